Source: an optimization exercise on an open RTL-to-GDS flow (aim: small area). Production flows keep margins and buffers that such runs may drop.
RTL that was checked went through simulation tests only; none was proved equivalent to the original.
Order is by start time. A run may have started before the one above it ended, and the first run may already hold edits.
Not every run is shown, and edits may drop behaviour that the tests do not exercise.
No functional check of the RTL was part of run 3.
Power figures rest on the tool's default switching activity, not on a simulated workload.

==> design/flow/design.v <==
module hvsync_generator(clk, rst, vga_h_sync, vga_v_sync, inDisplayArea, CounterX, CounterY);
input clk;
input rst;
output vga_h_sync, vga_v_sync;
output inDisplayArea;
output [9:0] CounterX;
output [8:0] CounterY;
reg [9:0] CounterX;
reg [8:0] CounterY;
wire CounterXmaxed = (CounterX==10'h2FF);
always @(posedge clk, posedge rst)
if(rst)
	CounterX <= 0;
else if(CounterXmaxed)
	CounterX <= 0;
else
	CounterX <= CounterX + 1;
always @(posedge clk, posedge rst)
if(rst)
	CounterY <= 0;
else if(CounterXmaxed) CounterY <= CounterY + 1;
reg	vga_HS, vga_VS;
always @(posedge clk, posedge rst)
if(rst) begin
	vga_HS <= 0;
	vga_VS <= 0;
end
else begin
	vga_HS <= (CounterX[9:4]==6'h29);  
	vga_VS <= (CounterY==500);  
end
reg inDisplayArea;
always @(posedge clk, posedge rst)
if(rst)
	inDisplayArea <= 0;
else if(inDisplayArea==0)
	inDisplayArea <= (CounterXmaxed) && (CounterY<478);
else
	inDisplayArea <= !(CounterX==629);
assign vga_h_sync = ~vga_HS;
assign vga_v_sync = ~vga_VS;
endmodule
module pong(clk, rst, Movleft, Movright, vga_h_sync, vga_v_sync, vga_R, vga_G, vga_B, Shoot);
input clk, rst, Movleft, Movright, Shoot;
output vga_h_sync, vga_v_sync, vga_R, vga_G, vga_B;
wire inDisplayArea;
wire [9:0] CounterX;
wire [8:0] CounterY;
integer start;
integer GameO;
hvsync_generator syncgen(.clk(clk), .rst(rst), .vga_h_sync(vga_h_sync), .vga_v_sync(vga_v_sync), 
  .inDisplayArea(inDisplayArea), .CounterX(CounterX), .CounterY(CounterY));
reg [8:0] PaddlePosition;  
reg [19:0] accum;
wire pps = (accum == 0);
always @(posedge clk, posedge rst) begin
    if(rst) begin
        PaddlePosition <= 249;
        accum <= 0;
    end
    else begin
        accum <= (pps ? 5_000 : accum) - 1;  
        if (pps && (start == 0) && (GameO==0)) begin
                if(Movright)
                   begin
                   	   if(~&PaddlePosition)begin         
                   		  PaddlePosition <= PaddlePosition + 1;
                   	   end
                   end
                else if (Movleft)
                   begin
                   	   if(|PaddlePosition)begin         
                   		   PaddlePosition <= PaddlePosition - 1;
                   	   end
                   end
        end
        if(start == 1) begin
            PaddlePosition <= 249;
        end
    end
end
reg ball_inX, ball_inY;
reg [9:0] ballX;  
reg [8:0] ballY;  
always @(posedge clk, posedge rst)
        if(rst) ball_inX <= 0;
        else if(ball_inX==0) ball_inX <= (CounterX==ballX) & ball_inY; 
        else ball_inX <= !(CounterX==ballX+16);  
always @(posedge clk, posedge rst)
        if(rst) ball_inY <= 0;
        else if(ball_inY==0) ball_inY <= (CounterY==ballY); 
        else ball_inY <= !(CounterY==ballY+16);  
wire ball = ball_inX & ball_inY;
wire border = (CounterX[9:3]==0) || (CounterX[9:3]==78) || (CounterY[8:3]==0) || (CounterY[8:3]==59);  
wire paddle = (CounterX>=PaddlePosition+8) && (CounterX<=PaddlePosition+120) && (CounterY[8:4]==27);  
wire BouncingObject = border | paddle;  
wire deatharea = (CounterX>=0) && (CounterX<=640) && (CounterY[8:4]==28);  
reg [8:4] y0; 
reg [8:4] y1;
reg [8:4] y2;
reg [8:4] y3;
reg [8:4] y4;
reg [8:4] y5;
reg [8:4] y6;
reg [8:4] y7;
reg [8:4] y8;
wire block0 =  (CounterX>=40) && (CounterX<= 100) && (CounterY[8:4] == y0);
wire block1 = (CounterX>=102) && (CounterX<= 162) && (CounterY[8:4] == y1);
wire block2 = (CounterX>=164) && (CounterX<= 224) && (CounterY[8:4] == y2);
wire block3 = (CounterX>=226) && (CounterX<= 286) && (CounterY[8:4] == y3);
wire block4 = (CounterX>=288) && (CounterX<= 348) && (CounterY[8:4] == y4);
wire block5 = (CounterX>=350) && (CounterX<= 410) && (CounterY[8:4] == y5);
wire block6 = (CounterX>=412) && (CounterX<= 472) && (CounterY[8:4] == y6);
wire block7 = (CounterX>=474) && (CounterX<= 534) && (CounterY[8:4] == y7);
wire block8 = (CounterX>=536) && (CounterX<= 596) && (CounterY[8:4] == y8);
wire blocks = block0 | block1 | block2 | block3 | block4 | block5 | block6 | block7 | block8;
reg ResetCollision;
always @(posedge clk, posedge rst) if(rst) ResetCollision <= 0; else ResetCollision <= (CounterY==500) & (CounterX==0);   
reg CollisionX1, CollisionX2, CollisionY1, CollisionY2;
always @(posedge clk, posedge rst) if(rst) CollisionX1<=0; else if(ResetCollision) CollisionX1<=0; else if(BouncingObject & (CounterX==ballX   ) & (CounterY==ballY+ 8)) CollisionX1<=1;
always @(posedge clk, posedge rst) if(rst) CollisionX2<=0; else if(ResetCollision) CollisionX2<=0; else if(BouncingObject & (CounterX==ballX+16) & (CounterY==ballY+ 8)) CollisionX2<=1;
always @(posedge clk, posedge rst) if(rst) CollisionY1<=0; else if(ResetCollision) CollisionY1<=0; else if(BouncingObject & (CounterX==ballX+ 8) & (CounterY==ballY   )) CollisionY1<=1;
always @(posedge clk, posedge rst) if(rst) CollisionY2<=0; else if(ResetCollision) CollisionY2<=0; else if(BouncingObject & (CounterX==ballX+ 8) & (CounterY==ballY+16)) CollisionY2<=1;
reg Block00Collision, Block01Collision, Block10Collision, Block11Collision, Block20Collision, Block21Collision, Block30Collision, Block31Collision, Block40Collision, Block41Collision, Blcok50Collision, Blcok51Collision, Block60Collision, Block61Collision, Block70Collision, Block71Collision, Block80Collision, Block81Collision;
always @(posedge clk, posedge rst) if(rst) Block00Collision<=0; else if(ResetCollision) Block00Collision<=0; else if(block0 & (CounterX==ballX) & (CounterY==ballY+8)) Block00Collision<=1;  
always @(posedge clk, posedge rst) if(rst) Block01Collision<=0; else if(ResetCollision) Block01Collision<=0; else if(block0 & (CounterX==ballX+8) & (CounterY==ballY)) Block01Collision<=1;
always @(posedge clk, posedge rst) if(rst) Block10Collision<=0; else if(ResetCollision) Block10Collision<=0; else if(block1 & (CounterX==ballX) & (CounterY==ballY+8)) Block10Collision<=1;  
always @(posedge clk, posedge rst) if(rst) Block11Collision<=0; else if(ResetCollision) Block11Collision<=0; else if(block1 & (CounterX==ballX+8) & (CounterY==ballY)) Block11Collision<=1;
always @(posedge clk, posedge rst) if(rst) Block20Collision<=0; else if(ResetCollision) Block20Collision<=0; else if(block2 & (CounterX==ballX) & (CounterY==ballY+8)) Block20Collision<=1;  
always @(posedge clk, posedge rst) if(rst) Block21Collision<=0; else if(ResetCollision) Block21Collision<=0; else if(block2 & (CounterX==ballX+8) & (CounterY==ballY)) Block21Collision<=1;
always @(posedge clk, posedge rst) if(rst) Block30Collision<=0; else if(ResetCollision) Block30Collision<=0; else if(block3 & (CounterX==ballX) & (CounterY==ballY+8)) Block30Collision<=1;  
always @(posedge clk, posedge rst) if(rst) Block31Collision<=0; else if(ResetCollision) Block31Collision<=0; else if(block3 & (CounterX==ballX+8) & (CounterY==ballY)) Block31Collision<=1;
always @(posedge clk, posedge rst) if(rst) Block40Collision<=0; else if(ResetCollision) Block40Collision<=0; else if(block4 & (CounterX==ballX) & (CounterY==ballY+8)) Block40Collision<=1;  
always @(posedge clk, posedge rst) if(rst) Block41Collision<=0; else if(ResetCollision) Block41Collision<=0; else if(block4 & (CounterX==ballX+8) & (CounterY==ballY)) Block41Collision<=1;
always @(posedge clk, posedge rst) if(rst) Blcok50Collision<=0; else if(ResetCollision) Blcok50Collision<=0; else if(block5 & (CounterX==ballX) & (CounterY==ballY+8)) Blcok50Collision<=1;  
always @(posedge clk, posedge rst) if(rst) Blcok51Collision<=0; else if(ResetCollision) Blcok51Collision<=0; else if(block5 & (CounterX==ballX+8) & (CounterY==ballY)) Blcok51Collision<=1;
always @(posedge clk, posedge rst) if(rst) Block60Collision<=0; else if(ResetCollision) Block60Collision<=0; else if(block6 & (CounterX==ballX) & (CounterY==ballY+8)) Block60Collision<=1;  
always @(posedge clk, posedge rst) if(rst) Block61Collision<=0; else if(ResetCollision) Block61Collision<=0; else if(block6 & (CounterX==ballX+8) & (CounterY==ballY)) Block61Collision<=1;
always @(posedge clk, posedge rst) if(rst) Block70Collision<=0; else if(ResetCollision) Block70Collision<=0; else if(block7 & (CounterX==ballX) & (CounterY==ballY+8)) Block70Collision<=1;  
always @(posedge clk, posedge rst) if(rst) Block71Collision<=0; else if(ResetCollision) Block71Collision<=0; else if(block7 & (CounterX==ballX+8) & (CounterY==ballY)) Block71Collision<=1;
always @(posedge clk, posedge rst) if(rst) Block80Collision<=0; else if(ResetCollision) Block80Collision<=0; else if(block8 & (CounterX==ballX) & (CounterY==ballY+8)) Block80Collision<=1;  
always @(posedge clk, posedge rst) if(rst) Block81Collision<=0; else if(ResetCollision) Block81Collision<=0; else if(block8 & (CounterX==ballX+8) & (CounterY==ballY)) Block81Collision<=1;
wire BlockCollision = Block00Collision | Block01Collision | Block10Collision | Block11Collision | Block20Collision | Block21Collision | Block30Collision | Block31Collision | Block40Collision | Block41Collision | Blcok50Collision | Blcok51Collision | Block60Collision | Block61Collision | Block70Collision | Block71Collision | Block80Collision | Block81Collision;
reg CollisionDeath;
always @(posedge clk, posedge rst) if(rst) CollisionDeath<=0; else if(ResetCollision) CollisionDeath<=0; else if(deatharea & (CounterX==ballX   ) & (CounterY==ballY+ 8)) CollisionDeath<=1;  
wire BCollision = ResetCollision;
reg [2:0] lives;
integer livereset;
integer exitstart;
integer respawn;
integer death;
reg [2:0] lives_n;
reg lives_dec;
integer GameO_n, livereset_n, respawn_n, start_n;
reg [8:4] y0_n, y1_n, y2_n, y3_n, y4_n, y5_n, y6_n, y7_n, y8_n;
always @* begin
    lives_n = lives; lives_dec = 0;
    GameO_n = GameO; livereset_n = livereset; respawn_n = respawn; start_n = start;
    y0_n = y0; y1_n = y1; y2_n = y2; y3_n = y3; y4_n = y4; y5_n = y5; y6_n = y6; y7_n = y7; y8_n = y8;
        if(BCollision | CollisionDeath | (lives_n==0) | Shoot)
        begin 
            if((Block00Collision | Block01Collision) & (respawn_n==0))
                y0_n = 30;
            else if((Block10Collision | Block11Collision) & (respawn_n==0))
                y1_n = 30;
            else if((Block20Collision | Block21Collision) & (respawn_n==0))
                y2_n = 30;
            else if((Block30Collision | Block31Collision) & (respawn_n==0))
                y3_n = 30;
            else if((Block40Collision | Block41Collision) & (respawn_n==0))
                y4_n = 30;
            else if((Blcok50Collision | Blcok51Collision) & (respawn_n==0))
                y5_n = 30;
            else if((Block60Collision | Block61Collision) & (respawn_n==0))
                y6_n = 30;
            else if((Block70Collision | Block71Collision) & (respawn_n==0))
                y7_n = 30;
            else if((Block80Collision | Block81Collision) & (respawn_n==0))
                y8_n = 30;
            else if(CollisionDeath && (livereset_n <= 0) && (GameO_n==0) && (start_n==0)) begin        
                lives_dec = 1;
                livereset_n = 1;
                end
            else if (Shoot && (GameO_n==0)) livereset_n = 0;
             if(Shoot && (GameO_n==1)) begin
                y0_n = 7; y1_n = 7; y2_n = 7; y3_n = 7; y4_n = 7; y5_n = 7; y6_n = 7; y7_n = 7; y8_n = 7;
                lives_n = 3;
                livereset_n = 1;
                start_n = 1;
                GameO_n = 0;
            end
            if(lives_n == 0) begin
                 GameO_n = 1;
            end
            if((exitstart == 1) && (start_n == 1)) begin
                start_n = 0;
            end
        end
        else if(y0_n==30 & y1_n==30 & y2_n==30 & y3_n==30 & y4_n==30 & y5_n==30 & y6_n==30 & y7_n==30 & y8_n==30)
        begin
            respawn_n = 1;
            lives_n = lives_n+1;
            y0_n = 7; y1_n = 7; y2_n = 7; y3_n = 7; y4_n = 7; y5_n = 7; y6_n = 7; y7_n = 7; y8_n = 7;
        end
        if(death==1 & respawn_n==1) begin
            respawn_n = 0;
        end
end
always @(posedge clk, posedge rst) begin
    if(rst) begin
        lives <= 3;
        GameO <= 0;
        y0 <= 7; y1 <= 7; y2 <= 7; y3 <= 7; y4 <= 7; y5 <= 7; y6 <= 7; y7 <= 7; y8 <= 7;
        livereset <= 0;
        respawn <= 0;
        start <= 1;
    end
    else begin
        lives <= lives_dec ? lives-1 : lives_n;
        GameO <= GameO_n;
        y0 <= y0_n; y1 <= y1_n; y2 <= y2_n; y3 <= y3_n; y4 <= y4_n; y5 <= y5_n; y6 <= y6_n; y7 <= y7_n; y8 <= y8_n;
        livereset <= livereset_n;
        respawn <= respawn_n;
        start <= start_n;
    end
end
reg [8:4] a0, a1, a2, a3, a4, a5;
reg [9:0] b0, b1, b2, b3, b4, b5, b6, b7, b8, b9, b10;
wire Gtop = (CounterX>=125) && (CounterX<=190) && (CounterY[8:4]==a0);       
wire Gbottom = (CounterX>=125) && (CounterX<=190) && (CounterY[8:4]==a1);    
wire Gmiddle = (CounterX>=165) && (CounterX<=190) && (CounterY[8:4]==a2);    
wire Gleft = (CounterX>=b0) && (CounterX<=135) && (CounterY[8:6]==3);       
wire Gright = (CounterX>=b1) && (CounterX<=190) && (CounterY[8:5]==7);      
wire Aleft = (CounterX>=b2) && (CounterX<=220) && (CounterY[8:6]==3);       
wire Aright = (CounterX>=b3) && (CounterX<=275) && (CounterY[8:6]==3);      
wire Atop = (CounterX>=210) && (CounterX<=275) && (CounterY[8:4]==a0);       
wire Amid = (CounterX>=210) && (CounterX<=275) && (CounterY[8:4]==a2);       
wire Mleft = (CounterX>=b4) && (CounterX<=305) && (CounterY[8:6]==3);       
wire Mright = (CounterX>=b5) && (CounterX<=360) && (CounterY[8:6]==3);      
wire Mtop1 = (CounterX>=295) && (CounterX<=322) && (CounterY[8:4]==a0);      
wire Mtop2 = (CounterX>=333) && (CounterX<=360) && (CounterY[8:4]==a0);      
wire Mmid = (CounterX>=b6) && (CounterX<=333) && (CounterY[8:6]==3);        
wire Eleft = (CounterX>=b7) && (CounterX<=390) && (CounterY[8:6]==3);       
wire Etop = (CounterX>=380) && (CounterX<=445) && (CounterY[8:4]==a0);       
wire Emid = (CounterX>=380) && (CounterX<=445) && (CounterY[8:4]==a2);       
wire Ebottom = (CounterX>=380) && (CounterX<=445) && (CounterY[8:4]==a1);    
wire Oleft = (CounterX>=b0) && (CounterX<=135) && (CounterY[8:6]==5);       
wire Oright = (CounterX>=b1) && (CounterX<=190) && (CounterY[8:6]==5);      
wire Otop = (CounterX>=125) && (CounterX<=190) && (CounterY[8:4]==a3);       
wire Obottom = (CounterX>=125) && (CounterX<=190) && (CounterY[8:4]==a5);    
wire Vleft = (CounterX>=b2) && (CounterX<=220) && (CounterY[8:5]==10);       
wire Vleft1 = (CounterX>=b2) && (CounterX<=220) && (CounterY[8:4]==19);      
wire Vleft2 = (CounterX>=b8) && (CounterX<=230) && (CounterY[8:4]==22);      
wire Vright = (CounterX>=b3) && (CounterX<=275) && (CounterY[8:5]==10);      
wire Vright1 = (CounterX>=b3) && (CounterX<=275) && (CounterY[8:4]==19);     
wire Vright2 = (CounterX>=b9) && (CounterX<=265) && (CounterY[8:4]==22);     
wire Vbottom = (CounterX>=230) && (CounterX<=255) && (CounterY[8:4]==a5);     
wire E2left = (CounterX>=b4) && (CounterX<=305) && (CounterY[8:6]==5);      
wire E2top = (CounterX>=295) && (CounterX<=360) && (CounterY[8:4]==a3);      
wire E2mid = (CounterX>=295) && (CounterX<=360) && (CounterY[8:4]==a4);      
wire E2bottom = (CounterX>=295) && (CounterX<=360) && (CounterY[8:4]==a5);   
wire Rleft = (CounterX>=b7) && (CounterX<=390) && (CounterY[8:6]==5);       
wire Rtop = (CounterX>=380) && (CounterX<=445) && (CounterY[8:4]==a3);       
wire Rmid = (CounterX>=380) && (CounterX<=435) && (CounterY[8:4]==a4);       
wire Rright = (CounterX>=b7) && (CounterX<=390) && (CounterY[8:5]==11);     
wire Rright2 = (CounterX>=b10) && (CounterX<=445) && (CounterY[8:4]==20);    
wire Rright3 = (CounterX>=b10) && (CounterX<=445) && (CounterY[8:5]==11);    
wire GameOver = Rright2 | Rright3 | Rleft | Rtop | Rmid | Rright | Gtop | Gbottom |Gmiddle | Gleft | Gright | Aleft | Aright | Atop | Amid | Mleft | Mright | Mtop1 | Mtop2 | Mmid | Eleft | Etop | Emid | Ebottom | Oleft | Oright | Otop | Obottom | Vleft | Vright | Vbottom | E2left | E2top | E2mid | E2bottom | Vleft2 | Vright2 | Vright1 | Vleft1;
always @(posedge clk, posedge rst)begin
    if(rst) begin
        a0 <= 30; a1 <= 30; a2 <= 30; a3 <= 30; a4 <= 30; a5 <= 30; b0 <= 136; b1 <= 191; b2 <= 221; b3 <= 276; b4 <= 306; b5 <= 361; b6 <= 334; b7 <= 391; b8 <= 231; b9 <= 266; b10 <= 446;
    end
    else begin
        if(GameO == 1)begin
            a0 <= 11; a1 <= 15; a2 <= 13; a3 <= 19; a4 <= 21; a5 <= 23; b0 <= 125; b1 <= 180; b2 <= 210; b3 <= 265; b4 <= 295; b5 <= 350; b6 <= 322; b7 <= 380; b8 <= 220; b9 <= 255; b10 <= 435;
        end
        else if(GameO == 0)begin
            a0 <= 30; a1 <= 30; a2 <= 30; a3 <= 30; a4 <= 30; a5 <= 30; b0 <= 136; b1 <= 191; b2 <= 221; b3 <= 276; b4 <= 306; b5 <= 361; b6 <= 334; b7 <= 391; b8 <= 231; b9 <= 266; b10 <= 446;
        end
    end
end
reg [8:4] c, c0, c1, c2;
reg [9:0] d1, d2, d3, d4;
wire threetop = (CounterX>=257) && (CounterX<=322) && (CounterY[8:4]==c0);  
wire threemid = (CounterX>=257) && (CounterX<=322) && (CounterY[8:4]==c1);  
wire threebottom = (CounterX>=257) && (CounterX<=322) && (CounterY[8:4]==c2);  
wire threeleft = (CounterX>=d4) && (CounterX<=322) && (CounterY[8:6]==3);  
wire twoleft = (CounterX>=d1) && (CounterX<= 267) && (CounterY[8:5]==7);  
wire tworight = (CounterX>=d3) && (CounterX<=322) && (CounterY[8:5]==6);  
wire onemid = (CounterX>=d2) && (CounterX<=295) && (CounterY[8:6]==3);  
wire onetop = (CounterX>=257) && (CounterX<=295) && (CounterY[8:4]==c); 
wire countdown = onemid | onetop | threebottom | threetop | threemid | threeleft | twoleft | tworight;
reg [27:0] accum1;
wire pps1 = (accum1 == 0);
reg [3:0] i;
reg s;
reg [3:0] i_n;
reg s_n;
reg [8:4] c_n, c0_n, c1_n, c2_n;
reg [9:0] d1_n, d2_n, d3_n, d4_n;
always @* begin
        i_n = i; s_n = s; c_n = c; c0_n = c0; c1_n = c1; c2_n = c2; d1_n = d1; d2_n = d2; d3_n = d3; d4_n = d4;
        if(pps1 && (start==1))begin
            i_n = i_n+1;
        end
        else if(start == 0) begin
            s_n = 0;
        end
        if(i_n==1)begin
            c0_n = 11; c1_n = 13; c2_n = 15; d4_n = 312;
        end
        if(i_n==2)begin
            d1_n = 257; d3_n = 312; d4_n = 323;
        end
        if(i_n==3)begin
            d1_n = 268; d2_n = 285; d3_n = 323; c0_n = 30; c1_n = 30; c_n = 11;
        end
        if(i_n==4)begin
            s_n = 1;
            c2_n = 30; d2_n = 296; c_n = 30;
            i_n = 0;
        end
end
always @(posedge clk, posedge rst) begin
    if(rst) begin
        accum1 <= 0;
        i <= 0;
        s <= 0;
        c <= 30; c0 <= 30; c1 <= 30; c2 <= 30; d1 <= 268; d2 <= 296; d3 <= 323; d4 <= 323;
    end
    else begin
        accum1 <= (pps1 ? 500_000 : accum1) - 1;
        i <= i_n; s <= s_n;
        c <= c_n; c0 <= c0_n; c1 <= c1_n; c2 <= c2_n; d1 <= d1_n; d2 <= d2_n; d3 <= d3_n; d4 <= d4_n;
    end
end
integer exitstart_n;
always @* begin
       exitstart_n = exitstart;
       if(s==1) begin
           exitstart_n = 1;
       end
       if((start==0) && (exitstart_n==1))begin
           exitstart_n = 0;
       end
end
always @(posedge clk, posedge rst)begin
    if(rst) begin
        exitstart <= 0;
    end
    else begin
        exitstart <= exitstart_n;
    end
end
wire UpdateBallPosition = ResetCollision;   
reg ball_dirX, ball_dirY;
integer negX;
integer negY;
integer posX;
integer posY;
reg [9:0] ballX_n;
reg [8:0] ballY_n;
reg ball_dirX_n, ball_dirY_n;
integer negX_n, negY_n, posX_n, posY_n, death_n;
always @* begin
    ballX_n = ballX; ballY_n = ballY; ball_dirX_n = ball_dirX; ball_dirY_n = ball_dirY;
    negX_n = negX; negY_n = negY; posX_n = posX; posY_n = posY; death_n = death;
        if(UpdateBallPosition && (GameO==0))
        begin
        	if(~(CollisionX1 & CollisionX2) & !death_n & (respawn==0) | BlockCollision)         
        	begin
        		ballX_n = ballX + (ball_dirX ? negX_n : posX_n);  
        		if(CollisionX2) ball_dirX_n = 1; 
        		else if(CollisionX1) ball_dirX_n = 0;
        		else if(BlockCollision & (posX_n == 0) & (negX_n == 0)) begin
        		      posX_n = 2;
        		      negX_n = -2;
        		      ball_dirY_n = 0;
        		      if(PaddlePosition > 249)
        		          ball_dirX_n = 0;
        		      else if(PaddlePosition < 249)
        		          ball_dirX_n = 1;
        		end
        		else if(BlockCollision & (ball_dirX==1) & (ball_dirY==0)) ball_dirY_n = 1;
        		else if(BlockCollision & (ball_dirX==0) & (ball_dirY==0)) ball_dirY_n = 1;
        		else if(BlockCollision & (ball_dirX==1) & (ball_dirY==1)) ball_dirY_n = 0;
        		else if(BlockCollision & (ball_dirX==0) & (ball_dirY==1)) ball_dirY_n = 0;
        	end
        	if(~(CollisionY1 & CollisionY2 & (respawn==0)) & !death_n | BlockCollision)         
        	begin
        		ballY_n = ballY + (ball_dirY ? negY_n : posY_n);  
        		if(CollisionY2) ball_dirY_n = 1; 
        		else if(CollisionY1) begin
        		  ball_dirY_n = 0;
        		  negX_n = -2;
        		  posX_n = 2;
        		end
        	end
        	if(CollisionDeath | (respawn==1))  
        	begin
        	   ballX_n = PaddlePosition+50;
               ballY_n = 420;
               negX_n = 0;  
               posX_n = 0;  
               negY_n = 0;
               posY_n = 0;
               death_n = 1;  
        	end
        	else if(death_n==1) begin
        	   ballX_n = PaddlePosition+55;
        	   if(Shoot && (start==0))begin  
        	       negY_n = -16;
        	       posY_n = 16;
        	       death_n = 0;
        	    end
        	end
        end
end
always @(posedge clk, posedge rst) begin
if(rst)begin
    negX <= 0; negY <= 0; posX <= 0; posY <= 0;
    death <= 1;
    ballX <= 180;
    ballY <= 420;
    ball_dirX <= 0;
    ball_dirY <= 0;
end
else begin
    negX <= negX_n; negY <= negY_n; posX <= posX_n; posY <= posY_n;
    death <= death_n;
    ballX <= ballX_n;
    ballY <= ballY_n;
    ball_dirX <= ball_dirX_n;
    ball_dirY <= ball_dirY_n;
end
end
wire R = BouncingObject | ball | GameOver;  
wire G = BouncingObject | ball | blocks | GameOver;
wire B = BouncingObject | ball | blocks | GameOver | countdown;
reg vga_R, vga_G, vga_B;
always @(posedge clk, posedge rst)
if(rst) begin
	vga_R <= 0;
	vga_G <= 0;
	vga_B <= 0;
end
else begin
	vga_R <= R & inDisplayArea;
	vga_G <= G & inDisplayArea;
	vga_B <= B & inDisplayArea;
end
endmodule
==> design/flow/run.sh <==
#!/bin/bash
# synth_recipe.tcl (not shown) runs the flow's synth.tcl, then flattens the netlist and writes it again
# the make line also repeats each setting of config.mk as NAME=value (left out here)
make -C /OpenROAD-flow-scripts/flow DESIGN_CONFIG=/design/flow/config.mk WORK_HOME=/design/flow/orfs CLKGATE_MAP_FILE= SYNTH_SCRIPT=/design/flow/synth_recipe.tcl finish
==> design/flow/config.mk <==
export PLATFORM = sky130hd
export DESIGN_NAME = pong
export DESIGN_NICKNAME = pong
export VERILOG_FILES = /design/flow/design.v
export SDC_FILE = /design/flow/constraint.sdc
export NUM_CORES = 4
export LEC_CHECK = 0
export CAP_MARGIN = 20
export CORE_MARGIN = 2
export CORE_UTILIZATION = 40
export SLEW_MARGIN = 20
==> design/flow/constraint.sdc <==
create_clock -name core_clock -period 20.0 [get_ports {clk}]
set_input_delay 4.0000 -clock core_clock [delete_from_list [all_inputs] [get_ports {clk}]]
set_output_delay 4.0000 -clock core_clock [all_outputs]
set_load 0.01 [all_outputs]
==> results of run 1 <==
sequential cells by signal, summed over array words and instances (netlist names), 3 cells and up:
register          cells
PaddlePosition        9
accum                20
accum1               28
ballX                10
ballY                 6
exitstart            32
i                     4
lives                 3
negX                 32
posX                 32
respawn              32
start                32
syncgen.CounterX     10
syncgen.CounterY      9
cells by family (layout without fill, tap and decap cells):
logic type                 count (synthesis)  after routing  synth area share (%)
AOI/OAI and AO/OA                        350            350                  12.4
xor gates and xnor gates                 125            125                  6.05
adders and majority gates                 99             99                  6.97
buffers and inverters                    154            167                  3.32
DFF                                      328            328                  45.6
muxes                                     24             24                  1.43
and+or+nand+nor                          823            823                  24.2
placed cells by master (no fill, tap or decap), types with 31 or more instances in the layout:
cell type  count
nand4_1       31
a21oi_1       93
nor4_1        76
ha_1          96
dfstp_2       33
nor2_1       198
nor2b_1      109
o21ai_0       91
xnor2_1       66
xor2_1        59
and2_1        38
dfrtp_1      295
nand2_1      133
nand3_1       51
clkbuf_16     38
inv_1         68
nor3_1        54
layer usage:
metal / share of wire, % / wire (um) / up-vias
met5: 0 / 0 / -
met4: 2.8 / 1220 / 0
met3: 4.8 / 2100 / 80
met2: 45 / 19700 / 341
met1: 47 / 20800 / 6845
li1: - / - / 6735
final timing paths:
kind / start / to / slack [ps] / cells after the start
max in group asynchronous: rst / respawn[16] / 14480 / 4
setup / recovery: Movright / PaddlePosition[8] / 13940 / 11
hold reg to reg: accum[0] / accum[0] / 460 / 1
setup reg to reg: syncgen.CounterX[0] / vga_B / 15580 / 10
min in group asynchronous: rst / negX[17] / 4030 / 2
hold / removal: accum[0] / accum[0] / 460 / 1
through the flow:
stage                     std cells  power (mW)
after floorplan                1903       0.706
after global placement         2438       0.715
after detailed placement       2438       0.716
after CTS                      2507        1.42
after global routing           2508        1.45
final                          2508        1.40
layout make-up:
class                           instances  share of cell area [%]
Multi-Input combinational cell       1421                    46.2
Sequential cell                       328                    41.2
Clock buffer                           56                    5.18
Tap cell                              592                    3.70
Timing Repair Buffer                   29                    1.36
Inverter                               69                    1.33
Clock inverter                         13                    1.07
where the power goes:
part / internal, mW / switching, mW / total, mW
clock: 0.417 / 0.279 / 0.696
sequential: 0.666 / 0.00256 / 0.669
combinational: 0.0100 / 0.0254 / 0.0354
total: 1.09 / 0.307 / 1.40
critical path: stages:
cell             delay, ps
clkdlybuf4s50_1        510
inv_1                  190
fa_1                   500
a21o_1                 190
a21oi_1                160
nor2b_1                 80
o21ai_0                210
a21oi_1                110
xnor2_1                140
or3_1                  310
a21oi_1                140
==> metrics.log, run 1 <==
INFO  metric run_status = complete, no violations
INFO  metric clk_path_buf_depth = 3
INFO  metric globalRoute.totalOverflow = 0
INFO  metric floorplan.initialDensity = 40.7%
INFO  metric final_antenna_net_count = 0
INFO  metric power_per_cell_area = 69.8 nW/um^2
INFO  metric dieArea = 47000 sq um
INFO  metric max_slew.worst_pin.slew = 1100 ps
INFO  metric ys_seq_elements = 328
INFO  metric aggregate_global_route_resource_usage = 19.2%
INFO  metric synthFlopType = dfrtp_1
INFO  metric final_cell_area = 20000 sq um
INFO  metric report.final.slew_viol_count = 0
INFO  metric path_clk_slew = 50 ps
INFO  metric slew_headroom = 26.2%
INFO  metric yosys_top_cell_by_area = dfrtp_1
INFO  metric gr-usage-met3 = 3.03%
INFO  metric area.sequential = 8250 sq um
INFO  metric final_util = 45.1%
INFO  metric netlist_top_cells_count = 295 x dfrtp_1, 200 x nor2_1, 133 x nand2_1
INFO  metric post-dp-hpwl = 30200 um
INFO  metric finalHoldViolCount = 0
INFO  metric num_rows = 77
INFO  metric cts_resized = 0
INFO  metric synth_area = 18100 sq um
INFO  metric clock_sink_count = 328
INFO  metric cp_data_required_time = 20480 ps
INFO  metric htree_levels = 2
INFO  metric clk_root_buffer_cell = clkbuf_16
INFO  metric port-buffer-count = 9
INFO  metric synth_area_leaders = dfrtp_1 41%, ha_1 6.6%, dfstp_2 4.8%, nor2_1 4.1%, nor2b_1 3.8%
INFO  metric setup_ws = 13940 ps
INFO  metric dpl_worst_slack = 13400 ps
INFO  metric crit_path_end_kind = register
INFO  metric worstPathMaxFanout = 9
INFO  metric synth-seq-area-share = 45.6%
INFO  metric hold_buffers_post_cts = 0
INFO  metric rsz_0062_raised_after_global_routing = false
INFO  metric die_w = 217 um
INFO  metric synth.yosys.warnings = 2
INFO  metric fin_crit_sh = 30.3%
INFO  metric p_leak = 9.48 nW
INFO  metric grt_antenna_before_repair = 0
INFO  metric synth_top_cell_area_share = 40.8%
INFO  metric grt.met2_usage = 29.9%
INFO  metric totalNegativeSetupSlack = 0 ps
INFO  metric finalHoldWorstSlack = 463 ps
INFO  metric finClkSkew = 19.5 ps
INFO  metric worst_hold_path_type = register to register
INFO  metric async_reset_ff_share = 100%
INFO  metric synthesis.instances = 1903
INFO  metric ir_worst_vdd = 0.0643 mV
INFO  metric initialDrtViolationCount = 981
INFO  metric grt_use_met1 = 27.1%
INFO  metric first_global_vias = 13777
INFO  metric number_of_enable_flip_flop_cells_after_synthesis = 0
INFO  metric boundaryPins = 10
INFO  metric synthDistinctLibCells = 92
INFO  metric fp.coreArea = 44400 sq um
INFO  metric max_cap_violations = 0
INFO  metric layout.filler_cells = 4161
INFO  metric drive_gt1_share = 8.46%
INFO  metric synth_nets = 2007
INFO  metric synth.avg_cell_area = 9.51 sq um
INFO  metric postCtsSetupBuffers = 0
INFO  metric placedInstanceArea = 18800 sq um
INFO  metric die-height = 217 um
INFO  metric final_nets = 1991
INFO  metric total_drc_errors_in_the_routed_layout = 0
INFO  metric finalSetupViolCount = 0
INFO  metric totalWireLength = 43800 um
INFO  metric crit_type = input port to register
INFO  metric multi_input_area = 9260 sq um
INFO  metric cts-buffers-inserted = 38
INFO  metric yosys.cell_count.top_type = dfrtp_1
INFO  metric area_growth_syn_to_layout = 10.8%
INFO  metric finalWorstPathRequiredPeriod = 6060 ps
INFO  metric routed_via_density = 5.58
INFO  metric antenna_diode_count = 0
INFO  metric route.vias.total = 14001
INFO  metric worst_ep_arrival_time = 6540 ps
INFO  metric grt_pass1_wl = 73100 um
INFO  metric gp_congestion = 0.973
INFO  metric post_drt_wl_per_cell = 17.5 um
INFO  metric achievable-frequency = 165 MHz
INFO  metric setup.worst_path.start_class = input port
INFO  metric busiest_layer = met2
INFO  metric drt_pass1_iterations = 6
INFO  metric cts_tree = done
INFO  metric grt_start_max_net_pins = 197
INFO  metric insertion_delay = 560 ps
==> inputs of run 2 (changes only) <==
==> design/flow/design.v (replaced) <==
module hvsync_generator(clk, rst, vga_h_sync, vga_v_sync, inDisplayArea, CounterX, CounterY, frame_tick);
input clk;
input rst;
output vga_h_sync, vga_v_sync;
output inDisplayArea;
output [9:0] CounterX;
output [8:0] CounterY;
output frame_tick;
reg [9:0] CounterX;
reg [8:0] CounterY;
wire CounterXmaxed = CounterX[9] & (&CounterX[7:0]);
always @(posedge clk, posedge rst)
if(rst)
	CounterX <= 0;
else if(CounterXmaxed)
	CounterX <= 0;
else
	CounterX <= CounterX + 1;
always @(posedge clk, posedge rst)
if(rst)
	CounterY <= 0;
else if(CounterXmaxed) CounterY <= CounterY + 1;
reg vga_HS, vga_VS;
always @(posedge clk, posedge rst)
if(rst) begin
	vga_HS <= 0;
	vga_VS <= 0;
end
else begin
	vga_HS <= CounterX[9] & CounterX[7] & ~CounterX[6] & ~CounterX[5] & CounterX[4];
	vga_VS <= (CounterY==500);
end
reg inDisplayArea;
always @(posedge clk, posedge rst)
if(rst)
	inDisplayArea <= 0;
else if(inDisplayArea==0)
	inDisplayArea <= (CounterXmaxed) && (CounterY<478);
else
	inDisplayArea <= !(CounterX==629);
assign frame_tick = vga_VS & (CounterX==1);
assign vga_h_sync = ~vga_HS;
assign vga_v_sync = ~vga_VS;
endmodule
module pong(clk, rst, Movleft, Movright, vga_h_sync, vga_v_sync, vga_R, vga_G, vga_B, Shoot);
input clk, rst, Movleft, Movright, Shoot;
output vga_h_sync, vga_v_sync, vga_R, vga_G, vga_B;
wire inDisplayArea;
wire [9:0] X;
wire [8:0] Y;
wire ResetCollision;
hvsync_generator syncgen(.clk(clk), .rst(rst), .vga_h_sync(vga_h_sync), .vga_v_sync(vga_v_sync),
  .inDisplayArea(inDisplayArea), .CounterX(X), .CounterY(Y), .frame_tick(ResetCollision));
wire [4:0] Yr = Y[8:4];
reg start, GameO, GameO_d, livereset, respawn, exitstart, death;
reg [2:0] lives;
reg [8:0] blk_gone;          
reg [12:0] accum;
reg [6:0] accum_hi;
wire pps = (accum == 0);
wire pps1 = pps & (accum_hi == 0);
always @(posedge clk, posedge rst)
    if(rst) begin
        accum <= 0;
        accum_hi <= 0;
    end
    else begin
        accum <= (pps ? 13'd5000 : accum) - 1'b1;
        if (pps) accum_hi <= (accum_hi == 0 ? 7'd100 : accum_hi) - 1'b1;
    end
reg [8:0] PaddlePosition;
always @(posedge clk, posedge rst)
    if(rst) PaddlePosition <= 249;
    else if(start) PaddlePosition <= 249;
    else if(pps & ~GameO) begin
        if(Movright) begin
            if(~&PaddlePosition) PaddlePosition <= PaddlePosition + 1'b1;
        end
        else if(Movleft) begin
            if(|PaddlePosition) PaddlePosition <= PaddlePosition - 1'b1;
        end
    end
reg [9:0] ballX;
reg [4:0] ballYr;
reg ball_dirX, ball_dirY, movX, movY;
wire [10:0] dX = {1'b0, X} - {1'b0, ballX};      
wire xb0  = (dX == 11'd0);
wire xb8  = (dX == 11'd8);
wire xb16 = (dX == 11'd16);
wire yrow  = (Yr == ballYr);
wire [5:0] ballYr1 = {1'b0, ballYr} + 1'b1;
wire yrow1 = ({1'b0, Yr} == ballYr1);
wire y4  = (Y[3:0] == 4'd4);
wire y12 = (Y[3:0] == 4'd12);
wire yb0  = y4 & yrow;       
wire yb8  = y12 & yrow;      
wire yb16 = y4 & yrow1;      
reg ball_inX, ball_inY;
always @(posedge clk, posedge rst)
        if(rst) ball_inX <= 0;
        else if(ball_inX==0) ball_inX <= xb0 & ball_inY;
        else ball_inX <= !xb16;
always @(posedge clk, posedge rst)
        if(rst) ball_inY <= 0;
        else if(ball_inY==0) ball_inY <= yb0;
        else ball_inY <= !yb16;
wire ball = ball_inX & ball_inY;
wire border = (X[9:3]==0) || (X[9:3]==78) || (Y[8:3]==0) || (Y[8:3]==59);
wire [10:0] dP = {1'b0, X} - {2'b0, PaddlePosition};     
wire paddle = ~dP[10] && (dP[9:0] >= 8) && (dP[9:0] <= 120) && (Yr==27);
wire BouncingObject = border | paddle;
wire deatharea = (X<=640) && (Yr==28);
wire [8:0] bcol;
assign bcol[0] = (X>=40)  && (X<=100);
assign bcol[1] = (X>=102) && (X<=162);
assign bcol[2] = (X>=164) && (X<=224);
assign bcol[3] = (X>=226) && (X<=286);
assign bcol[4] = (X>=288) && (X<=348);
assign bcol[5] = (X>=350) && (X<=410);
assign bcol[6] = (X>=412) && (X<=472);
assign bcol[7] = (X>=474) && (X<=534);
assign bcol[8] = (X>=536) && (X<=596);
wire row7 = (Yr == 7);
wire row30 = (Yr == 30);
wire [8:0] blk = bcol & (({9{row30}} & blk_gone) | ({9{row7}} & ~blk_gone));
wire blocks = |blk;
wire hitA = xb0 & yb8;       
wire hitB = xb8 & yb0;       
wire hitC = xb16 & yb8;      
wire hitD = xb8 & yb16;      
reg CollisionX1, CollisionX2, CollisionY1, CollisionY2, CollisionDeath;
reg [8:0] BlockHit;
always @(posedge clk, posedge rst)
    if(rst) begin
        CollisionX1 <= 0; CollisionX2 <= 0; CollisionY1 <= 0; CollisionY2 <= 0;
        CollisionDeath <= 0; BlockHit <= 0;
    end
    else if(ResetCollision) begin
        CollisionX1 <= 0; CollisionX2 <= 0; CollisionY1 <= 0; CollisionY2 <= 0;
        CollisionDeath <= 0; BlockHit <= 0;
    end
    else begin
        if(BouncingObject & hitA) CollisionX1 <= 1;
        if(BouncingObject & hitC) CollisionX2 <= 1;
        if(BouncingObject & hitB) CollisionY1 <= 1;
        if(BouncingObject & hitD) CollisionY2 <= 1;
        if(deatharea & hitA) CollisionDeath <= 1;
        BlockHit <= BlockHit | (blk & {9{hitA | hitB}});
    end
wire BlockCollision = |BlockHit;
reg [2:0] lives_n;
reg lives_dec;
reg GameO_n, livereset_n, respawn_n, start_n;
reg [8:0] blk_gone_n;
wire [8:0] first_hit = BlockHit & ~(BlockHit - 1'b1);
always @* begin
    lives_n = lives; lives_dec = 0;
    GameO_n = GameO; livereset_n = livereset; respawn_n = respawn; start_n = start;
    blk_gone_n = blk_gone;
    if(ResetCollision | CollisionDeath | (lives==0) | Shoot) begin
        if(BlockCollision & ~respawn)
            blk_gone_n = blk_gone | first_hit;
        else if(CollisionDeath & ~livereset & ~GameO & ~start) begin
            lives_dec = 1;
            livereset_n = 1;
        end
        else if(Shoot & ~GameO) livereset_n = 0;
        if(Shoot & GameO) begin
            blk_gone_n = 0;
            lives_n = 3;
            livereset_n = 1;
            start_n = 1;
            GameO_n = 0;
        end
        if(lives_n == 0) GameO_n = 1;
        if(exitstart & start_n) start_n = 0;
    end
    else if(&blk_gone) begin
        respawn_n = 1;
        lives_n = lives + 1'b1;
        blk_gone_n = 0;
    end
    if(death & respawn_n) respawn_n = 0;
end
reg [1:0] i;
reg s;
wire cd_step = pps1 & start;
always @(posedge clk, posedge rst)
    if(rst) begin
        i <= 0; s <= 0; exitstart <= 0;
    end
    else begin
        if(cd_step) begin
            i <= i + 1'b1;
            if(i == 3) s <= 1;
        end
        else if(~start) s <= 0;
        exitstart <= start & (s | exitstart);
    end
reg [9:0] ballX_n;
reg [4:0] ballYr_n;
reg ball_dirX_n, ball_dirY_n, movX_n, movY_n, death_n;
always @* begin
    ballX_n = ballX; ballYr_n = ballYr; ball_dirX_n = ball_dirX; ball_dirY_n = ball_dirY;
    movX_n = movX; movY_n = movY; death_n = death;
    if(ResetCollision & ~GameO) begin
        if((~(CollisionX1 & CollisionX2) & ~death & ~respawn) | BlockCollision) begin
            if(movX) ballX_n = ball_dirX ? ballX - 2'd2 : ballX + 2'd2;
            if(CollisionX2) ball_dirX_n = 1;
            else if(CollisionX1) ball_dirX_n = 0;
            else if(BlockCollision & ~movX) begin
                movX_n = 1;
                ball_dirY_n = 0;
                if(PaddlePosition > 249) ball_dirX_n = 0;
                else if(PaddlePosition < 249) ball_dirX_n = 1;
            end
            else if(BlockCollision) ball_dirY_n = ~ball_dirY;
        end
        if((~(CollisionY1 & CollisionY2 & ~respawn) & ~death) | BlockCollision) begin
            if(movY) ballYr_n = ball_dirY ? ballYr - 1'b1 : ballYr + 1'b1;
            if(CollisionY2) ball_dirY_n = 1;
            else if(CollisionY1) begin
                ball_dirY_n = 0;
                movX_n = 1;
            end
        end
        if(CollisionDeath | respawn) begin
            ballX_n = PaddlePosition + 10'd50;
            ballYr_n = 26;
            movX_n = 0;
            movY_n = 0;
            death_n = 1;
        end
        else if(death) begin
            ballX_n = PaddlePosition + 10'd55;
            if(Shoot & ~start) begin
                movY_n = 1;
                death_n = 0;
            end
        end
    end
end
always @(posedge clk, posedge rst)
    if(rst) begin
        lives <= 3;
        GameO <= 0;
        GameO_d <= 0;
        blk_gone <= 0;
        livereset <= 0;
        respawn <= 0;
        start <= 1;
        movX <= 0; movY <= 0;
        death <= 1;
        ballX <= 180;
        ballYr <= 26;
        ball_dirX <= 0;
        ball_dirY <= 0;
    end
    else begin
        lives <= lives_dec ? lives - 1'b1 : lives_n;
        GameO <= GameO_n;
        GameO_d <= GameO;
        blk_gone <= blk_gone_n;
        livereset <= livereset_n;
        respawn <= respawn_n;
        start <= start_n;
        movX <= movX_n; movY <= movY_n;
        death <= death_n;
        ballX <= ballX_n;
        ballYr <= ballYr_n;
        ball_dirX <= ball_dirX_n;
        ball_dirY <= ball_dirY_n;
    end
wire Gtop    = (X>=125) && (X<=190) && (Yr==11);
wire Gbottom = (X>=125) && (X<=190) && (Yr==15);
wire Gmiddle = (X>=165) && (X<=190) && (Yr==13);
wire Gleft   = (X>=125) && (X<=135) && (Y[8:6]==3);
wire Gright  = (X>=180) && (X<=190) && (Y[8:5]==7);
wire Aleft   = (X>=210) && (X<=220) && (Y[8:6]==3);
wire Aright  = (X>=265) && (X<=275) && (Y[8:6]==3);
wire Atop    = (X>=210) && (X<=275) && (Yr==11);
wire Amid    = (X>=210) && (X<=275) && (Yr==13);
wire Mleft   = (X>=295) && (X<=305) && (Y[8:6]==3);
wire Mright  = (X>=350) && (X<=360) && (Y[8:6]==3);
wire Mtop1   = (X>=295) && (X<=322) && (Yr==11);
wire Mtop2   = (X>=333) && (X<=360) && (Yr==11);
wire Mmid    = (X>=322) && (X<=333) && (Y[8:6]==3);
wire Eleft   = (X>=380) && (X<=390) && (Y[8:6]==3);
wire Etop    = (X>=380) && (X<=445) && (Yr==11);
wire Emid    = (X>=380) && (X<=445) && (Yr==13);
wire Ebottom = (X>=380) && (X<=445) && (Yr==15);
wire Oleft   = (X>=125) && (X<=135) && (Y[8:6]==5);
wire Oright  = (X>=180) && (X<=190) && (Y[8:6]==5);
wire Otop    = (X>=125) && (X<=190) && (Yr==19);
wire Obottom = (X>=125) && (X<=190) && (Yr==23);
wire Vleft   = (X>=210) && (X<=220) && (Y[8:5]==10);
wire Vleft1  = (X>=210) && (X<=220) && (Yr==19);
wire Vleft2  = (X>=220) && (X<=230) && (Yr==22);
wire Vright  = (X>=265) && (X<=275) && (Y[8:5]==10);
wire Vright1 = (X>=265) && (X<=275) && (Yr==19);
wire Vright2 = (X>=255) && (X<=265) && (Yr==22);
wire Vbottom = (X>=230) && (X<=255) && (Yr==23);
wire E2left  = (X>=295) && (X<=305) && (Y[8:6]==5);
wire E2top   = (X>=295) && (X<=360) && (Yr==19);
wire E2mid   = (X>=295) && (X<=360) && (Yr==21);
wire E2bottom= (X>=295) && (X<=360) && (Yr==23);
wire Rleft   = (X>=380) && (X<=390) && (Y[8:6]==5);
wire Rtop    = (X>=380) && (X<=445) && (Yr==19);
wire Rmid    = (X>=380) && (X<=435) && (Yr==21);
wire Rright  = (X>=380) && (X<=390) && (Y[8:5]==11);
wire Rright2 = (X>=435) && (X<=445) && (Yr==20);
wire Rright3 = (X>=435) && (X<=445) && (Y[8:5]==11);
wire GameOver = GameO_d & (Rright2 | Rright3 | Rleft | Rtop | Rmid | Rright | Gtop | Gbottom | Gmiddle | Gleft | Gright | Aleft | Aright | Atop | Amid | Mleft | Mright | Mtop1 | Mtop2 | Mmid | Eleft | Etop | Emid | Ebottom | Oleft | Oright | Otop | Obottom | Vleft | Vright | Vbottom | E2left | E2top | E2mid | E2bottom | Vleft2 | Vright2 | Vright1 | Vleft1);
wire xA = (X>=257) && (X<=322);
wire threeA   = xA && ((Yr==11) || (Yr==13));
wire threeB   = xA && (Yr==15);
wire threeleft= (X>=312) && (X<=322) && (Y[8:6]==3);
wire twoleft  = (X>=257) && (X<=267) && (Y[8:5]==7);
wire tworight = (X>=312) && (X<=322) && (Y[8:5]==6);
wire onemid   = (X>=285) && (X<=295) && (Y[8:6]==3);
wire onetop   = (X>=257) && (X<=295) && (Yr==11);
wire countdown = ((i==1 || i==2) && threeA) || ((i!=0) && threeB) || ((i==1) && threeleft)
              || ((i==2) && (twoleft || tworight)) || ((i==3) && (onemid || onetop));
wire R = BouncingObject | ball | GameOver;
wire G = R | blocks;
wire B = G | countdown;
reg vga_R, vga_G, vga_B;
always @(posedge clk, posedge rst)
if(rst) begin
	vga_R <= 0;
	vga_G <= 0;
	vga_B <= 0;
end
else begin
	vga_R <= R & inDisplayArea;
	vga_G <= G & inDisplayArea;
	vga_B <= B & inDisplayArea;
end
endmodule
==> run 2 against run 1 <==
  * Still clean
  * Synthesized area shrank 50%
  * Routed wire length down 42%
  * Count of clock-buffer cells in the layout shrank 47
  * Clock power down 72%
  * Final area shrank 52%
  * Sequential share of layout area is 12 points lower
  * Sequential cell count decreased by 217
  * Combinational power decreased by 53%
  * Non-clock buffer count down 5
  * Sequential power down 66%
==> metrics.log, run 2 <==
INFO  metric grt_use_met1 = 32.0% (+4.8 points)
INFO  metric largest_register = accum
INFO  metric synth_area = 9010 sq um (-50%)
INFO  metric hold_buffers_post_cts = 0 (unchanged)
INFO  metric final_common_cell = nand2_1
INFO  metric drive_gt1_share = 7.00% (-1.5 points)
INFO  metric num_rows = 54 (-30%)
INFO  metric totalWireLength = 25300 um (-42%)
INFO  metric path_buf_inv = 2 (unchanged)
INFO  metric synthFlopType = dfrtp_1
INFO  metric critical-path-slowest-cell = clkdlybuf4s50_1
INFO  metric busiest_layer = met2
INFO  metric timing.critical_path.max_delay_family = compound AO/OA/AOI/OAI gates
INFO  metric totalNegativeSetupSlack = 0 ps (unchanged)
INFO  metric number_of_flip_flops_in_the_largest_register = 13
INFO  metric report.final.slew_viol_count = 0 (unchanged)
INFO  metric floorplan.initialDensity = 41.0% (+0.28 points)
INFO  metric synth_top_cell_area_share = 26.1% (-15 points)
INFO  metric gp_congestion = 0.961 (-1.2%)
INFO  metric cts-buffers-inserted = 9 (-76%)
INFO  metric finalSetupViolCount = 0 (unchanged)
INFO  metric dieArea = 23700 sq um (-49%)
INFO  metric path_clk_slew = 90 ps (+40 ps)
INFO  metric worst_reg_to_reg_cells = 7 (-3)
INFO  metric gr-usage-met3 = 2.65% (-0.38 points)
INFO  metric crit_chain = clkdlybuf4s50_1 > inv_1 > ha_1 > nor2b_1 > o21ai_0 > a21boi_0 > o21ai_0 > a21oi_1 > xnor2_1 > or3_1 > a21oi_1
INFO  metric instances_no_fill = 1366 (-46%)
INFO  metric insertion_delay = 370 ps (-190 ps)
INFO  metric postCtsSetupBuffers = 0 (unchanged)
INFO  metric synth_area_leaders = dfrtp_1 26%, ha_1 8.3%, dfstp_2 5.0%, nand2_1 4.7%, a21oi_1 4.3%
INFO  metric worst_ep_arrival_time = 6540 ps (about the same)
INFO  metric die-height = 154 um (-29%)
INFO  metric first_global_vias = 7656 (-44%)
INFO  metric clk_path_buf_depth = 2 (-1)
INFO  metric synth.avg_cell_area = 8.17 sq um (-14%)
INFO  metric total_drc_errors_in_the_routed_layout = 0 (unchanged)
INFO  metric final_antenna_net_count = 0 (unchanged)
INFO  metric area_growth_syn_to_layout = 6.86%
INFO  metric layout.filler_cells = 2175 (-48%)
INFO  metric cts_resized = 0 (unchanged)
INFO  metric async_reset_ff_share = 100% (unchanged)
INFO  metric routed_via_density = 6.02 (+7.8%)
INFO  metric synth_nets = 1172 (-42%)
INFO  metric yosys_top_cell_by_area = dfrtp_1
INFO  metric synth-seq-area-share = 31.1% (-15 points)
INFO  metric grt_start_max_net_pins = 78 (-60%)
INFO  metric ys_seq_elements = 111 (-66%)
INFO  metric finalWorstPathRequiredPeriod = 6230 ps (+175 ps)
INFO  metric max_slew.worst_pin.slew = 967 ps (-136 ps)
INFO  metric fin_crit_sh = 31.2% (+0.87 points)
INFO  metric drt_pass1_iterations = 6 (unchanged)
INFO  metric clk_root_buffer_cell = clkbuf_16
INFO  metric crit_type = input port to register
INFO  metric final_nets = 1150 (-42%)
INFO  metric route.vias.total = 8217 (-41%)
INFO  metric max_cap_violations = 0 (unchanged)
INFO  metric number_of_enable_flip_flop_cells_after_synthesis = 0 (unchanged)
INFO  metric slew_headroom = 35.0% (+8.7 points)
INFO  metric fp.coreArea = 22000 sq um (-51%)
INFO  metric slowest_delay = 550 ps (+40 ps)
INFO  metric htree_levels = 3 (+1)
INFO  metric cp_num_cells = 11 (unchanged)
INFO  metric crit_path_end_kind = register
INFO  metric synth.yosys.warnings = 2 (unchanged)
INFO  metric grt.met2_usage = 32.9% (+3.0 points)
INFO  metric synthDistinctLibCells = 86 (-6.5%)
INFO  metric cp_data_required_time = 20300 ps (-180 ps)
INFO  metric post_drt_wl_per_cell = 18.5 um (+6.0%)
INFO  metric power_per_cell_area = 45.2 nW/um^2 (-35%)
INFO  metric aggregate_global_route_resource_usage = 21.7% (+2.5 points)
INFO  metric finalHoldViolCount = 0 (unchanged)
INFO  metric run_status = complete, no violations
INFO  metric rsz_0062_raised_after_global_routing = false
INFO  metric finClkSkew = 10.7 ps (-8.83 ps)
INFO  metric grt_antenna_before_repair = 0 (unchanged)
INFO  metric worstPathMaxFanout = 9 (unchanged)
INFO  metric boundaryPins = 10 (unchanged)
INFO  metric post-dp-hpwl = 18600 um (-38%)
INFO  metric netlist_top_cells_count = 112 x nand2_1, 98 x nor2_1, 94 x dfrtp_1
INFO  metric synthesis.instances = 1103 (-42%)
INFO  metric initialDrtViolationCount = 783 (-20%)
INFO  metric grt_pass1_wl = 41500 um (-43%)
INFO  metric port-buffer-count = 9 (unchanged)
INFO  metric die_w = 154 um (-29%)
INFO  metric setup.worst_path.start_class = input port
INFO  metric p_leak = 3.96 nW (-58%)
INFO  metric hold-path-cell-count = 1 (unchanged)
INFO  metric layout.cells.most_common_list = 112 x nand2_1, 98 x nor2_1, 94 x dfrtp_1
INFO  metric globalRoute.totalOverflow = 0 (unchanged)
INFO  metric clock_sink_count = 111 (-66%)
INFO  metric cell_count_post_placement = 1350 (-45%)
INFO  metric worst_hold_path_type = register to register
INFO  metric cts_tree = done
INFO  metric top_regs = accum (13), ballX (10), syncgen.CounterX (10)
INFO  metric antenna_diode_count = 0 (unchanged)
INFO  metric ir_worst_vdd = 0.0383 mV (-40%)
INFO  metric yosys.cell_count.top_type = nand2_1
INFO  metric achievable-frequency = 160 MHz (-2.8%)
==> run 2: kinds of logic after synthesis <==
family	count (synthesis)	synth area share, %
simple gates	422	24.3
compound gates	305	22.3
buf+inv	124	5.54
flops	111	31.1
xor+xnor	68	6.61
fa+ha+maj	64	9.22
mux	9	1.01
==> run 2: routing by layer <==
layer | share of wire, % | routed length, um
met1 | 48 | 12000
met2 | 43 | 11000
met3 | 6.8 | 1710
met4 | 2.1 | 542
met5 | 0 | 0
==> run 2: per-stage QoR <==
step | util (%) | instance area (sq um) | hold slack [ps] | power, mW | setup slack [ps]
2_1_floorplan | - | 9010 | 352 | 0.243 | 13100
3_3_place_gp | 42.4 | 9320 | 423 | 0.247 | 13400
3_5_place_dp | 42.4 | 9320 | 429 | 0.248 | 13400
4_1_cts | 43.8 | 9620 | 444 | 0.440 | 13780
5_1_grt | 43.8 | 9630 | 458 | 0.451 | 13550
6_report | 43.8 | 9630 | 434 | 0.435 | 13770
==> run 2: path summary, 6_finish.rpt <==
| path | start | to | slack [ps] |
|---|---|---|---|
| max | Movright | PaddlePosition[8] | 13770 |
| max reg2reg | syncgen.CounterY[6] | BlockHit[1] | 16190 |
| min | exitstart | start | 430 |
| min in group asynchronous | rst | lives[2] | 3990 |
| min reg2reg | exitstart | start | 430 |
| max in group asynchronous | rst | syncgen.CounterY[3] | 14940 |
==> run 2: layout make-up <==
cell class / instances / area [sq um] / share of cell area, %
repair buffers: 24 / 206 / 2.14
inverters: 67 / 254 / 2.64
flip-flops and latches: 111 / 2800 / 29.1
clock buffers: 9 / 225 / 2.34
multi-input cells: 868 / 5710 / 59.3
well taps: 280 / 350 / 3.64
clock inverters: 7 / 81.3 / 0.845
==> run 2: worst register-to-register path: stages, from the launching register on <==
cell and delay (ps):
dfrtp_1 910, nand3_1 480, nor3_1 650, a21oi_1 180, a2111oi_0 780, buf_4 250
o2111ai_1 190, a21oi_1 270
==> run 2: where the power goes <==
part | total (mW) | switching (mW) | internal [mW]
registers | 0.227 | 0.000807 | 0.226
clock network | 0.192 | 0.101 | 0.0906
logic | 0.0167 | 0.0112 | 0.00546
total | 0.435 | 0.113 | 0.322
==> inputs of run 3 (changes only) <==
--- a/design/flow/design.v
+++ b/design/flow/design.v
@@ -273,42 +273,24 @@
     end
-wire Gtop    = (X>=125) && (X<=190) && (Yr==11);
-wire Gbottom = (X>=125) && (X<=190) && (Yr==15);
-wire Gmiddle = (X>=165) && (X<=190) && (Yr==13);
-wire Gleft   = (X>=125) && (X<=135) && (Y[8:6]==3);
-wire Gright  = (X>=180) && (X<=190) && (Y[8:5]==7);
-wire Aleft   = (X>=210) && (X<=220) && (Y[8:6]==3);
-wire Aright  = (X>=265) && (X<=275) && (Y[8:6]==3);
-wire Atop    = (X>=210) && (X<=275) && (Yr==11);
-wire Amid    = (X>=210) && (X<=275) && (Yr==13);
-wire Mleft   = (X>=295) && (X<=305) && (Y[8:6]==3);
-wire Mright  = (X>=350) && (X<=360) && (Y[8:6]==3);
-wire Mtop1   = (X>=295) && (X<=322) && (Yr==11);
-wire Mtop2   = (X>=333) && (X<=360) && (Yr==11);
-wire Mmid    = (X>=322) && (X<=333) && (Y[8:6]==3);
-wire Eleft   = (X>=380) && (X<=390) && (Y[8:6]==3);
-wire Etop    = (X>=380) && (X<=445) && (Yr==11);
-wire Emid    = (X>=380) && (X<=445) && (Yr==13);
-wire Ebottom = (X>=380) && (X<=445) && (Yr==15);
-wire Oleft   = (X>=125) && (X<=135) && (Y[8:6]==5);
-wire Oright  = (X>=180) && (X<=190) && (Y[8:6]==5);
-wire Otop    = (X>=125) && (X<=190) && (Yr==19);
-wire Obottom = (X>=125) && (X<=190) && (Yr==23);
-wire Vleft   = (X>=210) && (X<=220) && (Y[8:5]==10);
-wire Vleft1  = (X>=210) && (X<=220) && (Yr==19);
-wire Vleft2  = (X>=220) && (X<=230) && (Yr==22);
-wire Vright  = (X>=265) && (X<=275) && (Y[8:5]==10);
-wire Vright1 = (X>=265) && (X<=275) && (Yr==19);
-wire Vright2 = (X>=255) && (X<=265) && (Yr==22);
-wire Vbottom = (X>=230) && (X<=255) && (Yr==23);
-wire E2left  = (X>=295) && (X<=305) && (Y[8:6]==5);
-wire E2top   = (X>=295) && (X<=360) && (Yr==19);
-wire E2mid   = (X>=295) && (X<=360) && (Yr==21);
-wire E2bottom= (X>=295) && (X<=360) && (Yr==23);
-wire Rleft   = (X>=380) && (X<=390) && (Y[8:6]==5);
-wire Rtop    = (X>=380) && (X<=445) && (Yr==19);
-wire Rmid    = (X>=380) && (X<=435) && (Yr==21);
-wire Rright  = (X>=380) && (X<=390) && (Y[8:5]==11);
-wire Rright2 = (X>=435) && (X<=445) && (Yr==20);
-wire Rright3 = (X>=435) && (X<=445) && (Y[8:5]==11);
-wire GameOver = GameO_d & (Rright2 | Rright3 | Rleft | Rtop | Rmid | Rright | Gtop | Gbottom | Gmiddle | Gleft | Gright | Aleft | Aright | Atop | Amid | Mleft | Mright | Mtop1 | Mtop2 | Mmid | Eleft | Etop | Emid | Ebottom | Oleft | Oright | Otop | Obottom | Vleft | Vright | Vbottom | E2left | E2top | E2mid | E2bottom | Vleft2 | Vright2 | Vright1 | Vleft1);
+function inr; input [9:0] x; input [9:0] lo; input [9:0] hi; inr = (x >= lo) && (x <= hi); endfunction
+wire I1 = inr(X,125,135), I2 = inr(X,125,190), I3 = inr(X,165,190), I4 = inr(X,180,190), I5 = inr(X,210,220),
+     I6 = inr(X,210,275), I7 = inr(X,265,275), I8 = inr(X,295,305), I9 = inr(X,295,322), I10 = inr(X,322,333),
+     I11 = inr(X,333,360), I12 = inr(X,350,360), I13 = inr(X,380,390), I14 = inr(X,380,445), I15 = inr(X,295,360),
+     I16 = inr(X,435,445), I17 = inr(X,380,435), I18 = inr(X,220,230), I19 = inr(X,255,265), I20 = inr(X,230,255);
+wire S = I1|I5|I7|I8|I12|I10|I13;
+wire T = I1|I4|I8|I13;
+reg go_row;
+always @* case (Yr)
+  11: go_row = I2|I6|I9|I11|I14;
+  12: go_row = S;
+  13: go_row = S|I3|I6|I14;
+  14: go_row = S|I4;
+  15: go_row = S|I4|I2|I14;
+  19: go_row = I2|I5|I7|I15|I14;
+  20: go_row = T|I5|I7|I16;
+  21: go_row = T|I5|I7|I15|I17;
+  22: go_row = T|I18|I19|I16;
+  23: go_row = T|I20|I15|I16|I2;
+  default: go_row = 0;
+endcase
+wire GameOver = GameO_d & go_row;
 wire xA = (X>=257) && (X<=322);
==> design/flow/flow/run.sh (new file) <==
#!/bin/bash
# Own layout flow: the standard ORFS flow (standard.sh), with one change
# to synthesis: the combinational logic is mapped by ABC with an area-oriented
# script (flow/abc.script) and Yosys's adder cell mapping is skipped, so ABC
# sees the adders as plain logic. Registers are mapped exactly as in the
# standard synthesis. Every tool's output goes to a log file in this folder
# (ORFS also keeps its per-step logs under orfs/logs/).
set -euo pipefail
W=$PWD
rm -rf "$W/scripts_x"
cp -r "$FLOW_HOME/scripts" "$W/scripts_x"
cp "$W/flow/abc.script" "$W/scripts_x/abc_speed.script"
bash standard.sh SCRIPTS_DIR="$W/scripts_x" ADDER_MAP_FILE= synth > "$W/synth.log" 2>&1
bash standard.sh SCRIPTS_DIR="$W/scripts_x" ADDER_MAP_FILE= finish > "$W/layout.log" 2>&1
test -f "$W/out/final.def"
==> design/flow/flow/abc.script (new file) <==
&get -n
&st
&deepsyn -T 60
&dch -f
&nf -R 1000
&put
topo
==> design/flow/standard.sh (new file) <==
#!/bin/bash
# synth_recipe.tcl (not shown) runs the flow's synth.tcl, then flattens the netlist and writes it again
# the make line also repeats each setting of config.mk as NAME=value (left out here)
make -C /OpenROAD-flow-scripts/flow DESIGN_CONFIG=/design/flow/config.mk WORK_HOME=/design/flow/orfs CLKGATE_MAP_FILE= SYNTH_SCRIPT=/design/flow/synth_recipe.tcl "${@:-finish}"
removed: design/flow/run.sh
==> run 3 against run 2 <==
  * Still clean on timing, DRC and antenna
  * Maximum frequency rose by 8.4%
  * Clock skew increased by 3.5 ps
  * Clock power up 3%
  * Routed wire length down 25%
  * Final cell count down 26%
  * Critical path type unchanged
  * Critical endpoint is now lives[2]
  * Highest routed layer unchanged
==> metrics.log, run 3 <==
INFO  metric run_status = complete, no violations
INFO  metric aggregate_global_route_resource_usage = 23.2% (+1.5 points)
INFO  metric top_regs = accum (13), ballX (10), syncgen.CounterX (10)
INFO  metric number_of_enable_flip_flop_cells_after_synthesis = 0 (unchanged)
INFO  metric totalWireLength = 18900 um (-25%)
INFO  metric crit-reg2reg-capture = ballX[9]
INFO  metric drive_gt1_share = 5.04% (-2.0 points)
INFO  metric worst_ep_arrival_time = 6010 ps (-530 ps)
INFO  metric setup.worst_path.end = lives[2]
INFO  metric fp.coreArea = 15800 sq um (-28%)
INFO  metric synth_top_cell_area_share = 36.7% (+11 points)
INFO  metric routed_via_density = 5.95 (-1.0%)
INFO  metric finalWorstPathRequiredPeriod = 5750 ps (-481 ps)
INFO  metric die_w = 131 um (-15%)
INFO  metric path_clk_slew = 70 ps (-20 ps)
INFO  metric port-buffer-count = 9 (unchanged)
INFO  metric clk_path_buf_depth = 2 (unchanged)
INFO  metric finClkSkew = 14.2 ps (+3.54 ps)
INFO  metric worst_reg_to_reg_cells = 16 (+9)
INFO  metric worst_hold_startpoint = exitstart
INFO  metric grt_start_max_net_pins = 62 (-21%)
INFO  metric clock_sink_count = 111 (unchanged)
INFO  metric achievable-frequency = 174 MHz (+8.4%)
INFO  metric gp_congestion = 0.982 (+2.2%)
INFO  metric first_global_vias = 5564 (-27%)
INFO  metric crit_type = input port to register
INFO  metric worst_hold_path_type = register to register
INFO  metric max_cap_violations = 0 (unchanged)
INFO  metric layout.filler_cells = 1564 (-28%)
INFO  metric ir_worst_vdd = 0.0407 mV (+6.4%)
INFO  metric r2r_start = syncgen.CounterX[4]
INFO  metric rrSetupSlack = 15500 ps (-690 ps)
INFO  metric instances_no_fill = 1009 (-26%)
INFO  metric critical_path.startpoint = Shoot
INFO  metric total_drc_errors_in_the_routed_layout = 0 (unchanged)
INFO  metric synthFlopType = dfrtp_1
INFO  metric synthesis.instances = 763 (-31%)
INFO  metric grt_pass1_wl = 30300 um (-27%)
INFO  metric post-dp-hpwl = 13600 um (-27%)
INFO  metric post_drt_wl_per_cell = 18.7 um (+1.0%)
INFO  metric clk_root_buffer_cell = clkbuf_16
INFO  metric max_slew.worst_pin.slew = 964 ps (-2.76 ps)
INFO  metric cts_tree = done
INFO  metric netlist_top_cells_count = 107 x nand2_1, 94 x dfrtp_1, 87 x nor2_1
INFO  metric critPathMostFrequentCell = nand2_1
INFO  metric yosys.cell_count.top_type = nand2_1
INFO  metric route.vias.total = 6007 (-27%)
INFO  metric htree_levels = 3 (unchanged)
INFO  metric synth.avg_cell_area = 8.41 sq um (+3.0%)
INFO  metric insertion_delay = 380 ps (about the same)
INFO  metric floorplan.initialDensity = 40.7% (-0.33 points)
INFO  metric setup_ws = 14250 ps (+481 ps)
INFO  metric antenna_diode_count = 0 (unchanged)
INFO  metric synth_area_leaders = dfrtp_1 37%, dfstp_2 7.0%, nand2_1 6.3%, o21ai_0 5.8%, a21oi_1 5.3%
INFO  metric grt_antenna_before_repair = 0 (unchanged)
INFO  metric setup.worst_path.start_class = input port
INFO  metric p_leak = 2.89 nW (-27%)
INFO  metric slew_headroom = 35.2% (+0.28 points)
INFO  metric final_nets = 793 (-31%)
INFO  metric synth.yosys.warnings = 2 (unchanged)
INFO  metric ys_seq_elements = 111 (unchanged)
INFO  metric cp_data_required_time = 20260 ps (-40 ps)
INFO  metric die-height = 131 um (-15%)
INFO  metric cts-buffers-inserted = 9 (unchanged)
INFO  metric boundaryPins = 10 (unchanged)
INFO  metric final_common_cell = nand2_1
INFO  metric postCtsSetupBuffers = 0 (unchanged)
INFO  metric globalRoute.totalOverflow = 0 (unchanged)
INFO  metric final_cell_area = 7140 sq um (-26%)
INFO  metric worstPathMaxFanout = 7 (-2)
INFO  metric finalHoldViolCount = 0 (unchanged)
INFO  metric totalNegativeSetupSlack = 0 ps (unchanged)
INFO  metric async_reset_ff_share = 100% (unchanged)
INFO  metric rsz_0062_raised_after_global_routing = false
INFO  metric initialDrtViolationCount = 652 (-17%)
INFO  metric largest_register = accum
INFO  metric placedInstanceArea = 6820 sq um (-27%)
INFO  metric finalSetupViolCount = 0 (unchanged)
INFO  metric power_per_cell_area = 61.6 nW/um^2 (+36%)
INFO  metric final_antenna_net_count = 0 (unchanged)
INFO  metric number_of_flip_flops_in_the_largest_register = 13 (unchanged)
INFO  metric synth_area = 6420 sq um (-29%)
INFO  metric yosys_top_cell_by_area = dfrtp_1
INFO  metric synth_nets = 768 (-34%)
INFO  metric layout.cells.most_common_list = 107 x nand2_1, 94 x dfrtp_1, 87 x nor2_1
INFO  metric synthDistinctLibCells = 56 (-35%)
INFO  metric drt_pass1_iterations = 5 (-1)
INFO  metric critical-path-slowest-cell = or4_1
INFO  metric report.final.slew_viol_count = 0 (unchanged)
INFO  metric cell_count_post_placement = 993 (-26%)
INFO  metric num_rows = 46 (-15%)
INFO  metric dieArea = 17100 sq um (-28%)
INFO  metric fin_crit_sh = 28.8% (-2.4 points)
INFO  metric cts_resized = 0 (unchanged)
INFO  metric crit_path_end_kind = register
INFO  metric area_growth_syn_to_layout = 11.3%
INFO  metric crit_chain = clkdlybuf4s50_1 > nor3_1 > nand2_1 > or4_1 > a21oi_1 > nand2_1 > xor2_1
INFO  metric hold_buffers_post_cts = 0 (unchanged)
INFO  metric synth-seq-area-share = 43.6% (+13 points)
INFO  metric dpl_worst_slack = 13900 ps (+500 ps)
INFO  metric slowest_delay = 580 ps (+30 ps)
run 3: how the worst min path moves through the flow:
stage,cells past startpoint,to,slack [ps]
detailed placement,1,start,410
global route,1,start,450
global placement,1,start,420
finish,1,start,420
CTS,1,start,420
floorplan,1,start,380
run 3: area by class of cell:
class	count	area, sq um	share of cell area (%)
Tap cell	216	270	3.78
Multi-Input combinational cell	628	3530	49.4
Clock buffer	10	239	3.35
Sequential cell	111	2800	39.2
Clock inverter	6	83.8	1.17
Inverter	24	92.6	1.30
Timing Repair Buffer	14	128	1.79
run 3: cells by family (layout without fill, tap and decap cells):
logic type	count (synthesis)	after routing	synth area share [%]
compound gates	226	226	21.7
xor+xnor	52	52	7.10
buf+inv	24	54	1.40
flops	111	111	43.6
mux	4	4	0.663
simple gates	346	346	25.5
run 3: power by group:
group,switching [mW],total (mW),internal [mW]
Sequential,0.00319,0.229,0.226
Combinational,0.00920,0.0138,0.00464
Clock,0.0933,0.197,0.104
run 3: metal layers:
metal	routed length [um]	track usage, %
met1	8820	33.0
met2	8300	34.1
met3	1150	5.09
met4	585	10.2
met5	0	0
run 3: worst max-delay path: cells and delay by family:
kind,cells,cell delay (ps)
AO/OA/AOI/OAI,1,270
XOR/XNOR,1,160
buffers and inverters,1,530
AND/OR/NAND/NOR,4,1050
run 3: metrics by stage:
stage	hold WS [ps]	power, mW	utilization (%)
2_1_floorplan	384	0.243	-
3_3_place_gp	420	0.247	43.2
3_5_place_dp	407	0.248	43.2
4_1_cts	420	0.445	45.3
5_1_grt	448	0.456	45.3
6_report	419	0.440	45.3
==> inputs of run 4 (changes only) <==
--- a/design/flow/design.v
+++ b/design/flow/design.v
@@ -32,10 +32,3 @@
 end
-reg inDisplayArea;
-always @(posedge clk, posedge rst)
-if(rst)
-	inDisplayArea <= 0;
-else if(inDisplayArea==0)
-	inDisplayArea <= (CounterXmaxed) && (CounterY<478);
-else
-	inDisplayArea <= !(CounterX==629);
+wire inDisplayArea = (CounterY != 0) && (CounterY <= 478) && (CounterX <= 629);
 assign frame_tick = vga_VS & (CounterX==1);
==> design/flow/flow/run.sh (replaced) <==
#!/bin/bash
# Own layout flow: the standard ORFS flow (standard.sh) with these changes:
#  - synthesis maps the combinational logic with ABC using an area-oriented
#    script (flow/abc.script: &deepsyn, then &dch/&nf) instead of ORFS's
#    delay-oriented one, and skips Yosys's adder cell mapping so that ABC
#    sees adders as plain logic. Registers are mapped exactly as in the
#    standard synthesis (same Yosys passes up to ABC).
#  - synthesis runs eight times, four at a time, with different &deepsyn
#    seeds, and the smallest netlist is kept for the layout.
#  - the port buffers are sky130_fd_sc_hd__buf_1.
# Each run's full output goes to a log file in this folder (ORFS keeps its
# per-step logs under orfs/logs/).
set -euo pipefail
W=$PWD
SEEDS="0 1 2 3 4 5 6 7"
run_seed() {
  s=$1
  rm -rf "$W/scripts_$s" "$W/orfs_$s"
  cp -r "$FLOW_HOME/scripts" "$W/scripts_$s"
  sed "s/@SEED@/$s/" "$W/flow/abc.script" > "$W/scripts_$s/abc_speed.script"
  bash standard.sh SCRIPTS_DIR="$W/scripts_$s" ADDER_MAP_FILE= WORK_HOME="$W/orfs_$s" synth > "$W/synth_$s.log" 2>&1 || true
}
for s in 0 1 2 3; do run_seed $s & done
wait
for s in 4 5 6 7; do run_seed $s & done
wait
best=""; best_area=""
for s in $SEEDS; do
  rpt="$W/orfs_$s/reports/$FLOW_PLATFORM/pong/base/synth_stat.txt"
  [[ -f "$rpt" ]] || continue
  a=$(awk '/Chip area for module/ {print $NF}' "$rpt")
  echo "seed $s: area $a" >> "$W/synth_choice.log"
  if [[ -z "$best" ]] || awk -v a="$a" -v b="$best_area" 'BEGIN{exit !(a < b)}'; then
    best=$s; best_area=$a
  fi
done
echo "chosen seed $best ($best_area)" >> "$W/synth_choice.log"
rm -rf "$W/orfs"
mv "$W/orfs_$best" "$W/orfs"
for s in $SEEDS; do [[ "$s" == "$best" ]] || rm -rf "$W/orfs_$s" "$W/scripts_$s"; done
bash standard.sh SCRIPTS_DIR="$W/scripts_$best" ADDER_MAP_FILE= BUFFER_PORTS_ARGS="-buffer_cell sky130_fd_sc_hd__buf_1" finish > "$W/layout.log" 2>&1
test -f "$W/out/final.def"
==> design/flow/flow/abc.script (replaced) <==
&get -n
&st
&deepsyn -J 100 -T 300 -S @SEED@
&dch -f
&nf -R 1000
&put
topo
--- a/design/flow/config.mk
+++ b/design/flow/config.mk
@@ -9,3 +9,5 @@
 export CORE_MARGIN = 2
-export CORE_UTILIZATION = 40
+export CORE_UTILIZATION = 60
+export CTS_BUF_LIST = sky130_fd_sc_hd__clkbuf_8
+export PLACE_DENSITY = 0.7
 export SLEW_MARGIN = 20
==> run 4 against run 3 <==
  * Die area down 33%
  * Sequential share of layout area up 1.6 points
  * Setup slack better by 240 ps
  * Utilization up 21 points
  * Routed wire length down 6.0%
  * Via count down 0.30%
  * Global-route usage up 9.5 points
  * Final cell count down 9.2%
  * Combinational power up 14%
  * Power down 10%
  * First-iteration DRC count up 8.4%
  * Non-clock buffer count unchanged
  * Critical endpoint is now blk_gone[6]
  * Largest cell class unchanged
==> metrics.log, run 4 <==
INFO  metric crit_path_end_kind = register
INFO  metric rsz_0062_raised_after_global_routing = false
INFO  metric gp_congestion = 0.962 (-2.1%)
INFO  metric slew_headroom = 28.2% (-7.1 points)
INFO  metric synthesis.instances = 750 (-1.7%)
INFO  metric cts_resized = 0 (unchanged)
INFO  metric final_nets = 780 (-1.6%)
INFO  metric insertion_delay = 380 ps (about the same)
INFO  metric synthDistinctLibCells = 51 (-8.9%)
INFO  metric drt_pass1_iterations = 6 (+1)
INFO  metric cell_count_post_placement = 900 (-9.4%)
INFO  metric die-height = 107 um (-18%)
INFO  metric final_cell_area = 6800 sq um (-4.8%)
INFO  metric async_reset_ff_share = 100% (unchanged)
INFO  metric ys_seq_elements = 110 (-0.90%)
INFO  metric ir_worst_vdd = 0.0428 mV (+5.1%)
INFO  metric drive_gt1_share = 4.87% (-0.17 points)
INFO  metric route.vias.total = 5989 (-0.30%)
INFO  metric p_leak = 2.74 nW (-5.0%)
INFO  metric synthFlopType = dfrtp_1
INFO  metric dr.max_layer_used = met4
INFO  metric area_growth_syn_to_layout = 7.37%
INFO  metric achievable-frequency = 181 MHz (+4.3%)
INFO  metric largest_family_of_logic_cells_by_synthesized_area = simple AND/OR/NAND/NOR gates
INFO  metric first_global_vias = 5572 (+0.14%)
INFO  metric dpl_worst_slack = 14140 ps (+241 ps)
INFO  metric post-dp-hpwl = 12700 um (-6.9%)
INFO  metric number_of_enable_flip_flop_cells_after_synthesis = 0 (unchanged)
INFO  metric finClkSkew = 12.0 ps (-2.24 ps)
INFO  metric finalWorstPathRequiredPeriod = 5520 ps (-238 ps)
INFO  metric htree_levels = 3 (unchanged)
INFO  metric synth_top_cell_area_share = 36.7% (+0.090 points)
INFO  metric max_slew.worst_pin.slew = 1050 ps (+86.3 ps)
INFO  metric aggregate_global_route_resource_usage = 32.7% (+9.5 points)
INFO  metric boundaryPins = 10 (unchanged)
INFO  metric report.final.slew_viol_count = 0 (unchanged)
INFO  metric layout.filler_cells = 897 (-43%)
INFO  metric run_status = complete, no violations
INFO  metric clk_root_buffer_cell = clkbuf_8
INFO  metric totalWireLength = 17700 um (-6.0%)
INFO  metric synth_area_leaders = dfrtp_1 37%, dfstp_2 7.1%, o21ai_0 5.7%, nor2_1 5.3%, nand2_1 5.0%
INFO  metric routed_via_density = 6.54 (+9.8%)
INFO  metric path_clk_slew = 110 ps (+40 ps)
INFO  metric setup.worst_path.start_class = input port
INFO  metric largest_register = accum
INFO  metric number_of_flip_flops_in_the_largest_register = 13 (unchanged)
INFO  metric num_rows = 37 (-20%)
INFO  metric placedInstanceArea = 6580 sq um (-3.5%)
INFO  metric wire_length_the_detailed_router_placed_on_met1 = 7890 um (-11%)
INFO  metric clk_path_buf_depth = 2 (unchanged)
INFO  metric finalHoldWorstSlack = 462 ps (+42.8 ps)
INFO  metric grt_antenna_before_repair = 0 (unchanged)
INFO  metric floorplan.initialDensity = 61.6% (+21 points)
INFO  metric total_drc_errors_in_the_routed_layout = 0 (unchanged)
INFO  metric netlist_top_cells_count = 93 x dfrtp_1, 90 x nor2_1, 84 x nand2_1
INFO  metric cts_tree = done
INFO  metric synth_area = 6330 sq um (-1.3%)
INFO  metric setup_ws = 14480 ps (+238 ps)
INFO  metric initialDrtViolationCount = 707 (+8.4%)
INFO  metric met2_routed_wirelength = 8040 um (-3.2%)
INFO  metric globalRoute.totalOverflow = 0 (unchanged)
INFO  metric power_per_cell_area = 58.1 nW/um^2 (-5.6%)
INFO  metric postCtsSetupBuffers = 0 (unchanged)
INFO  metric top_regs = accum (13), ballX (10), syncgen.CounterX (10)
INFO  metric synth.avg_cell_area = 8.44 sq um (+0.40%)
INFO  metric multi_input_area = 3440 sq um (-2.7%)
INFO  metric finalHoldViolCount = 0 (unchanged)
INFO  metric max_cap_violations = 0 (unchanged)
INFO  metric post_synth_fa_ha_maj_area_fraction = 0% (unchanged)
INFO  metric dieArea = 11400 sq um (-33%)
INFO  metric final_antenna_net_count = 0 (unchanged)
INFO  metric met3_length = 1480 um (+29%)
INFO  metric layout.cells.most_common_list = 93 x dfrtp_1, 90 x nor2_1, 84 x nand2_1
INFO  metric cp_data_required_time = 20320 ps (+60 ps)
INFO  metric synth_nets = 755 (-1.7%)
INFO  metric worst_ep_arrival_time = 5830 ps (-180 ps)
INFO  metric synth-seq-area-share = 43.8% (+0.18 points)
INFO  metric yosys.cell_count.top_type = dfrtp_1
INFO  metric crit_type = input port to register
INFO  metric synth_mux_area_share = 0.158% (-0.50 points)
INFO  metric clock_sink_count = 110 (-0.90%)
INFO  metric antenna_diode_count = 0 (unchanged)
INFO  metric post_drt_wl_per_cell = 19.4 um (+3.6%)
INFO  metric fp.coreArea = 10300 sq um (-35%)
INFO  metric synth.yosys.warnings = 2 (unchanged)
INFO  metric final_common_cell = dfrtp_1
INFO  metric instances_no_fill = 916 (-9.2%)
INFO  metric synthSimpleGateAreaFrac = 24.4% (-1.2 points)
INFO  metric cts-buffers-inserted = 9 (unchanged)
INFO  metric die_w = 107 um (-18%)
INFO  metric yosys.area_share.xor_xnor = 7.05% (-0.044 points)
INFO  metric worstPathMaxFanout = 8 (+1)
INFO  metric port-buffer-count = 9 (unchanged)
INFO  metric yosys_top_cell_by_area = dfrtp_1
INFO  metric worst_hold_path_type = register to register
INFO  metric grt_pass1_wl = 28800 um (-4.8%)
INFO  metric fin_crit_sh = 27.6% (-1.2 points)
INFO  metric grt_start_max_net_pins = 60 (-3.2%)
INFO  metric hold_buffers_post_cts = 0 (unchanged)
INFO  metric area.sequential = 2770 sq um (-0.89%)
INFO  metric synth_compound_gate_area_share = 22.7% (+0.98 points)
INFO  metric totalNegativeSetupSlack = 0 ps (unchanged)
INFO  metric finalSetupViolCount = 0 (unchanged)
-- run 4: cell count changes after synthesis, sizes merged, moves of 5 or more --
cell    change
clkinv      +9
o211ai      +5
or3         +5
a21oi       -7
o22ai       +7
and3        -6
nand2      -23
-- run 4: cell families after synthesis --
| kind of cell | count (synthesis) |
|---|---|
| xor gates and xnor gates | 51 |
| buffers and inverters | 33 |
| muxes | 1 |
| AOI/OAI and AO/OA | 230 |
| DFF | 110 |
| and+or+nand+nor | 325 |
-- run 4: worst max-delay path, cell delays in order --
cell and delay, ps:
buf_1 250, nor4_1 150, a2111oi_0 910, nor3b_1 330, a32o_1 200
-- run 4: layer usage --
metal | track usage, % | vias up
met3 | 7.29 | 27
met5 | 0 | -
met2 | 49.3 | 276
met1 | 48.1 | 2882
met4 | 8.44 | 0
li1 | - | 2804
-- run 4: layout make-up --
| type | count | area share, % |
|---|---|---|
| well taps | 136 | 2.50 |
| flip-flops and latches | 110 | 40.8 |
| clock inverters | 7 | 1.45 |
| multi-input cells | 607 | 50.5 |
| repair buffers | 14 | 1.05 |
| clock buffers | 9 | 1.82 |
| inverters | 33 | 1.86 |
-- run 4: worst paths after layout --
path	from	endpoint	slack (ps)	cells past startpoint
max	Shoot	blk_gone[6]	14480	5
min	accum[8]	accum[8]	460	1
max reg2reg	syncgen.CounterX[5]	ballX[9]	15280	13
min reg2reg	accum[8]	accum[8]	460	1
max in group asynchronous	rst	PaddlePosition[2]	15090	3
min in group asynchronous	rst	BlockHit[6]	3720	2
-- run 4: metrics by stage --
step | power, mW | util [%]
global route | 0.409 | 66.2
detailed placement | 0.247 | 64.0
CTS | 0.397 | 66.2
global placement | 0.246 | 64.0
floorplan | 0.242 | -
finish | 0.395 | 66.2
-- run 4: power by group --
part | leakage, nW | total [mW] | switching, mW | internal [mW]
clock | 0.114 | 0.152 | 0.0805 | 0.0717
sequential | 1.39 | 0.227 | 0.00330 | 0.224
combinational | 1.24 | 0.0158 | 0.0108 | 0.00496
==> inputs of run 5 (changes only) <==
--- a/design/flow/design.v
+++ b/design/flow/design.v
@@ -50,5 +50,5 @@
 reg [8:0] blk_gone;          
-reg [12:0] accum;
+reg [9:0] accum8;
 reg [6:0] accum_hi;
-wire pps = (accum == 0);
+wire pps = (X[2:0] == 0) & (accum8 == 0);
 wire pps1 = pps & (accum_hi == 0);
@@ -56,3 +56,3 @@
     if(rst) begin
-        accum <= 0;
+        accum8 <= 0;
         accum_hi <= 0;
@@ -60,3 +60,3 @@
     else begin
-        accum <= (pps ? 13'd5000 : accum) - 1'b1;
+        if (&X[2:0]) accum8 <= (accum8[9] & accum8[6] & accum8[5] & accum8[4]) ? 10'd0 : accum8 + 1'b1;   
         if (pps) accum_hi <= (accum_hi == 0 ? 7'd100 : accum_hi) - 1'b1;
--- a/design/flow/config.mk
+++ b/design/flow/config.mk
@@ -9,5 +9,5 @@
 export CORE_MARGIN = 2
-export CORE_UTILIZATION = 60
+export CORE_UTILIZATION = 75
 export CTS_BUF_LIST = sky130_fd_sc_hd__clkbuf_8
-export PLACE_DENSITY = 0.7
+export PLACE_DENSITY = 0.85
 export SLEW_MARGIN = 20
==> run 5 against run 4 <==
  * Clock skew up 7.7 ps
  * Setup slack worse by 180 ps
  * Combinational power is 52% lower
  * Synthesized area is 2.0% lower
  * Sequential power decreased by 3%
==> metrics.log, run 5 <==
INFO  metric rrSetupSlack = 14950 ps (-330 ps)
INFO  metric die_w = 95.0 um (-11%)
INFO  metric async_reset_ff_share = 100% (unchanged)
INFO  metric final_common_cell = nand2_1
INFO  metric totalNegativeSetupSlack = 0 ps (unchanged)
INFO  metric worst_hold_startpoint = accum_hi[6]
INFO  metric floorplan.initialDensity = 76.3% (+15 points)
INFO  metric finalHoldViolCount = 0 (unchanged)
INFO  metric top_regs = accum8 (10), ballX (10), syncgen.CounterX (10)
INFO  metric synth_nets = 754 (-0.13%)
INFO  metric path_clk_slew = 110 ps (about the same)
INFO  metric grt.met2_usage = 65.6% (+16 points)
INFO  metric slowest_delay = 370 ps (-540 ps)
INFO  metric clk_path_buf_depth = 2 (unchanged)
INFO  metric grt_antenna_before_repair = 0 (unchanged)
INFO  metric path_buf_inv = 1 (unchanged)
INFO  metric synthesis.instances = 749 (-0.13%)
INFO  metric placedInstanceArea = 6390 sq um (-2.8%)
INFO  metric power_per_cell_area = 54.4 nW/um^2 (-6.4%)
INFO  metric synthFlopType = dfrtp_1
INFO  metric gr-usage-met3 = 11.3% (+4.0 points)
INFO  metric r2r_start = syncgen.CounterX[5]
INFO  metric drt_pass1_iterations = 8 (+2)
INFO  metric fin_total_pwr = 0.358 mW (-9.5%)
INFO  metric crit_type = input port to register
INFO  metric gp_congestion = 0.982 (+2.1%)
INFO  metric number_of_enable_flip_flop_cells_after_synthesis = 0 (unchanged)
INFO  metric achievable-frequency = 176 MHz (-3.1%)
INFO  metric route.vias.total = 6490 (+8.4%)
INFO  metric max_slew.worst_pin.slew = 1110 ps (+56.6 ps)
INFO  metric fp.coreArea = 8130 sq um (-21%)
INFO  metric crit_path_end_kind = register
INFO  metric synth_area_leaders = dfrtp_1 36%, dfstp_2 7.2%, o21ai_0 7.2%, nand2_1 5.6%, a21oi_1 5.3%
INFO  metric dieArea = 9020 sq um (-21%)
INFO  metric netlist_top_cells_count = 93 x nand2_1, 90 x dfrtp_1, 89 x o21ai_0
INFO  metric run_status = complete, no violations
INFO  metric layout.cells.most_common_list = 93 x nand2_1, 90 x dfrtp_1, 89 x o21ai_0
INFO  metric synth.yosys.warnings = 2 (unchanged)
INFO  metric totalWireLength = 18500 um (+4.3%)
INFO  metric clk_root_buffer_cell = clkbuf_8
INFO  metric hold_path_end = accum_hi[6]
INFO  metric die-height = 95.0 um (-11%)
INFO  metric synth_top_cell_area_share = 36.3% (-0.48 points)
INFO  metric post_drt_wl_per_cell = 21.0 um (+8.4%)
INFO  metric hold-path-cell-count = 1 (unchanged)
INFO  metric synthDistinctLibCells = 53 (+3.9%)
INFO  metric worst_ep_arrival_time = 6020 ps (+190 ps)
INFO  metric report.final.slew_viol_count = 0 (unchanged)
INFO  metric aggregate_global_route_resource_usage = 43.0% (+10 points)
INFO  metric timing.critical_path.max_delay_family = simple AND/OR/NAND/NOR gates
INFO  metric grt_start_max_net_pins = 59 (-1.7%)
INFO  metric max_cap_violations = 0 (unchanged)
INFO  metric p_leak = 2.52 nW (-8.2%)
INFO  metric fin_crit_sh = 28.5% (+0.89 points)
INFO  metric critical-path-slowest-cell = nor2_1
INFO  metric worst_reg_to_reg_cells = 17 (+4)
INFO  metric cts-buffers-inserted = 9 (unchanged)
INFO  metric finalSetupViolCount = 0 (unchanged)
INFO  metric yosys.cell_count.top_type = nand2_1
INFO  metric ys_seq_elements = 107 (-2.7%)
INFO  metric ir_worst_vdd = 0.0480 mV (+12%)
INFO  metric worstPathMaxFanout = 6 (-2)
INFO  metric boundaryPins = 10 (unchanged)
INFO  metric finClkSkew = 19.7 ps (+7.72 ps)
INFO  metric critPathMostFrequentCell = nor2_1
INFO  metric finalHoldWorstSlack = 477 ps (+14.7 ps)
INFO  metric grt_use_met1 = 56.8% (+8.7 points)
INFO  metric worst_hold_path_type = register to register
INFO  metric globalRoute.totalOverflow = 0 (unchanged)
INFO  metric hold_buffers_post_cts = 0 (unchanged)
INFO  metric cp_data_required_time = 20330 ps (about the same)
INFO  metric final_antenna_net_count = 0 (unchanged)
INFO  metric routed_via_density = 7.37 (+13%)
INFO  metric area_growth_syn_to_layout = 5.90%
INFO  metric crit-reg2reg-capture = ballX[9]
INFO  metric synth_area = 6210 sq um (-2.0%)
INFO  metric num_rows = 33 (-11%)
INFO  metric finalWorstPathRequiredPeriod = 5690 ps (+179 ps)
INFO  metric postCtsSetupBuffers = 0 (unchanged)
INFO  metric synth-seq-area-share = 43.5% (-0.34 points)
INFO  metric yosys_top_cell_by_area = dfrtp_1
INFO  metric first_global_vias = 6087 (+9.2%)
INFO  metric final_cell_area = 6580 sq um (-3.3%)
INFO  metric setup.worst_path.start_class = input port
INFO  metric drive_gt1_share = 4.51% (-0.36 points)
INFO  metric slew_headroom = 25.5% (-2.6 points)
INFO  metric busiest_layer = met2
INFO  metric htree_levels = 3 (unchanged)
INFO  metric crit_chain = buf_1 > nor2_1 > or3_1 > a21oi_1 > o21ai_0 > nor2_1 > o21ai_0 > nor3_1 > nor2_1 > nand2_1
INFO  metric clock_sink_count = 107 (-2.7%)
INFO  metric post-dp-hpwl = 13100 um (+3.0%)
INFO  metric port-buffer-count = 9 (unchanged)
INFO  metric cts_resized = 0 (unchanged)
INFO  metric initialDrtViolationCount = 928 (+31%)
INFO  metric cts_tree = done
INFO  metric insertion_delay = 390 ps (about the same)
INFO  metric grt_pass1_wl = 30000 um (+3.9%)
INFO  metric total_drc_errors_in_the_routed_layout = 0 (unchanged)
INFO  metric final_nets = 776 (-0.51%)
INFO  metric rsz_0062_raised_after_global_routing = false
INFO  metric final_util = 80.8% (+15 points)
INFO  metric synth.avg_cell_area = 8.29 sq um (-1.8%)
INFO  metric antenna_diode_count = 0 (unchanged)
==> run 5: cell types whose count changed after synthesis, sizes merged, moves of 5 or more <==
cell	change
xor2	-13
nor2b	-7
nand2b	+7
a21oi	+5
o21ai	+17
and3	+10
nor4	-6
a31oi	+6
nand2	+9
clkinv	-6
==> run 5: area by class of cell <==
cell class | count | area, sq um
clock buffers | 9 | 124
inverters | 27 | 104
well taps | 105 | 131
fillers | 537 | 1560
flip-flops and latches | 107 | 2700
multi-input cells | 615 | 3410
clock inverters | 7 | 60.1
repair buffers | 11 | 48.8
==> run 5: stage by stage <==
step,setup WS [ps],cells
floorplan,14190,749
detailed placement,13980,865
global placement,14200,865
global route,14050,881
CTS,14360,881
finish,14310,881
==> run 5: layer usage <==
metal	up-vias	part of all wire (%)
met4	0	4.7
met2	522	46
met5	-	0
li1	2806	-
met3	118	12
met1	3044	38
==> run 5: where the power goes <==
| part | leakage, nW | total (mW) | switching, mW | internal (mW) |
|---|---|---|---|---|
| clock network | 0.0955 | 0.130 | 0.0826 | 0.0479 |
| registers | 1.39 | 0.220 | 0.00208 | 0.217 |
| logic | 1.03 | 0.00758 | 0.00621 | 0.00137 |
| total | 2.52 | 0.358 | 0.0909 | 0.267 |
==> run 5: worst register-to-register path: stages (launching register included) <==
cell and delay (ps):
dfrtp_1 610, clkinv_1 360, nand2_1 270, nor3_1 210, o21ai_0 190, or3_1 640, nor2_1 320, o21ai_0 210
clkinv_1 70, nand2_1 170, or3_1 430, or3_1 340, o21ai_0 330, nor3b_1 300, nor2_1 100, a21oi_1 160
xnor2_1 130, a21oi_1 80
==> run 5: worst max path at each step <==
stage | cells past startpoint | to | start | slack, ps
5_1_grt | 10 | PaddlePosition[6] | Movright | 14050
4_1_cts | 10 | PaddlePosition[6] | Movright | 14360
2_1_floorplan | 1 | BlockHit[0] | rst | 14190
3_5_place_dp | 10 | PaddlePosition[6] | Movright | 13980
6_report | 10 | PaddlePosition[7] | Movright | 14310
3_3_place_gp | 10 | PaddlePosition[6] | Movright | 14200
==> run 5: logic make-up after synthesis <==
group / count (synthesis) / synth area share, %
mux: 3 / 0.504
flops: 107 / 43.5
buf+inv: 27 / 1.63
compound gates: 239 / 23.1
simple gates: 333 / 25.6
xor+xnor: 40 / 5.64
==> inputs of run 6 (changes only) <==
--- a/design/flow/config.mk
+++ b/design/flow/config.mk
@@ -9,5 +9,5 @@
 export CORE_MARGIN = 2
-export CORE_UTILIZATION = 75
+export CORE_UTILIZATION = 60
 export CTS_BUF_LIST = sky130_fd_sc_hd__clkbuf_8
-export PLACE_DENSITY = 0.85
+export PLACE_DENSITY = 0.7
 export SLEW_MARGIN = 20
==> run 6 against run 5 <==
  * Still clean
  * Sequential share of layout area decreased by 0.39 points
  * Critical path depth unchanged
  * Non-clock buffer count increased by 1
  * Register-to-register slack improved by 50 ps
  * Power increased by 2.4%
  * Utilization decreased by 16 points
  * Setup slack improved by 95 ps
  * Die area increased by 24%
  * Combinational power increased by 2%
  * Sequential cell count unchanged
  * Critical path type unchanged
==> metrics.log, run 6 <==
INFO  metric grt_pass1_wl = 28800 um (-4.1%)
INFO  metric clk_root_buffer_cell = clkbuf_8
INFO  metric slew_headroom = 35.3% (+9.8 points)
INFO  metric final_nets = 777 (+0.13%)
INFO  metric grt_antenna_before_repair = 0 (unchanged)
INFO  metric first_global_vias = 5704 (-6.3%)
INFO  metric num_rows = 37 (+12%)
INFO  metric async_reset_ff_share = 100% (unchanged)
INFO  metric total_drc_errors_in_the_routed_layout = 0 (unchanged)
INFO  metric drive_gt1_share = 4.76% (+0.25 points)
INFO  metric drt_pass1_iterations = 5 (-3)
INFO  metric path_clk_slew = 100 ps (about the same)
INFO  metric synth-seq-area-share = 43.5% (unchanged)
INFO  metric globalRoute.totalOverflow = 0 (unchanged)
INFO  metric hold_path_end = accum_hi[3]
INFO  metric grt_start_max_net_pins = 55 (-6.8%)
INFO  metric layout.cells.most_common_list = 93 x nand2_1, 90 x dfrtp_1, 89 x o21ai_0
INFO  metric area_growth_syn_to_layout = 6.93%
INFO  metric synth_area = 6210 sq um (unchanged)
INFO  metric crit_path_end_kind = register
INFO  metric power_per_cell_area = 55.2 nW/um^2 (+1.4%)
INFO  metric die_w = 106 um (+11%)
INFO  metric finalSetupViolCount = 0 (unchanged)
INFO  metric worst_hold_path_type = register to register
INFO  metric netlist_top_cells_count = 93 x nand2_1, 90 x dfrtp_1, 89 x o21ai_0
INFO  metric ir_worst_vdd = 0.0393 mV (-18%)
INFO  metric area.sequential = 2700 sq um (unchanged)
INFO  metric max_slew.worst_pin.slew = 957 ps (-150 ps)
INFO  metric fin_total_pwr = 0.366 mW (+2.4%)
INFO  metric max_cap_violations = 0 (unchanged)
INFO  metric layout.filler_cells = 887 (+65%)
INFO  metric port-buffer-count = 9 (unchanged)
INFO  metric synth.avg_cell_area = 8.29 sq um (unchanged)
INFO  metric finalWorstPathRequiredPeriod = 5600 ps (-95.3 ps)
INFO  metric fin_crit_sh = 28.0% (-0.48 points)
INFO  metric die-height = 106 um (+11%)
INFO  metric worst_hold_startpoint = accum_hi[3]
INFO  metric cts_resized = 0 (unchanged)
INFO  metric run_status = complete, no violations
INFO  metric aggregate_global_route_resource_usage = 32.3% (-11 points)
INFO  metric cp_data_required_time = 20330 ps (about the same)
INFO  metric top_regs = accum8 (10), ballX (10), syncgen.CounterX (10)
INFO  metric crit-reg2reg-capture = ballX[9]
INFO  metric multi_input_area = 3410 sq um (unchanged)
INFO  metric rsz_0062_raised_after_global_routing = false
INFO  metric synth_nets = 754 (unchanged)
INFO  metric totalWireLength = 17500 um (-5.4%)
INFO  metric setup.worst_path.start_class = input port
INFO  metric p_leak = 2.53 nW (+0.55%)
INFO  metric insertion_delay = 390 ps (about the same)
INFO  metric boundaryPins = 10 (unchanged)
INFO  metric floorplan.initialDensity = 61.0% (-15 points)
INFO  metric dpl_worst_slack = 14060 ps (+83.1 ps)
INFO  metric yosys_top_cell_by_area = dfrtp_1
INFO  metric synthDistinctLibCells = 53 (unchanged)
INFO  metric rrSetupSlack = 15000 ps (+50 ps)
INFO  metric number_of_enable_flip_flop_cells_after_synthesis = 0 (unchanged)
INFO  metric gp_congestion = 1.04 (+6.0%)
INFO  metric routed_via_density = 6.68 (-9.4%)
INFO  metric worstPathMaxFanout = 6 (unchanged)
INFO  metric ys_seq_elements = 107 (unchanged)
INFO  metric cts-buffers-inserted = 9 (unchanged)
INFO  metric wire_length_the_detailed_router_placed_on_met1 = 7550 um (+8.1%)
INFO  metric worst_ep_arrival_time = 5930 ps (-90 ps)
INFO  metric dieArea = 11200 sq um (+24%)
INFO  metric setup_ws = 14400 ps (+95.3 ps)
INFO  metric antenna_diode_count = 0 (unchanged)
INFO  metric synth.yosys.warnings = 2 (unchanged)
INFO  metric final_common_cell = nand2_1
INFO  metric hold_buffers_post_cts = 0 (unchanged)
INFO  metric worst_reg_to_reg_cells = 17 (unchanged)
INFO  metric finalHoldViolCount = 0 (unchanged)
INFO  metric post-dp-hpwl = 12500 um (-4.3%)
INFO  metric final_antenna_net_count = 0 (unchanged)
INFO  metric achievable-frequency = 179 MHz (+1.7%)
INFO  metric yosys.cell_count.top_type = nand2_1
INFO  metric htree_levels = 3 (unchanged)
INFO  metric clk_path_buf_depth = 2 (unchanged)
INFO  metric route.vias.total = 6095 (-6.1%)
INFO  metric postCtsSetupBuffers = 0 (unchanged)
INFO  metric crit_type = input port to register
INFO  metric synth_area_leaders = dfrtp_1 36%, dfstp_2 7.2%, o21ai_0 7.2%, nand2_1 5.6%, a21oi_1 5.3%
INFO  metric report.final.slew_viol_count = 0 (unchanged)
INFO  metric finClkSkew = 15.7 ps (-3.98 ps)
INFO  metric r2r_start = syncgen.CounterX[5]
INFO  metric synth_top_cell_area_share = 36.3% (unchanged)
INFO  metric post_drt_wl_per_cell = 19.1 um (-8.7%)
INFO  metric cts_tree = done
INFO  metric dr.max_layer_used = met4
INFO  metric met3_length = 1390 um (-36%)
INFO  metric synthFlopType = dfrtp_1
INFO  metric hold-path-cell-count = 1 (unchanged)
INFO  metric initialDrtViolationCount = 674 (-27%)
INFO  metric clock_sink_count = 107 (unchanged)
INFO  metric synthesis.instances = 749 (unchanged)
INFO  metric met2_routed_wirelength = 8080 um (-4.5%)
INFO  metric fp.coreArea = 10200 sq um (+25%)
INFO  metric totalNegativeSetupSlack = 0 ps (unchanged)
run 6: cell counts after synthesis:
No cell type changed its count.
run 6: where the power goes:
group / switching (mW) / internal (mW) / total (mW)
sequential: 0.00211 / 0.217 / 0.220
clock: 0.0775 / 0.0616 / 0.139
combinational: 0.00633 / 0.00137 / 0.00770
total: 0.0859 / 0.280 / 0.366
run 6: per-layer routing:
metal  track usage [%]  vias up
li1                  -     2802
met3              4.76       52
met1              46.1     2920
met2              49.8      321
met5                 0        -
met4              13.2        0
run 6: cell families (layout without fill, tap and decap cells):
logic type / count (synthesis) / after routing / share of synthesized area (%)
compound gates: 239 / 239 / 23.1
xor+xnor: 40 / 40 / 5.64
buf+inv: 27 / 55 / 1.63
flops: 107 / 107 / 43.5
mux: 3 / 3 / 0.504
simple gates: 333 / 333 / 25.6
run 6: worst max path at each step:
stage             start           endpoint  cells after the start
2_1_floorplan       rst        BlockHit[0]                      1
3_3_place_gp   Movright  PaddlePosition[7]                     10
3_5_place_dp   Movright  PaddlePosition[6]                     10
4_1_cts        Movright  PaddlePosition[6]                     10
5_1_grt        Movright  PaddlePosition[7]                     10
6_report       Movright  PaddlePosition[6]                     10
run 6: layout make-up:
class / count / share of cell area [%]
multi-input cells: 615 / 51.3
flip-flops and latches: 107 / 40.6
well taps: 136 / 2.56
clock buffers: 10 / 2.07
inverters: 27 / 1.56
clock inverters: 6 / 0.961
repair buffers: 12 / 0.848
run 6: per-stage QoR:
| step | instances | util (%) | hold slack (ps) | instance area [sq um] |
|---|---|---|---|---|
| floorplan | 749 | - | 383 | 6210 |
| finish | 913 | 65.2 | 479 | 6640 |
| CTS | 913 | 65.2 | 465 | 6640 |
| detailed placement | 897 | 63.2 | 456 | 6440 |
| global placement | 897 | 63.2 | 452 | 6440 |
| global route | 913 | 65.2 | 492 | 6640 |
run 6: worst max-delay path, stage by stage:
cell,delay [ps]
buf_1,190
nor2_1,70
or3_1,330
a21oi_1,140
o21ai_0,140
nor2_1,340
o21ai_0,330
nor3_1,250
nor2_1,60
nand2_1,80
==> inputs of run 7 (changes only) <==
--- a/design/flow/flow/run.sh
+++ b/design/flow/flow/run.sh
@@ -10,2 +10,3 @@
 #  - the port buffers are sky130_fd_sc_hd__buf_1.
+#  - clock tree synthesis inserts no dummy loads (CTS_ARGS below).
 # Each run's full output goes to a log file in this folder (ORFS keeps its
@@ -40,3 +41,3 @@
 for s in $SEEDS; do [[ "$s" == "$best" ]] || rm -rf "$W/orfs_$s" "$W/scripts_$s"; done
-bash standard.sh SCRIPTS_DIR="$W/scripts_$best" ADDER_MAP_FILE= BUFFER_PORTS_ARGS="-buffer_cell sky130_fd_sc_hd__buf_1" finish > "$W/layout.log" 2>&1
+bash standard.sh SCRIPTS_DIR="$W/scripts_$best" ADDER_MAP_FILE= BUFFER_PORTS_ARGS="-buffer_cell sky130_fd_sc_hd__buf_1" CTS_ARGS="-sink_clustering_enable -repair_clock_nets -buf_list sky130_fd_sc_hd__clkbuf_8 -dont_use_dummy_load" finish > "$W/layout.log" 2>&1
 test -f "$W/out/final.def"
--- a/design/flow/config.mk
+++ b/design/flow/config.mk
@@ -9,5 +9,5 @@
 export CORE_MARGIN = 2
-export CORE_UTILIZATION = 60
+export CORE_UTILIZATION = 75
 export CTS_BUF_LIST = sky130_fd_sc_hd__clkbuf_8
-export PLACE_DENSITY = 0.7
+export PLACE_DENSITY = 0.85
 export SLEW_MARGIN = 20
==> run 7 against run 6 <==
  * Setup slack got worse by 150 ps
  * Worst hold slack got worse by 6.2 ps
  * Critical path depth unchanged
  * Non-clock buffer count decreased by 1
  * Sequential power about the same
  * Utilization increased by 15 points
  * Power decreased by 8.4%
  * Synthesized cell count unchanged
  * Count of clock-buffer cells in the layout decreased by 1
  * Routed wire length increased by 5.3%
  * Final cell count decreased by 4.3%
  * Combinational power decreased by 2%
  * Critical endpoint unchanged
==> metrics.log, run 7 <==
INFO  metric crit_type = input port to register
INFO  metric finClkSkew = 35.8 ps (+20.0 ps)
INFO  metric async_reset_ff_share = 100% (unchanged)
INFO  metric cp_data_required_time = 20300 ps (-30 ps)
INFO  metric final_util = 80.1% (+15 points)
INFO  metric seqPwrFrac = 65.4% (+5.5 points)
INFO  metric synthFlopType = dfrtp_1
INFO  metric synth_top_cell_area_share = 36.3% (unchanged)
INFO  metric fp.coreArea = 8130 sq um (-20%)
INFO  metric worst_hold_path_type = register to register
INFO  metric power_per_cell_area = 51.5 nW/um^2 (-6.7%)
INFO  metric antenna_diode_count = 0 (unchanged)
INFO  metric multi_input_area = 3410 sq um (unchanged)
INFO  metric yosys.cell_count.top_type = nand2_1
INFO  metric globalRoute.totalOverflow = 0 (unchanged)
INFO  metric layout.filler_cells = 553 (-38%)
INFO  metric fin_total_pwr = 0.335 mW (-8.4%)
INFO  metric drt_pass1_iterations = 8 (+3)
INFO  metric worstPathMaxFanout = 6 (unchanged)
INFO  metric die_w = 95.0 um (-10%)
INFO  metric synth.avg_cell_area = 8.29 sq um (unchanged)
INFO  metric initialDrtViolationCount = 888 (+32%)
INFO  metric post_drt_wl_per_cell = 21.1 um (+10%)
INFO  metric netlist_top_cells_count = 93 x nand2_1, 90 x dfrtp_1, 89 x o21ai_0
INFO  metric grt_antenna_before_repair = 0 (unchanged)
INFO  metric placedInstanceArea = 6390 sq um (-0.72%)
INFO  metric instances_no_fill = 874 (-4.3%)
INFO  metric htree_levels = 3 (unchanged)
INFO  metric yosys_top_cell_by_area = dfrtp_1
INFO  metric p_switching = 0.0760 mW (-12%)
INFO  metric total_drc_errors_in_the_routed_layout = 0 (unchanged)
INFO  metric ir_worst_vdd = 0.0395 mV (+0.59%)
INFO  metric setup.worst_path.start_class = input port
INFO  metric first_global_vias = 6089 (+6.7%)
INFO  metric setup_ws = 14250 ps (-153 ps)
INFO  metric synthDistinctLibCells = 53 (unchanged)
INFO  metric grt_pass1_wl = 29800 um (+3.5%)
INFO  metric cell_count_post_placement = 865 (-3.6%)
INFO  metric final_antenna_net_count = 0 (unchanged)
INFO  metric worst_ep_arrival_time = 6050 ps (+120 ps)
INFO  metric max_cap_violations = 0 (unchanged)
INFO  metric finalHoldWorstSlack = 473 ps (-6.24 ps)
INFO  metric synth_area = 6210 sq um (unchanged)
INFO  metric grt_start_max_net_pins = 59 (+7.3%)
INFO  metric insertion_delay = 380 ps (about the same)
INFO  metric final_nets = 776 (-0.13%)
INFO  metric finalHoldViolCount = 0 (unchanged)
INFO  metric netSwitchingFraction = 22.6% (-0.81 points)
INFO  metric totalNegativeSetupSlack = 0 ps (unchanged)
INFO  metric routed_via_density = 7.31 (+9.5%)
INFO  metric ys_seq_elements = 107 (unchanged)
INFO  metric final_common_cell = nand2_1
INFO  metric clk_root_buffer_cell = clkbuf_8
INFO  metric internal-power = 0.260 mW (-7.5%)
INFO  metric die-height = 95.0 um (-10%)
INFO  metric synth_area_leaders = dfrtp_1 36%, dfstp_2 7.2%, o21ai_0 7.2%, nand2_1 5.6%, a21oi_1 5.3%
INFO  metric hold_buffers_post_cts = 0 (unchanged)
INFO  metric cts_resized = 0 (unchanged)
INFO  metric pwr-share-comb = 2.2% (about the same)
INFO  metric area.sequential = 2700 sq um (unchanged)
INFO  metric dieArea = 9020 sq um (-19%)
INFO  metric final_cell_area = 6520 sq um (-1.9%)
INFO  metric synth_nets = 754 (unchanged)
INFO  metric clock_sink_count = 107 (unchanged)
INFO  metric num_rows = 33 (-11%)
INFO  metric run_status = complete, no violations
INFO  metric cts-buffers-inserted = 9 (unchanged)
INFO  metric report.final.slew_viol_count = 0 (unchanged)
INFO  metric rsz_0062_raised_after_global_routing = false
INFO  metric synth.yosys.warnings = 2 (unchanged)
INFO  metric synth-seq-area-share = 43.5% (unchanged)
INFO  metric max_slew.worst_pin.slew = 1100 ps (+140 ps)
INFO  metric port-buffer-count = 9 (unchanged)
INFO  metric route.vias.total = 6387 (+4.8%)
INFO  metric postCtsSetupBuffers = 0 (unchanged)
INFO  metric area_growth_syn_to_layout = 4.94%
INFO  metric synthesis.instances = 749 (unchanged)
INFO  metric number_of_enable_flip_flop_cells_after_synthesis = 0 (unchanged)
INFO  metric cts_tree = done
INFO  metric p_leak = 2.49 nW (-1.8%)
INFO  metric boundaryPins = 10 (unchanged)
INFO  metric fin_crit_sh = 28.8% (+0.77 points)
INFO  metric pwr-share-clk = 32.3% (-5.7 points)
INFO  metric aggregate_global_route_resource_usage = 42.7% (+10 points)
INFO  metric finalWorstPathRequiredPeriod = 5750 ps (+153 ps)
INFO  metric path_clk_slew = 80 ps (-20 ps)
INFO  metric post-dp-hpwl = 13100 um (+4.5%)
INFO  metric gp_congestion = 0.982 (-5.6%)
INFO  metric totalWireLength = 18400 um (+5.3%)
INFO  metric dpl_worst_slack = 13980 ps (-83.1 ps)
INFO  metric finalSetupViolCount = 0 (unchanged)
INFO  metric achievable-frequency = 174 MHz (-2.7%)
INFO  metric clk_path_buf_depth = 2 (unchanged)
INFO  metric slew_headroom = 26.2% (-9.1 points)
INFO  metric layout.cells.most_common_list = 93 x nand2_1, 90 x dfrtp_1, 89 x o21ai_0
INFO  metric floorplan.initialDensity = 76.3% (+15 points)
INFO  metric drive_gt1_share = 3.77% (-0.99 points)
INFO  metric crit_path_end_kind = register
INFO  metric top_regs = accum8 (10), ballX (10), syncgen.CounterX (10)
[run 7: cell counts after synthesis]
No cell type changed its count.
[run 7: routing by layer]
layer	vias up	wire length (um)	global-route usage, %
met4	0	874	21.0
li1	2787	-	-
met1	2992	6800	56.4
met5	-	0	0
met3	102	2200	9.42
met2	506	8540	66.7
[run 7: cells by family (layout without fill, tap and decap cells)]
| group | after synthesis | count (layout) | share of synthesized area [%] |
|---|---|---|---|
| DFF | 107 | 107 | 43.5 |
| and+or+nand+nor | 333 | 333 | 25.6 |
| xor gates and xnor gates | 40 | 40 | 5.64 |
| muxes | 3 | 3 | 0.504 |
| AOI/OAI and AO/OA | 239 | 239 | 23.1 |
| buffers and inverters | 27 | 47 | 1.63 |
[run 7: path summary, 6_finish.rpt]
kind / from / endpoint / slack (ps) / cells after the start
max in group asynchronous: rst / ballX[1] / 15160 / 3
worst max-delay path: Movright / PaddlePosition[6] / 14250 / 10
worst max register to register: syncgen.CounterX[3] / ballX[9] / 14890 / 15
worst min register to register: accum_hi[6] / accum_hi[6] / 470 / 1
worst min-delay path: accum_hi[6] / accum_hi[6] / 470 / 1
min in group asynchronous: rst / BlockHit[3] / 3660 / 2
[run 7: area by class of cell]
type / count / share of cell area (%)
clock buffer: 9 / 1.90
inverter: 27 / 1.59
multi-input combinational: 615 / 52.3
sequential: 107 / 41.4
tap: 105 / 2.02
timing repair buffer: 11 / 0.749
[run 7: critical path: stages]
cell and delay, ps:
buf_1 200, nor2_1 70, or3_1 360, a21oi_1 150, o21ai_0 160, nor2_1 370, o21ai_0 330, nor3_1 270
nor2_1 60, nand2_1 80
[run 7: power groups by stage]
stage,combinational (mW),clock (mW),sequential [mW]
after floorplan,0.00541,0,0.223
after global placement,0.00730,0,0.223
after detailed placement,0.00773,0,0.223
after CTS,0.00773,0.107,0.219
after global routing,0.00886,0.115,0.220
final,0.00753,0.108,0.220
==> inputs of run 8 (changes only) <==
--- a/design/flow/flow/run.sh
+++ b/design/flow/flow/run.sh
@@ -41,3 +41,3 @@
 for s in $SEEDS; do [[ "$s" == "$best" ]] || rm -rf "$W/orfs_$s" "$W/scripts_$s"; done
-bash standard.sh SCRIPTS_DIR="$W/scripts_$best" ADDER_MAP_FILE= BUFFER_PORTS_ARGS="-buffer_cell sky130_fd_sc_hd__buf_1" CTS_ARGS="-sink_clustering_enable -repair_clock_nets -buf_list sky130_fd_sc_hd__clkbuf_8 -dont_use_dummy_load" finish > "$W/layout.log" 2>&1
+bash standard.sh SCRIPTS_DIR="$W/scripts_$best" ADDER_MAP_FILE= BUFFER_PORTS_ARGS="-buffer_cell sky130_fd_sc_hd__buf_1" CTS_ARGS="-sink_clustering_enable -sink_clustering_size 27 -sink_clustering_max_diameter 150 -sink_clustering_levels 1 -repair_clock_nets -buf_list sky130_fd_sc_hd__clkbuf_8 -dont_use_dummy_load" finish > "$W/layout.log" 2>&1
 test -f "$W/out/final.def"
==> run 8 against run 7 <==
  * Global-route usage unchanged
  * Non-clock buffer count is the same
  * Sequential power is essentially flat
  * Sequential share of layout area did not move
  * Clock skew stayed put
  * Maximum frequency unchanged
  * Power unchanged
  * Critical endpoint unchanged
  * Largest power group unchanged
  * Highest routed layer unchanged
==> metrics.log, run 8 <==
INFO  metric initialDrtViolationCount = 888 (unchanged)
INFO  metric top_regs = accum8 (10), ballX (10), syncgen.CounterX (10)
INFO  metric max_cap_violations = 0 (unchanged)
INFO  metric synth_top_cell_area_share = 36.3% (unchanged)
INFO  metric synth_area = 6210 sq um (unchanged)
INFO  metric worst_hold_path_type = register to register
INFO  metric dpl_worst_slack = 13980 ps (unchanged)
INFO  metric synth_area_leaders = dfrtp_1 36%, dfstp_2 7.2%, o21ai_0 7.2%, nand2_1 5.6%, a21oi_1 5.3%
INFO  metric layout.filler_cells = 553 (unchanged)
INFO  metric antenna_diode_count = 0 (unchanged)
INFO  metric floorplan.initialDensity = 76.3% (unchanged)
INFO  metric final_cell_area = 6520 sq um (unchanged)
INFO  metric cts_tree = done
INFO  metric routed_via_density = 7.31 (unchanged)
INFO  metric synth_compound_gate_area_share = 23.1% (unchanged)
INFO  metric grt_start_max_net_pins = 59 (unchanged)
INFO  metric finalWorstPathRequiredPeriod = 5750 ps (unchanged)
INFO  metric cts-buffers-inserted = 9 (unchanged)
INFO  metric slew_headroom = 26.2% (unchanged)
INFO  metric synthSimpleGateAreaFrac = 25.6% (unchanged)
INFO  metric setup.worst_path.start_class = input port
INFO  metric number_of_enable_flip_flop_cells_after_synthesis = 0 (unchanged)
INFO  metric port-buffer-count = 9 (unchanged)
INFO  metric run_status = complete, no violations
INFO  metric rsz_0062_raised_after_global_routing = false
INFO  metric netlist_top_cells_count = 93 x nand2_1, 90 x dfrtp_1, 89 x o21ai_0
INFO  metric gp_congestion = 0.982 (unchanged)
INFO  metric fp.coreArea = 8130 sq um (unchanged)
INFO  metric drive_gt1_share = 3.77% (unchanged)
INFO  metric htree_levels = 3 (unchanged)
INFO  metric path_clk_slew = 80 ps (about the same)
INFO  metric cp_data_required_time = 20300 ps (about the same)
INFO  metric synth.yosys.warnings = 2 (unchanged)
INFO  metric power_per_cell_area = 51.5 nW/um^2 (unchanged)
INFO  metric finClkSkew = 35.8 ps (unchanged)
INFO  metric instances_no_fill = 874 (unchanged)
INFO  metric finalHoldWorstSlack = 473 ps (unchanged)
INFO  metric drt_pass1_iterations = 8 (unchanged)
INFO  metric area_growth_syn_to_layout = 4.94% (unchanged)
INFO  metric worst_ep_arrival_time = 6050 ps (about the same)
INFO  metric num_rows = 33 (unchanged)
INFO  metric async_reset_ff_share = 100% (unchanged)
INFO  metric report.final.slew_viol_count = 0 (unchanged)
INFO  metric crit_type = input port to register
INFO  metric cell_count_post_placement = 865 (unchanged)
INFO  metric totalWireLength = 18400 um (unchanged)
INFO  metric fin_total_pwr = 0.335 mW (unchanged)
INFO  metric synth_mux_area_share = 0.504% (unchanged)
INFO  metric synth-seq-area-share = 43.5% (unchanged)
INFO  metric clk_path_buf_depth = 2 (unchanged)
INFO  metric post_drt_wl_per_cell = 21.1 um (unchanged)
INFO  metric first_global_vias = 6089 (unchanged)
INFO  metric final_util = 80.1% (unchanged)
INFO  metric finalSetupViolCount = 0 (unchanged)
INFO  metric dieArea = 9020 sq um (unchanged)
INFO  metric post-dp-hpwl = 13100 um (unchanged)
INFO  metric ir_worst_vdd = 0.0395 mV (unchanged)
INFO  metric post_synth_fa_ha_maj_area_fraction = 0% (unchanged)
INFO  metric clock_sink_count = 107 (unchanged)
INFO  metric crit_path_end_kind = register
INFO  metric aggregate_global_route_resource_usage = 42.7% (unchanged)
INFO  metric synth.avg_cell_area = 8.29 sq um (unchanged)
INFO  metric placedInstanceArea = 6390 sq um (unchanged)
INFO  metric final_nets = 776 (unchanged)
INFO  metric fin_crit_sh = 28.8% (unchanged)
INFO  metric grt_antenna_before_repair = 0 (unchanged)
INFO  metric postCtsSetupBuffers = 0 (unchanged)
INFO  metric layout.cells.most_common_list = 93 x nand2_1, 90 x dfrtp_1, 89 x o21ai_0
INFO  metric worstPathMaxFanout = 6 (unchanged)
INFO  metric max_slew.worst_pin.slew = 1100 ps (unchanged)
INFO  metric final_antenna_net_count = 0 (unchanged)
INFO  metric synthesis.instances = 749 (unchanged)
INFO  metric yosys_top_cell_by_area = dfrtp_1
INFO  metric synth_nets = 754 (unchanged)
INFO  metric synthFlopType = dfrtp_1
INFO  metric globalRoute.totalOverflow = 0 (unchanged)
INFO  metric final_common_cell = nand2_1
INFO  metric route.vias.total = 6387 (unchanged)
INFO  metric synthDistinctLibCells = 53 (unchanged)
INFO  metric boundaryPins = 10 (unchanged)
INFO  metric clk_root_buffer_cell = clkbuf_8
INFO  metric die-height = 95.0 um (unchanged)
INFO  metric insertion_delay = 380 ps (about the same)
INFO  metric cts_resized = 0 (unchanged)
INFO  metric setup_ws = 14250 ps (unchanged)
INFO  metric hold_buffers_post_cts = 0 (unchanged)
INFO  metric achievable-frequency = 174 MHz (unchanged)
INFO  metric die_w = 95.0 um (unchanged)
INFO  metric largest_family_of_logic_cells_by_synthesized_area = simple AND/OR/NAND/NOR gates
INFO  metric p_leak = 2.49 nW (unchanged)
INFO  metric finalHoldViolCount = 0 (unchanged)
INFO  metric grt_pass1_wl = 29800 um (unchanged)
INFO  metric ys_seq_elements = 107 (unchanged)
INFO  metric total_drc_errors_in_the_routed_layout = 0 (unchanged)
INFO  metric yosys.cell_count.top_type = nand2_1
INFO  metric totalNegativeSetupSlack = 0 ps (unchanged)
INFO  metric yosys.area_share.xor_xnor = 5.64% (unchanged)
-- run 8: cell counts after synthesis --
No cell type changed its count.
-- run 8: worst paths after layout --
| kind | start | end | slack [ps] | cells after the start |
|---|---|---|---|---|
| max | Movright | PaddlePosition[6] | 14250 | 10 |
| min | accum_hi[6] | accum_hi[6] | 470 | 1 |
| max reg2reg | syncgen.CounterX[3] | ballX[9] | 14890 | 15 |
| min reg2reg | accum_hi[6] | accum_hi[6] | 470 | 1 |
| max in group asynchronous | rst | ballX[1] | 15160 | 3 |
| min in group asynchronous | rst | BlockHit[3] | 3660 | 2 |
-- run 8: cell families (layout without fill, tap and decap cells) --
family / count (synthesis) / count (layout)
xor gates and xnor gates: 40 / 40
AOI/OAI and AO/OA: 239 / 239
buffers and inverters: 27 / 47
and+or+nand+nor: 333 / 333
DFF: 107 / 107
muxes: 3 / 3
-- run 8: layout make-up --
class	count	area, sq um	area share (%)
Sequential cell	107	2700	41.4
Timing Repair Buffer	11	48.8	0.749
Multi-Input combinational cell	615	3410	52.3
Inverter	27	104	1.59
Clock buffer	9	124	1.90
Tap cell	105	131	2.02
-- run 8: power breakdown --
part	switching, mW	internal (mW)
clock network	0.0677	0.0407
registers	0.00205	0.217
logic	0.00616	0.00137
total	0.0760	0.260
-- run 8: layer usage --
layer | vias up | track usage, % | wire, um
met5 | - | 0 | 0
met3 | 102 | 9.42 | 2200
met1 | 2992 | 56.4 | 6800
li1 | 2787 | - | -
met4 | 0 | 21.0 | 874
met2 | 506 | 66.7 | 8540
-- run 8: worst max-delay path, cell delays in order --
cell and delay (ps):
buf_1 200, nor2_1 70, or3_1 360, a21oi_1 150, o21ai_0 160, nor2_1 370
o21ai_0 330, nor3_1 270, nor2_1 60, nand2_1 80
==> inputs of run 9 (changes only) <==
--- a/design/flow/flow/run.sh
+++ b/design/flow/flow/run.sh
@@ -10,3 +10,4 @@
 #  - the port buffers are sky130_fd_sc_hd__buf_1.
-#  - clock tree synthesis inserts no dummy loads (CTS_ARGS below).
+#  - clock tree synthesis inserts no dummy loads and uses a clkbuf_4 root
+#    buffer with clkbuf_8 elsewhere (CTS_ARGS below).
 # Each run's full output goes to a log file in this folder (ORFS keeps its
@@ -15,3 +16,3 @@
 W=$PWD
-SEEDS="0 1 2 3 4 5 6 7"
+SEEDS="6"
 run_seed() {
@@ -23,5 +24,5 @@
 }
-for s in 0 1 2 3; do run_seed $s & done
+for s in 6; do run_seed $s & done
 wait
-for s in 4 5 6 7; do run_seed $s & done
+true
 wait
@@ -41,3 +42,3 @@
 for s in $SEEDS; do [[ "$s" == "$best" ]] || rm -rf "$W/orfs_$s" "$W/scripts_$s"; done
-bash standard.sh SCRIPTS_DIR="$W/scripts_$best" ADDER_MAP_FILE= BUFFER_PORTS_ARGS="-buffer_cell sky130_fd_sc_hd__buf_1" CTS_ARGS="-sink_clustering_enable -sink_clustering_size 27 -sink_clustering_max_diameter 150 -sink_clustering_levels 1 -repair_clock_nets -buf_list sky130_fd_sc_hd__clkbuf_8 -dont_use_dummy_load" finish > "$W/layout.log" 2>&1
+bash standard.sh SCRIPTS_DIR="$W/scripts_$best" ADDER_MAP_FILE= BUFFER_PORTS_ARGS="-buffer_cell sky130_fd_sc_hd__buf_1" CTS_ARGS="-sink_clustering_enable -repair_clock_nets -buf_list sky130_fd_sc_hd__clkbuf_8 -root_buf sky130_fd_sc_hd__clkbuf_4 -dont_use_dummy_load" finish > "$W/layout.log" 2>&1
 test -f "$W/out/final.def"
==> design/flow/flow/abc.script (replaced) <==
&get -n
&st
&deepsyn -J 100 -T 300 -S @SEED@
&dch -f
&nf -R 1000 -p -F 10 -A 10 -a
&put
topo
--- a/design/flow/config.mk
+++ b/design/flow/config.mk
@@ -9,5 +9,5 @@
 export CORE_MARGIN = 2
-export CORE_UTILIZATION = 75
+export CORE_UTILIZATION = 85
 export CTS_BUF_LIST = sky130_fd_sc_hd__clkbuf_8
-export PLACE_DENSITY = 0.85
+export PLACE_DENSITY = 0.92
 export SLEW_MARGIN = 20
==> run 9 against run 8 <==
  * The flow now stops in global placement without I/O (3_1_place_gp_skip_io)
  * Synthesized cell count decreased by 1.6%
  * Synthesized area decreased by 0.24%
==> metrics.log, run 9 <==
INFO  metric yosys.cell_count.top_type = dfrtp_1
INFO  metric floorplan.initialDensity = 86.8% (+10 points)
INFO  metric synth_top_cell_area_share = 36.4% (+0.088 points)
INFO  metric synth_area_leaders = dfrtp_1 36%, dfstp_2 7.2%, o21ai_0 6.7%, a21oi_1 5.6%, nand2_1 5.2%
INFO  metric synth.yosys.warnings = 2 (unchanged)
INFO  metric number_of_enable_flip_flop_cells_after_synthesis = 0 (unchanged)
INFO  metric synth-seq-area-share = 43.6% (+0.11 points)
INFO  metric ys_seq_elements = 107 (unchanged)
INFO  metric synthFlopType = dfrtp_1
INFO  metric synthDistinctLibCells = 52 (-1.9%)
INFO  metric synth_area = 6190 sq um (-0.24%)
INFO  metric run_status = aborted with a tool error
INFO  metric die-height = 89.4 um (-5.9%)
INFO  metric yosys_top_cell_by_area = dfrtp_1
INFO  metric synthesis.instances = 737 (-1.6%)
INFO  metric synth_nets = 742 (-1.6%)
INFO  metric die_w = 89.4 um (-5.9%)
INFO  metric netlist_top_cells_count = 90 x dfrtp_1, 85 x nand2_1, 83 x o21ai_0
INFO  metric async_reset_ff_share = 100% (unchanged)
INFO  metric num_rows = 31 (-6.1%)
INFO  metric error_message = [ERROR GPL-0301] Utilization 100.519 % exceeds 100%.
INFO  metric failing_step = global placement without I/O (3_1_place_gp_skip_io)
INFO  metric synth.avg_cell_area = 8.41 sq um (+1.4%)
run 9: cells by family after synthesis:
kind of cell | share of synthesized area (%)
and+or+nand+nor | 25.0
AOI/OAI and AO/OA | 23.2
DFF | 43.6
xor gates and xnor gates | 5.94
buffers and inverters | 1.76
muxes | 0.505
==> inputs of run 10 (changes only) <==
--- a/design/flow/flow/run.sh
+++ b/design/flow/flow/run.sh
@@ -10,4 +10,3 @@
 #  - the port buffers are sky130_fd_sc_hd__buf_1.
-#  - clock tree synthesis inserts no dummy loads and uses a clkbuf_4 root
-#    buffer with clkbuf_8 elsewhere (CTS_ARGS below).
+#  - clock tree synthesis inserts no dummy loads (CTS_ARGS below).
 # Each run's full output goes to a log file in this folder (ORFS keeps its
@@ -16,3 +15,3 @@
 W=$PWD
-SEEDS="6"
+SEEDS="0 1 2 3 4 5 6 7"
 run_seed() {
@@ -24,5 +23,5 @@
 }
-for s in 6; do run_seed $s & done
+for s in 0 1 2 3; do run_seed $s & done
 wait
-true
+for s in 4 5 6 7; do run_seed $s & done
 wait
@@ -42,3 +41,3 @@
 for s in $SEEDS; do [[ "$s" == "$best" ]] || rm -rf "$W/orfs_$s" "$W/scripts_$s"; done
-bash standard.sh SCRIPTS_DIR="$W/scripts_$best" ADDER_MAP_FILE= BUFFER_PORTS_ARGS="-buffer_cell sky130_fd_sc_hd__buf_1" CTS_ARGS="-sink_clustering_enable -repair_clock_nets -buf_list sky130_fd_sc_hd__clkbuf_8 -root_buf sky130_fd_sc_hd__clkbuf_4 -dont_use_dummy_load" finish > "$W/layout.log" 2>&1
+bash standard.sh SCRIPTS_DIR="$W/scripts_$best" ADDER_MAP_FILE= BUFFER_PORTS_ARGS="-buffer_cell sky130_fd_sc_hd__buf_1" CTS_ARGS="-sink_clustering_enable -repair_clock_nets -buf_list sky130_fd_sc_hd__clkbuf_8 -dont_use_dummy_load" finish > "$W/layout.log" 2>&1
 test -f "$W/out/final.def"
--- a/design/flow/config.mk
+++ b/design/flow/config.mk
@@ -9,5 +9,5 @@
 export CORE_MARGIN = 2
-export CORE_UTILIZATION = 85
+export CORE_UTILIZATION = 75
 export CTS_BUF_LIST = sky130_fd_sc_hd__clkbuf_8
-export PLACE_DENSITY = 0.92
+export PLACE_DENSITY = 0.85
 export SLEW_MARGIN = 20
==> run 10 against run 9 <==
  * Now clean on timing, DRC and antenna
  * Synthesized cell count is the same
  * Synthesized area did not move
==> metrics.log, run 10 <==
INFO  metric run_status = complete, no violations
INFO  metric synthesis.instances = 737 (unchanged)
INFO  metric cp_data_required_time = 20280 ps
INFO  metric post-dp-hpwl = 12700 um
INFO  metric grt_start_max_net_pins = 69
INFO  metric worstPathMaxFanout = 6
INFO  metric layout.cells.most_common_list = 90 x dfrtp_1, 85 x nand2_1, 83 x o21ai_0
INFO  metric crit_type = input port to register
INFO  metric path_clk_slew = 110 ps
INFO  metric achievable-frequency = 174 MHz
INFO  metric setup.worst_path.start_class = input port
INFO  metric synthSimpleGateAreaFrac = 25.0% (unchanged)
INFO  metric totalNegativeSetupSlack = 0 ps
INFO  metric rsz_0062_raised_after_global_routing = false
INFO  metric floorplan.initialDensity = 76.5% (-10 points)
INFO  metric drive_gt1_share = 4.34%
INFO  metric netlist_top_cells_count = 90 x dfrtp_1, 85 x nand2_1, 83 x o21ai_0
INFO  metric finalHoldViolCount = 0
INFO  metric power_per_cell_area = 51.4 nW/um^2
INFO  metric pwr-share-comb = 2.4%
INFO  metric async_reset_ff_share = 100% (unchanged)
INFO  metric post_synth_fa_ha_maj_area_fraction = 0% (unchanged)
INFO  metric worst_hold_path_type = register to register
INFO  metric rrSetupSlack = 14290 ps
INFO  metric report.final.slew_viol_count = 0
INFO  metric max_cap_violations = 0
INFO  metric clk_path_buf_depth = 2
INFO  metric die_w = 94.9 um (+6.2%)
INFO  metric top_regs = accum8 (10), ballX (10), syncgen.CounterX (10)
INFO  metric dieArea = 9000 sq um
INFO  metric boundaryPins = 10
INFO  metric p_switching = 0.0768 mW
INFO  metric crit_path_end_kind = register
INFO  metric finalHoldWorstSlack = 480 ps
INFO  metric port-buffer-count = 9
INFO  metric worst_reg_to_reg_cells = 15
INFO  metric ir_worst_vdd = 0.0521 mV
INFO  metric hold_buffers_post_cts = 0
INFO  metric cts_resized = 0
INFO  metric drt_pass1_iterations = 8
INFO  metric synth_mux_area_share = 0.505% (unchanged)
INFO  metric critical_path.startpoint = Movright
INFO  metric setup.worst_path.end = PaddlePosition[7]
INFO  metric insertion_delay = 380 ps
INFO  metric pwr-share-clk = 32.4%
INFO  metric clk_root_buffer_cell = clkbuf_8
INFO  metric final_common_cell = dfrtp_1
INFO  metric largest_family_of_logic_cells_by_synthesized_area = simple AND/OR/NAND/NOR gates
INFO  metric grt_antenna_before_repair = 0
INFO  metric synth-seq-area-share = 43.6% (unchanged)
INFO  metric final_cell_area = 6540 sq um
INFO  metric placedInstanceArea = 6400 sq um
INFO  metric seqPwrFrac = 65.2%
INFO  metric synthDistinctLibCells = 52 (unchanged)
INFO  metric area_growth_syn_to_layout = 5.53%
INFO  metric internal-power = 0.260 mW
INFO  metric fp.coreArea = 8090 sq um
INFO  metric r2r_start = syncgen.CounterX[6]
INFO  metric synth.yosys.warnings = 2 (unchanged)
INFO  metric routed_via_density = 7.37
INFO  metric cts-buffers-inserted = 9
INFO  metric gp_congestion = 1.11
INFO  metric route.vias.total = 6373
INFO  metric clock_sink_count = 107
INFO  metric synth.avg_cell_area = 8.41 sq um (unchanged)
INFO  metric final_util = 80.8%
INFO  metric grt_pass1_wl = 29600 um
INFO  metric synth_compound_gate_area_share = 23.2% (unchanged)
INFO  metric netSwitchingFraction = 22.8%
INFO  metric num_rows = 33 (+6.5%)
INFO  metric cts_tree = done
INFO  metric die-height = 94.9 um (+6.2%)
INFO  metric totalWireLength = 18600 um
INFO  metric crit-reg2reg-capture = ballX[9]
INFO  metric number_of_enable_flip_flop_cells_after_synthesis = 0 (unchanged)
INFO  metric final_antenna_net_count = 0
INFO  metric antenna_diode_count = 0
INFO  metric yosys.area_share.xor_xnor = 5.94% (unchanged)
INFO  metric synth_top_cell_area_share = 36.4% (unchanged)
INFO  metric synth_nets = 742 (unchanged)
INFO  metric slew_headroom = 44.3%
INFO  metric finalWorstPathRequiredPeriod = 5740 ps
INFO  metric synthFlopType = dfrtp_1
INFO  metric postCtsSetupBuffers = 0
INFO  metric synth_area_leaders = dfrtp_1 36%, dfstp_2 7.2%, o21ai_0 6.7%, a21oi_1 5.6%, nand2_1 5.2%
INFO  metric final_nets = 767
INFO  metric aggregate_global_route_resource_usage = 42.7%
INFO  metric max_slew.worst_pin.slew = 835 ps
INFO  metric first_global_vias = 6058
INFO  metric globalRoute.totalOverflow = 0
INFO  metric total_drc_errors_in_the_routed_layout = 0
INFO  metric yosys.cell_count.top_type = dfrtp_1
INFO  metric fin_total_pwr = 0.336 mW
INFO  metric worst_ep_arrival_time = 6020 ps
INFO  metric synth_area = 6190 sq um (unchanged)
INFO  metric p_leak = 2.54 nW
INFO  metric finClkSkew = 37.1 ps
INFO  metric htree_levels = 3
INFO  metric fin_crit_sh = 28.7%
INFO  metric post_drt_wl_per_cell = 21.5 um
INFO  metric yosys_top_cell_by_area = dfrtp_1
INFO  metric initialDrtViolationCount = 823
INFO  metric ys_seq_elements = 107 (unchanged)
INFO  metric finalSetupViolCount = 0
-- run 10: cell counts after synthesis --
No cell type changed its count.
-- run 10: power groups by stage --
stage | clock network (mW) | registers [mW] | logic (mW)
6_report | 0.109 | 0.219 | 0.00792
3_5_place_dp | 0 | 0.223 | 0.00804
5_1_grt | 0.117 | 0.220 | 0.00924
4_1_cts | 0.107 | 0.219 | 0.00813
3_3_place_gp | 0 | 0.223 | 0.00748
2_1_floorplan | 0 | 0.223 | 0.00550
-- run 10: cells by family after synthesis --
group / after synthesis
AND/OR/NAND/NOR: 318
AO/OA/AOI/OAI: 238
buffers and inverters: 29
multiplexers: 3
XOR/XNOR: 42
flip-flops: 107
-- run 10: worst min path at each step --
stage | from | end | depth (start not counted)
2_1_floorplan | exitstart | start | 1
3_3_place_gp | accum_hi[3] | accum_hi[3] | 2
3_5_place_dp | exitstart | start | 1
4_1_cts | accum_hi[6] | accum_hi[6] | 1
5_1_grt | accum_hi[6] | accum_hi[6] | 1
6_report | accum_hi[6] | accum_hi[6] | 1
-- run 10: critical path, stage by stage --
cell,delay (ps)
buf_1,200
nor2_1,70
or3_1,350
a21oi_1,160
o21ai_0,170
nor2_1,330
o21ai_0,310
o21ai_0,320
nand2_1,100
-- run 10: cell type report --
cell class                 instances  area [sq um]
sequential                       107          2700
multi-input combinational        601          3400
inverter                          29           111
clock buffer                       9           124
tap                              105           131
timing repair buffer              14          71.3
fill                             521          1560
-- run 10: layer usage --
| layer | global-route usage, % | up-vias | part of all wire (%) |
|---|---|---|---|
| met5 | 0 | - | 0 |
| met4 | 24.4 | 0 | 6.1 |
| met3 | 9.26 | 139 | 11 |
| met2 | 67.0 | 508 | 45 |
| met1 | 54.9 | 2967 | 37 |
| li1 | - | 2759 | - |
-- run 10: through the flow --
| step | setup WS [ps] | cells |
|---|---|---|
| floorplan | 14190 | 737 |
| CTS | 14380 | 865 |
| finish | 14260 | 865 |
| global route | 13980 | 865 |
| global placement | 14220 | 856 |
| detailed placement | 14010 | 856 |

## re-timing with driven ports
Ports are ideal in the flow. The routed layouts listed here were re-timed in OpenROAD. Step 1 (the two cells are an assumption about what drives the block):
set clk [get_ports {clk}]
set_driving_cell -lib_cell sky130_fd_sc_hd__clkbuf_16 $clk
set_driving_cell -lib_cell sky130_fd_sc_hd__buf_2 [delete_from_list [all_inputs] $clk]
Step 2 moves the port delays by t, midway between the first and last clock arrival at a register: inputs arrive t later, outputs are due t later. That takes back most of the time a late clock gives input paths. Slacks: ideal ports / drivers / drivers and shift; pairs: ideal ports / drivers.
run	t (ns)	slack for setup (ns)	slew at the worst register clock pin (ns)
run 1	0.605	13.940 / 13.946 / 13.340	0.06 / 0.06
run 2	0.415	13.765 / 13.790 / 13.375	0.09 / 0.09
run 3	0.411	14.246 / 14.267 / 13.856	0.08 / 0.08
run 4	0.414	14.484 / 14.501 / 14.087	0.11 / 0.11
run 5	0.413	14.306 / 14.314 / 13.901	0.12 / 0.12
run 6	0.414	14.401 / 14.412 / 13.998	0.11 / 0.11
run 7	0.400	14.248 / 14.257 / 13.857	0.11 / 0.11
run 8	0.400	14.248 / 14.257 / 13.857	0.11 / 0.11
run 10	0.399	14.261 / 14.273 / 13.874	0.11 / 0.11
After both steps every run listed still meets setup and hold. The setup slack of run 1, which loses most, moves by +0.006 ns with the drivers and by -0.600 ns with both steps.
